This is an optimization exercise on Yosys and OpenROAD, whose aim is small area, not a production implementation. Function was checked by simulation only, so behaviour that the tests miss may differ from the original. Order is by start time. A run may have started before the one above it ended, and the first run may already hold edits. The series may have gaps, and a smaller design here may also do less where the tests do not look.

==> flow/design.v <==
module spi (
input clk,
input rst,
input sclk_fall,
input en,
input [7:0] byte_idata,
output mosi,
output reg [2:0] state
);
always @(posedge clk) begin
  if (rst == 1'b1) begin
    state <= 7;
  end
  else begin
    if (en == 1'b1) begin
      if (sclk_fall == 1'b1) begin
        state <= state -1;
      end
    end
    else begin
      state <= 7;
    end
  end
end
assign mosi = (en == 1'b1) ? byte_idata[state] :  1'b1; 
endmodule
module SDDivider(
input clk,
input rst,
input en,
input [7:0] value,
output reg sclk,
output sclk_fall
);
reg [7:0] cpt;
always @(posedge clk) begin
  if (rst == 1'b1) begin
    sclk <= 1'b1;
    cpt <=0;
  end
  else begin 
    if (en == 1'b1) begin
      if (cpt == value ) begin
        sclk <= ~sclk;
        cpt <= 0;
      end
      else begin
        cpt <= cpt + 1;
      end
    end
  end
end
assign sclk_fall = ((cpt == 8'h00) && sclk==1'b0) ? 1'b1: 1'b0;
endmodule
module spi_cmd(
input clk,
input rst,
input [6:0] cmd,
input [31:0] idata,
input en,
input sclk_fall,
input sclk,
output mosi,
input miso, 
output valid_status,
output reg rdy,
output [6:0] resp_status,
output [7:0] data_out,
output data_out_valid
);
reg [2:0] cpt;
wire [45:0] cmd_message;
wire [7:0] data;
wire [2:0] spi_state;
wire known_cmd;
wire spi_en;
wire valid_status_internal;
reg valid_status_internal_q;
wire cpt_inf6;
reg sclk_q;
reg en_q;
reg [7:0] rsp_message;
reg [11:0] recv_cpt;
reg [1:0] recv_state;
reg data_out_valid_q;
assign cmd_message = (cmd == 6'd0) ?  46'h000000000095 :
                     (cmd == 6'd1) ?  46'h010000000095 :  
                     (cmd == 6'd17) ? {6'h11,idata,8'h00} :  
                                      46'hffffffffffff;
assign data = (cpt == 4'd0)  ? {2'b01,cmd_message[45:40]} : 
               (cpt == 4'd1)  ? cmd_message[39:32] :
               (cpt == 4'd2)  ? cmd_message[31:24] :
               (cpt == 4'd3)  ? cmd_message[23:16] :
               (cpt == 4'd4)  ? cmd_message[15:8] :
               (cpt == 4'd5)  ? cmd_message[7:0] : 
               8'hff;
always @(posedge clk) begin
  if (rst == 1'b1) begin
    cpt <= 0;
  end
  else begin
    if (en_q == 1'b1 ) begin
      if ( sclk_fall == 1'b1) begin
        if (spi_state == 3'b000 && cpt_inf6 == 1'b1)begin
          cpt <= cpt +1;
        end
      end
    end
    else begin
      cpt <= 0;
    end
  end
end
always @(posedge clk) begin 
  if (rst == 1'b1) begin
    rsp_message <= 8'hFF;
  end
  else begin
    if (sclk_q == 1'b0 && sclk == 1'b1) begin
      rsp_message <= {rsp_message[6:0],miso};
    end
  end
end
assign known_cmd = (cmd == 6'd0 || cmd == 6'd1 || cmd == 6'd17 );
assign valid_status_internal = (cpt == 6 && rsp_message[7] ==1'b0 && known_cmd && rdy== 1'b0) ? 1'b1 : 1'b0;
assign resp_status = rsp_message[6:0];
assign valid_status = valid_status_internal_q == 1'b0 && valid_status_internal == 1'b1 && recv_state==2'b00; 
always @(posedge clk) begin
  if (rst == 1'b1) begin
    rdy <= 1'b1;
    en_q <= 1'b0;
    valid_status_internal_q <= 1'b0;
  end
  else begin
    valid_status_internal_q <= valid_status_internal;
    if (en == 1'b1) begin
      rdy <= 1'b0; 
    end
    if (rdy == 1'b0) begin
      if (sclk == 1'b0) begin
        en_q <= 1'b1;
      end
    end
    if ((cmd == 6'd0 || cmd == 6'd1)  && cpt == 6 && valid_status == 1'b1 ) begin
      rdy <= 1'b1;
      en_q <= 1'b0;
    end
    else if ((cmd == 6'd17)  && recv_state == 2'b11 && recv_cpt[4] == 1'b1) begin
      rdy <= 1'b1;
      en_q <= 1'b0;
    end
  end
end
always @(posedge clk) begin
  if (rst == 1'b1) begin
    sclk_q <= 1'b1;
  end
  else begin
    sclk_q <= sclk;
  end 
end
assign spi_en = en_q && (cpt_inf6 == 1'b1);
assign cpt_inf6 = (cpt < 6)? 1'b1 : 1'b0;
spi spi0 (
.clk(clk),
.rst(rst),
.sclk_fall(sclk_fall),
.en(spi_en),
.byte_idata(data),
.mosi(mosi),
.state(spi_state)
);
always @(posedge clk) begin 
  if (rst == 1'b1) begin
    recv_state <= 2'b00;
    recv_cpt <= 0;
    data_out_valid_q <= 0;
  end
  else begin
    if ((data_out_valid == 1'b1 || data_out_valid_q==1'b1) && recv_cpt[2:0] == 3'b111 && recv_state == 2'b10 ) begin
      data_out_valid_q <= 1'b1;
    end
    else begin
      data_out_valid_q <= 1'b0;
    end
    if (sclk_q == 1'b0 && sclk == 1'b1) begin
       case(recv_state)
       2'b00: begin
         if (cmd == 6'd17 && rsp_message[7] == 1'b0 && valid_status_internal == 1'b1) begin
         recv_cpt <= 0;
         recv_state <=2'b01;
         end
       end
       2'b01: begin
       if (rsp_message[7:0] == 8'hfe) begin
         recv_state <= 2'b10;
       end
       end
       2'b10: begin
       if (recv_cpt == 12'b111111111111) begin
         recv_cpt <=0;
         recv_state <= 2'b11;
       end
       else begin
         recv_cpt <= recv_cpt + 1;
       end
       end
       2'b11:begin
       if (recv_cpt[4:0] == 5'b10000) begin
         recv_cpt <=0;
         recv_state <= 2'b00;
       end
       else begin
         recv_cpt <= recv_cpt + 1;
       end
       end
       endcase
    end
  end
end
assign data_out = rsp_message[7:0];
assign data_out_valid = data_out_valid_q == 1'b0 && recv_cpt[2:0] == 3'b111 && recv_state == 2'b10;
endmodule
module SDBoot(
    input clk,
    input rst,
    output [6:0] cmd,
    output reg SDctrl_start,
    output en_clk,
    output [7:0] div_clk,
    output reg cs,
    input sclk_fall,
    input SDctrl_valid_status,
    input [6:0] SDctrl_status,
    input SDctrl_available 
);
reg [1:0] state;
reg [6:0] cnt;
always @(posedge clk) begin
  if (rst == 1'b1) begin
    state <= 2'b00;
    cnt <= 7'b0000000;
    cs <= 1'b1;
    SDctrl_start <= 1'b0;
  end
  else begin
    SDctrl_start <= 1'b0;
    if (state != 2'b00 && SDctrl_valid_status == 1'b1) begin
      cnt <= SDctrl_status;
    end
    case(state)
      2'b00: begin
        if (cnt[3:0] == 4'b1111) begin
          state <= 2'b01;
          SDctrl_start <= 1'b1;
          cs <= 1'b0;
        end
        else begin
          if (sclk_fall == 1'b1) begin
            cnt[3:0] <= cnt[3:0] +1;
          end
        end
      end
      2'b01: begin
        if (SDctrl_available == 1'b1 && cnt == 7'h01 ) begin
          SDctrl_start <= 1'b1;
          state <= 2'b10;
        end
        else begin
          state <= 2'b01;
        end
      end
      2'b10: begin
        if (SDctrl_available == 1'b1 && cnt == 7'h00 ) begin
          state <= 2'b11;
        end
        else if (SDctrl_available == 1'b1 && cnt == 7'h01) begin
          state <= 2'b11;
        end
        else begin
          state <= 2'b10;
        end
      end
      2'b11: begin
        if (SDctrl_available == 1'b1 && cnt == 7'h01 ) begin
          SDctrl_start <= 1'b1;
          state<=2'b10;
        end
      end
    endcase
  end
end
assign div_clk = (cnt == 7'h00 && state == 2'b11  ) ? 8'h00 : 8'hff;
assign en_clk = 1'b1;
assign cmd = (cnt == 7'h00 && state == 2'b11) ? 7'h11 :
             (state == 2'b10 || state == 2'b11) ? 7'h01 : 7'h00;
endmodule
module SDctrl(
input clk,
input rst,
output sclk,
output mosi,
input miso, 
output cs,
output [6:0] cmd,
input [31:0] address,
input en,
output valid_status,
output [6:0] resp_status,
output rdy,
output [7:0] data_out,
output data_out_valid
);
wire sd_en_q; 
wire en_clk;
wire [7:0] div_clk;
wire en_boot;
wire sclk_fall;
SDDivider spi_clk0(
.clk(clk),
.rst(rst),
.en(en_clk),
.value(div_clk),
.sclk(sclk),
.sclk_fall(sclk_fall)
);
spi_cmd spi_cmd0(
.clk(clk),
.rst(rst),
.cmd(cmd),
.idata(address),
.en(sd_en_q),
.sclk_fall(sclk_fall),
.sclk(sclk),
.mosi(mosi),
.miso(miso), 
.resp_status(resp_status),
.valid_status(valid_status),
.rdy(rdy),
.data_out(data_out),
.data_out_valid(data_out_valid)
);
SDBoot SDBoot0(
.clk(clk),
.rst(rst),
.cmd(cmd),
.SDctrl_start(en_boot),
.en_clk(en_clk),
.div_clk(div_clk),
.cs(cs),
.sclk_fall(sclk_fall),
.SDctrl_valid_status(valid_status),
.SDctrl_status(resp_status),
.SDctrl_available(rdy) 
);
assign sd_en_q = en || en_boot;
endmodule
module SDdriver(
    input clk,
    input rst,
    input start,
    input stop,
    input [7:0] sample_code,
    input fifo_empty,
    input fifo_prog,
    output reg fifo_wr,
    output reg [15:0] fifo_data,
    input [7:0] SDctrl_data,
    input SDctrl_valid,
    input SDctrl_available,
    output [31:0] SDctrl_address,
    output reg SDctrl_start,
    output reg [2:0] state,
    output reg [31:0] nb_data
);
reg [10:0] data_cpt;
reg [7:0] addr;
reg [22:0] block_cnt;
reg block_part;
reg [7:0] sample_code_latch;
wire finish;
wire [8:0] cpt_bottom;
wire state_end;
reg state_end_latch;
reg SDctrl_available_latch;
always @(posedge clk) begin
  if(rst == 1'b1) begin
    fifo_wr <= 1'b0;
    SDctrl_start <= 1'b0;
    state <= 3'b000;
    block_cnt <= 23'h000000;
    nb_data <= 32'h00000000;
    data_cpt <= 11'h000;
    addr <= 8'h00;
    block_part <= 1'b0;
    sample_code_latch <= 8'h00;
  end
  else begin
    fifo_wr <= 1'b0;
    SDctrl_start <= 1'b0;
    case(state)
    3'b000: begin
      if (start == 1'b1 && SDctrl_available == 1'b1 && SDctrl_available_latch == 1'b1) begin
        state <= 3'b001;
        SDctrl_start <= 1'b1;
        data_cpt <= 11'h000;
        block_cnt <= 23'h000000;
	sample_code_latch <= sample_code+1;
      end
      else begin
        state <= 3'b000;
      end
    end
    3'b001: begin
      if (fifo_empty == 1'b1 & state_end_latch == 1'b1 & SDctrl_available == 1'b1 && SDctrl_available_latch == 1'b1) begin
	state <= 3'b100;
	data_cpt <= 11'h000;
	SDctrl_start <= 1'b1;
      end
      else begin
	state <= 3'b001;
	if (SDctrl_valid == 1'b1 ) begin
	  data_cpt <= data_cpt +1;
	  case(data_cpt)
            0+((sample_code_latch)<<3): addr[7:0] <= SDctrl_data;
            1+((sample_code_latch)<<3): {block_cnt[6:0],block_part} <= SDctrl_data;
            2+((sample_code_latch)<<3): block_cnt[14:7] <= SDctrl_data;
            3+((sample_code_latch)<<3): block_cnt[22:15] <= SDctrl_data;
            4+((sample_code_latch)<<3): nb_data[7:0] <= SDctrl_data;
            5+((sample_code_latch)<<3): nb_data[15:8] <= SDctrl_data;
            6+((sample_code_latch)<<3): nb_data[23:16] <= SDctrl_data;
            7+((sample_code_latch)<<3): nb_data[31:24] <= SDctrl_data;
	  endcase
	end
      end
    end
    3'b100: begin
      if (finish ==  1'b1)begin
        state <= 3'b000;
      end
      else if (SDctrl_available == 1'b1 &&SDctrl_available_latch == 1'b1 && state_end_latch == 1'b1) begin
	state <= 3'b011;
      end
      else begin
	state <= 3'b100;
	if (SDctrl_valid == 1'b1 ) begin
	  data_cpt <= data_cpt + 1;
	  if (data_cpt==11'h1ff) begin
	    block_cnt <= block_cnt +1;
	  end
	  if (cpt_bottom <= data_cpt ) begin
	    nb_data <= nb_data -1;
            if (data_cpt[0]==1'b0) begin
               fifo_data[7:0] <= SDctrl_data;
            end
            else begin
               fifo_data[15:8] <= SDctrl_data;
               fifo_wr<= 1'b1;
            end
	  end
	end
      end
    end
    3'b010: begin
      if (finish ==  1'b1 && state_end_latch == 1'b1)begin
        state <= 3'b000;
      end
      else if ( finish == 1'b0 && state_end_latch == 1'b1) begin
	state <= 3'b011;
	block_part <= ~block_part;
	if (block_part == 1'b1) begin
	  block_cnt <= block_cnt + 1;
        end
      end
      else begin
	state <= 3'b010;
	if (SDctrl_valid == 1'b1 ) begin
	  data_cpt <= data_cpt + 1;
	  if (cpt_bottom <= data_cpt ) begin
	    nb_data <= nb_data -1;
            if (data_cpt[0]==1'b0) begin
               fifo_data[7:0] <= SDctrl_data;
            end
            else begin
               fifo_data[15:8] <= SDctrl_data;
               fifo_wr<= 1'b1;
            end
	  end
	end
      end
    end
    3'b011:begin
      if (finish ==  1'b1)begin
        state <= 3'b000;
      end
      else if (fifo_prog == 1'b1 && SDctrl_available == 1'b1 && SDctrl_available_latch == 1'b1) begin
	state <= 3'b010;
        SDctrl_start <= 1'b1;
	data_cpt <= 11'h000;
      end
      else begin
	state <= 3'b011;
      end
    end
    endcase
  end
end
assign finish = (nb_data == 0 || stop==1'b1)? 1'b1 : 1'b0;
assign SDctrl_address = {block_cnt,9'b000000000} ; 
assign cpt_bottom = (state == 3'b100) ? {block_part,addr[7:0]} : {block_part,8'h00}; 
assign state_end = (state == 3'b001 && data_cpt == 7+((sample_code_latch)<<3) +1) ||
	           (state == 3'b100 && data_cpt == 11'h1ff) || 
		   (state == 3'b010 && block_part == 1'b0 && data_cpt == 11'h0ff) ||
		   (state == 3'b010 && block_part == 1'b1 && data_cpt == 11'h1ff) ||
		   finish;
always @(posedge clk) begin
  if(rst == 1'b1) begin
    state_end_latch <= 1'b0;
    SDctrl_available_latch <= 1'b0;
  end
  else begin
    SDctrl_available_latch <= SDctrl_available;
    if ((state == 3'b001 && state_end == 1'b1) ||
       (state == 3'b100 && state_end == 1'b1) ||
       (state == 3'b010 && state_end == 1'b1) 
       )
    begin
      state_end_latch <= 1'b1; 
    end
    else if (SDctrl_available_latch == 1'b1 ) begin
      state_end_latch <= 1'b0;
    end
  end
end
endmodule
module SDReader (
input clk,
input rst,
output sclk,
output mosi,
input miso,
output cs,
input [7:0] id,
input note_on,
input note_off,
output fifo_wr,
output [15:0] fifo_data,
input fifo_empty,
input fifo_prog,
output [2:0] state
);
wire [31:0] sd_address;
wire SDctrl_start;
wire rdy_w;
wire [7:0] data_driver;
wire data_driver_valid;
SDctrl SDctrl0(
.clk(clk),
.rst(rst),
.sclk(sclk),
.mosi(mosi),
.miso(miso),
.cs(cs),
.cmd(),
.address(sd_address),
.en( SDctrl_start ),
.valid_status(),
.resp_status(),
.rdy(rdy_w),
.data_out(data_driver),
.data_out_valid(data_driver_valid)
);
SDdriver SDdriver0(
.clk(clk),
.rst(rst),
.start(note_on),
.stop(note_off),
.sample_code(id),
.fifo_empty(fifo_empty),
.fifo_prog(fifo_prog),
.fifo_wr(fifo_wr),
.fifo_data(fifo_data),
.SDctrl_data(data_driver),
.SDctrl_valid(data_driver_valid),
.SDctrl_available(rdy_w),
.SDctrl_address(sd_address),
.SDctrl_start(SDctrl_start),
.state(state),
.nb_data()
);
endmodule
==> flow/run.sh <==
#!/bin/bash
# synth_recipe.tcl (not shown) runs the flow's synth.tcl, then flattens the netlist and writes it again
# the make line also repeats each setting of config.mk as NAME=value (left out here)
make -C /OpenROAD-flow-scripts/flow DESIGN_CONFIG=/design/flow/config.mk WORK_HOME=/design/flow/orfs CLKGATE_MAP_FILE= SYNTH_SCRIPT=/design/flow/synth_recipe.tcl finish
==> flow/config.mk <==
export PLATFORM = sky130hd
export DESIGN_NAME = SDReader
export DESIGN_NICKNAME = SDReader
export VERILOG_FILES = /design/flow/design.v
export SDC_FILE = /design/flow/constraint.sdc
export NUM_CORES = 4
export LEC_CHECK = 0
export CAP_MARGIN = 20
export CORE_MARGIN = 2
export CORE_UTILIZATION = 40
export SLEW_MARGIN = 20
==> flow/constraint.sdc <==
create_clock -name core_clock -period 10.0 [get_ports {clk}]
set_input_delay 2.0000 -clock core_clock [delete_from_list [all_inputs] [get_ports {clk}]]
set_output_delay 2.0000 -clock core_clock [all_outputs]
set_load 0.01 [all_outputs]
==> results of run 1 <==
-- routing by layer --
metal / track usage / vias to the layer above / wire (um)
met4: 0.0596 / 0 / 442
met2: 0.340 / 286 / 12000
met3: 0.0321 / 36 / 1550
met5: 0 / - / 0
li1: - / 4382 / -
met1: 0.318 / 4261 / 12800
-- state kept, by name, indices dropped and copies added (netlist names), 2 cells and up --
register	count
SDdriver0.addr	8
SDdriver0.fifo_data	16
SDdriver0.block_cnt	23
SDdriver0.state	3
SDctrl0.spi_cmd0.rsp_message	8
SDctrl0.spi_cmd0.recv_state	2
SDctrl0.spi_cmd0.recv_cpt	12
SDctrl0.SDBoot0.state	2
SDdriver0.sample_code_latch	8
SDctrl0.spi_clk0.cpt	8
SDctrl0.SDBoot0.cnt	7
SDdriver0.nb_data	32
SDctrl0.spi_cmd0.spi0.state	3
SDdriver0.data_cpt	11
SDctrl0.spi_cmd0.cpt	3
-- cells by family after synthesis --
family	count (synthesis)
AOI/OAI and AO/OA	318
xor gates and xnor gates	41
adders and majority gates	39
buffers and inverters	111
DFF	159
muxes	21
and+or+nand+nor	510
-- cells in the mapped netlist, types with 6 or more instances --
master and n:
edfxtp_1 16, xnor2_1 23, nand2_1 131, inv_1 41
nor2b_1 8, and3_1 19, xor2_1 16, o21a_1 6
o22ai_1 7, a21o_1 6, a31oi_1 18, nand4_1 22
a211oi_1 17, nand2b_1 18, or3_1 11, o211ai_1 7
o32ai_1 16, dfxtp_1 143, ha_1 39, clkbuf_1 53
o21ai_0 71, buf_2 11, o31ai_1 11, nor3_1 33
mux2i_1 20, a311oi_1 6, and2_1 14, nand3_1 53
a21oi_1 98, nor4_1 13, nor2_1 136
-- worst max-delay path by stage --
stage,endpoint,slack [ps],cells past startpoint
floorplan,mosi,5610,11
global placement,mosi,4820,6
detailed placement,mosi,4900,8
CTS,mosi,4430,8
global route,mosi,4150,10
finish,mosi,4380,7
-- final cells by class --
class,count,area share
Clock buffer,17,0.0397
Sequential cell,159,0.312
Inverter,43,0.0151
Timing Repair Buffer,49,0.0427
Multi-Input combinational cell,929,0.538
Tap cell,319,0.0373
Clock inverter,15,0.0155
-- tightest hold or removal path, stage by stage, from the launching register on --
cell	delay (ps)
dfxtp_1	310
nand2_1	50
nand2_1	40
-- per-stage QoR --
stage / worst slack, ps / cell area [sq um] / hold WS, ps
CTS: 4430 / 10700 / 455
finish: 4380 / 10700 / 449
floorplan: 5610 / 9540 / 424
detailed placement: 4900 / 10100 / 441
global placement: 4820 / 10100 / 440
global route: 4150 / 10700 / 485
==> summary.txt, run 1 <==
Clock network
  • Post-CTS Setup Bufs: 0
  • CTS root buf: clkbuf_16
  • Clock Pin Slew Worst Setup and Hold Paths: 80 ps
  • CTS tree: built
  • Count of hold-fix buffers inserted at cts: 0
  • CTS Buf Count: 17
  • Max Root-Sink Buffers: 2
  • Clock sinks: 159
  • CTS resizes: 0
  • H-tree lvl count: 4
  • Clock Latency Late Sink: 440 ps

Cells and area
  • Nets@finish: 1253
  • Layout area overhead: 12.3%
  • Commonest cells after routing, fill and taps aside: 143 x dfxtp_1, 136 x nor2_1, 131 x nand2_1, 97 x a21oi_1, 71 x o21ai_0
  • Fin cells: 1531
  • Area of the multi-input gates: 5760 sq um
  • Sequential cell area: 3340 sq um
  • Layout fillers: 2314
  • # diodes: 0
  • Fin util: 0.456
  • Layout cells sized above 1: 0.0611
  • Most common cell after layout, fill and taps aside: dfxtp_1

Timing
  • RSZ-0062 raised after global routing: false
  • Layout Skew: 11.0 ps
  • Fin crit share: 0.562
  • Setup tns final: 0 ps
  • Minimum clock period: 5620 ps
  • Final setup viols: 0
  • Final Hold Viols: 0
  • Max Slew Vio Count: 0
  • Worst slew pin tran: 973 ps
  • Fmax: 0.178 GHz
  • Slew HR: 0.345

Placement
  • Half-perimeter wire length after placement: 18900 um
  • Cells after DPL: 1499
  • Placer congestion estimate: 0.971
  • Count of buffers from port buffering: 37

Worst hold path
  • Worst hold start: SDctrl0.SDBoot0.cs$_SDFFE_PP1P_
  • HP Class: reg2reg
  • Min-Delay Endpoint: SDctrl0.SDBoot0.cs$_SDFFE_PP1P_
  • Hold path depth: 2

Floorplanning
  • Die area: 25100 sq um
  • Initial core utilization: 0.406
  • Core footprint: 23500 sq um
  • Die Wd: 158 um
  • Chip height: 158 um
  • FP Rows: 56
  • # IOs: 38

Setup path
  • WP data required: 8000 ps
  • CP max stage cell: or4b_1
  • CP max FO: 11
  • Worst path max stage delay: 590 ps
  • Crit path from: SDctrl0.SDBoot0.state[1]$_SDFFE_PP0P_
  • Critical Path End Type: primary output
  • CP cell instances: or4b_1, nor2_1, o211ai_1, o21ai_0, nor4b_1, or4_1, clkdlybuf4s50_1
  • FF-to-FF setup slack: 6140 ps
  • Top Family by Delay on Critical Path: simple AND/OR/NAND/NOR gates
  • CP Class: reg2out
  • R2R cell count: 10
  • WP data arrival: 3620 ps
  • Crit path launch type: register
  • Worst flop-to-flop path startpoint: SDdriver0.state[0]$_SDFFE_PP0N_
  • Reg-to-reg critical path endpoint: SDdriver0.nb_data[24]$_SDFFE_PP0P_
  • WP buf/inv: 1

Global routing
  • First-pass GRT wire length: 43700 um
  • GRT Overall Usage: 0.220
  • Initial antenna violation count: 0
  • Grt ovf: 0
  • Largest net degree at the start of global routing: 54
  • Vias in the first global route: 8095

Synthesis
  • Synth Area in Simple Gates: 0.272
  • Sequential-to-total area share from yosys stat: 0.351
  • Synth cell types: 83
  • Leading area contributor after synthesis: dfxtp_1
  • XOR/XNOR Fraction of Synth Area: 0.0404
  • Synthesized instance count: 1199
  • Yosys top cell area share: 0.300
  • Synth Area in Adders: 0.0512
  • Net Count, Synth: 1253
  • Largest family of logic cells by synthesized area: simple AND/OR/NAND/NOR gates
  • Post-synthesis mux area share: 0.0222
  • Post-synthesis register bit count: 159
  • Compound-cell area share of the yosys netlist: 0.217
  • Top_reg_cell synth: dfxtp_1
  • Mapped cell area: 9540 sq um
  • Post-synthesis area per instance: 7.95 sq um
  • Ys Warns: 6
  • Top post-synthesis cells by area: dfxtp_1 30%, nor2_1 5.4%, nand2_1 5.2%, a21oi_1 5.1%, ha_1 5.1%
  • FFs w/ async S/R, synth: 0
  • Number of synthesized flops with an enable pin: 16

Flow run
  • Max cap viols: 0

Detailed routing
  • Via density: 5.86
  • Via count: 8965
  • DRT Wirelength: 26800 um
  • First-iteration detailed-routing DRC count: 632
  • DRC viols: 0
  • Drt wl/cell: 17.5 um
  • Antenna Violating Nets Remaining: 0
  • DR pass1 iterations: 5

Run status
  • Status: finished clean
Power of run 1 is not shown: the default activity estimate is doubtful for this run.
==> run 2: changes to the inputs <==
==> flow/design.v (replaced) <==
module SDReader (
input clk,
input rst,
output sclk,
output mosi,
input miso,
output cs,
input [7:0] id,
input note_on,
input note_off,
output reg fifo_wr,
output [15:0] fifo_data,
input fifo_empty,
input fifo_prog,
output reg [2:0] state
);
localparam B_RESET = 2'd0, B_CMD0 = 2'd1, B_CMD1 = 2'd2, B_WAIT = 2'd3;
reg [1:0] bstate;
reg [3:0] bcnt;
reg bstart;
wire c0 = (bcnt == 4'd0);
wire c1 = (bcnt == 4'd1);
wire cmd17 = (bstate == B_WAIT) && c0;     
wire cmd1 = bstate[1] && !cmd17;
assign cs = (bstate == B_RESET);
reg sclk_r;
reg [7:0] dcpt;
wire dz = (dcpt == 8'd0);
wire tog = cmd17 ? dz : (dcpt == 8'hff);
wire sclk_fall = dz && !sclk_r;
assign sclk = sclk_r;
always @(posedge clk) begin
  if (rst) begin
    sclk_r <= 1'b1;
    dcpt <= 8'd0;
  end
  else begin
    if (tog) sclk_r <= ~sclk_r;
    dcpt <= (cmd17 && dz) ? 8'd0 : dcpt + 8'd1;
  end
end
reg [2:0] cpt;        
reg [2:0] sst;        
reg [7:0] rsp;
reg rdy, en_q, vsi_q, sclk_q, dov_q;
reg [1:0] rstate;
reg [11:0] rcpt;
localparam R_IDLE = 2'd0, R_HEADER = 2'd1, R_DATA = 2'd2, R_CRC = 2'd3;
wire dstart_w;
wire en = dstart_w | bstart;
wire rise = !sclk_q && sclk_r;
wire cpt_inf6 = (cpt < 3'd6);
wire spi_en = en_q && cpt_inf6;
wire vsi = (cpt == 3'd6) && !rsp[7] && !rdy;
wire valid_status = !vsi_q && vsi && (rstate == R_IDLE);
wire x7 = (rcpt[2:0] == 3'b111) && (rstate == R_DATA);
wire dvalid = x7 && !dov_q;
wire [22:0] blk;
reg [7:0] cbyte;
always @(*) begin
  case (cpt)
    3'd0: cbyte = {2'b01, 1'b0, cmd17, 3'b000, cmd17 | cmd1};
    3'd1: cbyte = cmd17 ? blk[22:15] : 8'h00;
    3'd2: cbyte = cmd17 ? blk[14:7] : 8'h00;
    3'd3: cbyte = cmd17 ? {blk[6:0], 1'b0} : 8'h00;
    3'd4: cbyte = 8'h00;
    default: cbyte = cmd17 ? 8'h00 : 8'h95;
  endcase
end
assign mosi = spi_en ? cbyte[sst] : 1'b1;
always @(posedge clk) begin
  if (en_q) begin
    if (sclk_fall && sst == 3'd0 && cpt_inf6) cpt <= cpt + 3'd1;
  end
  else cpt <= 3'd0;
  if (spi_en) begin
    if (sclk_fall) sst <= sst - 3'd1;
  end
  else sst <= 3'd7;
  if (rise) rsp <= {rsp[6:0], miso};
  vsi_q <= vsi;
  dov_q <= x7;
  if (rise) rcpt <= rstate[1] ? rcpt + 12'd1 : 12'd0;
end
always @(posedge clk) begin
  if (rst) begin
    rdy <= 1'b1;
    en_q <= 1'b0;
    sclk_q <= 1'b1;
    rstate <= R_IDLE;
  end
  else begin
    sclk_q <= sclk_r;
    if (en) rdy <= 1'b0;
    if (!rdy && !sclk_r) en_q <= 1'b1;
    if ((!cmd17 && valid_status) || (cmd17 && rstate == R_CRC && rcpt[4])) begin
      rdy <= 1'b1;
      en_q <= 1'b0;
    end
    if (rise) begin
      case (rstate)
        R_IDLE: if (cmd17 && vsi) rstate <= R_HEADER;
        R_HEADER: if (rsp == 8'hfe) rstate <= R_DATA;
        R_DATA: if (&rcpt) rstate <= R_CRC;
        R_CRC: if (rcpt[4:0] == 5'b10000) rstate <= R_IDLE;
      endcase
    end
  end
end
always @(posedge clk) begin
  if (rst) begin
    bstate <= B_RESET;
    bcnt <= 4'd0;
    bstart <= 1'b0;
  end
  else begin
    bstart <= 1'b0;
    if (bstate != B_RESET && valid_status)
      bcnt <= (|rsp[6:1]) ? 4'hf : {3'b000, rsp[0]};
    case (bstate)
      B_RESET:
        if (&bcnt) begin
          bstate <= B_CMD0;
          bstart <= 1'b1;
        end
        else if (sclk_fall) bcnt <= bcnt + 4'd1;
      B_CMD0:
        if (rdy && c1) begin
          bstart <= 1'b1;
          bstate <= B_CMD1;
        end
      B_CMD1:
        if (rdy && (c0 || c1)) bstate <= B_WAIT;
      B_WAIT:
        if (rdy && c1) begin
          bstart <= 1'b1;
          bstate <= B_CMD1;
        end
    endcase
  end
end
localparam S_IDLE = 3'b000, S_BOOT = 3'b001, S_FIRST = 3'b100, S_FETCH = 3'b010,
           S_WAIT = 3'b011;
reg dstart;
reg [22:0] block_cnt;
reg block_part;
reg [31:0] nb_data;
reg [10:0] dc;
reg [7:0] addr;
reg [7:0] lo;
reg sel;               
reg al;                
assign dstart_w = dstart;
assign blk = block_cnt;
assign fifo_data = {rsp, lo};
wire finish = (nb_data == 32'd0) || note_off;
wire st_boot = (state == S_BOOT);
wire st_first = (state == S_FIRST);
wire st_fetch = (state == S_FETCH);
wire end1ff = (dc[8:0] == 9'h1ff);
wire state_end = (st_boot && dc == 11'd8) ||
                 (st_first && end1ff) ||
                 (st_fetch && dc[7:0] == 8'hff && dc[8] == block_part) ||
                 finish;
wire bottom_ok = st_first ? ({block_part, addr} <= dc[8:0]) : (!block_part || dc[8]);
wire ready2 = rdy && al;
always @(posedge clk) begin
  if (rst) begin
    fifo_wr <= 1'b0;
    dstart <= 1'b0;
    state <= S_IDLE;
    nb_data <= 32'd0;
    addr <= 8'd0;
    block_part <= 1'b0;
    al <= 1'b0;
  end
  else begin
    fifo_wr <= 1'b0;
    dstart <= 1'b0;
    al <= rdy;
    case (state)
      S_IDLE:
        if (note_on && ready2) begin
          state <= S_BOOT;
          dstart <= 1'b1;
          dc <= {id == 8'hfe, ~id, 3'b000};
          block_cnt <= 23'd0;
        end
      S_BOOT:
        if (fifo_empty && sel && ready2) begin
          state <= S_FIRST;
          dc <= 11'd0;
          dstart <= 1'b1;
        end
        else if (dvalid) begin
          dc <= dc + 11'd1;
          if (dc[10:3] == 8'd0)
            case (dc[2:0])
              3'd0: addr <= rsp;
              3'd1: {block_cnt[6:0], block_part} <= rsp;
              3'd2: block_cnt[14:7] <= rsp;
              3'd3: block_cnt[22:15] <= rsp;
              3'd4: nb_data[7:0] <= rsp;
              3'd5: nb_data[15:8] <= rsp;
              3'd6: nb_data[23:16] <= rsp;
              3'd7: nb_data[31:24] <= rsp;
            endcase
        end
      S_FIRST:
        if (finish) state <= S_IDLE;
        else if (ready2 && sel) state <= S_WAIT;
        else if (dvalid) begin
          dc <= dc + 11'd1;
          if (end1ff) block_cnt <= block_cnt + 23'd1;
          if (bottom_ok) begin
            nb_data <= nb_data - 32'd1;
            if (!dc[0]) lo <= rsp;
            else fifo_wr <= 1'b1;
          end
        end
      S_FETCH:
        if (sel) begin
          if (finish) state <= S_IDLE;
          else begin
            state <= S_WAIT;
            block_part <= ~block_part;
            if (block_part) block_cnt <= block_cnt + 23'd1;
          end
        end
        else if (dvalid) begin
          dc <= dc + 11'd1;
          if (bottom_ok) begin
            nb_data <= nb_data - 32'd1;
            if (!dc[0]) lo <= rsp;
            else fifo_wr <= 1'b1;
          end
        end
      S_WAIT:
        if (finish) state <= S_IDLE;
        else if (fifo_prog && ready2) begin
          state <= S_FETCH;
          dstart <= 1'b1;
          dc <= 11'd0;
        end
      default: ;
    endcase
  end
end
always @(posedge clk) begin
  if ((st_boot || st_first || st_fetch) && state_end) sel <= 1'b1;
  else if (al) sel <= 1'b0;
end
endmodule
==> run 2 against run 1 <==
Compared with the run above:
- critical path depth grew 2
- global-route usage shrank 0.16 points
- die area shrank 12%
- critical endpoint unchanged
- non-clock buffer count grew 1
- flip-flop and latch count shrank 20
- clock-buffer cell count grew 1
- first-iteration DRC count grew 2.2%
- design area shrank 10%
- register-to-register slack gained 420 ps
- sequential share of layout area grew 4.1 points
- synthesized area shrank 12%
==> summary.txt, run 2 <==
Worst hold path
  • HP Class: reg2reg (unchanged)

Run status
  • Status: finished clean (unchanged)

Cells and area
  • Layout cells sized above 1: 0.0807 (was 0.0611)
  • Fin util: 0.471 (was 0.456)
  • Final Instance Area: 9630 sq um (was 10700 sq um)
  • Nets@finish: 1007 (was 1253)
  • Biggest register: nb_data (was SDdriver0.nb_data)
  • Commonest cells after routing, fill and taps aside: 84 x nand2_1, 77 x dfxtp_1, 75 x nor2_1, 66 x o21ai_0, 62 x edfxtp_1 (was 143 x dfxtp_1, 136 x nor2_1, 131 x nand2_1, 97 x a21oi_1, 71 x o21ai_0)
  • Largest register FFs: 32 (unchanged)
  • Layout area overhead: 14.8% (was 12.3%)
  • Most common cell after layout, fill and taps aside: nand2_1 (was dfxtp_1)
  • Biggest registers after layout: nb_data (32), block_cnt (23), rcpt (12) (was SDdriver0.nb_data (32), SDdriver0.block_cnt (23), SDdriver0.fifo_data (16))
  • # diodes: 0 (unchanged)

Timing
  • Worst slew pin tran: 942 ps (was 973 ps)
  • Final setup viols: 0 (unchanged)
  • Final Hold Viols: 0 (unchanged)
  • Setup tns final: 0 ps (unchanged)
  • Slew HR: 0.372 (was 0.345)
  • Fmax: 0.201 GHz (was 0.178 GHz)
  • PnR worst setup slack: 5030 ps (was 4380 ps)
  • Fin crit share: 0.497 (was 0.562)
  • RSZ-0062 raised after global routing: false (unchanged)
  • Layout Skew: 10.1 ps (was 11.0 ps)
  • Minimum clock period: 4970 ps (was 5620 ps)
  • Max Slew Vio Count: 0 (unchanged)

Setup path
  • Top Family by Delay on Critical Path: compound AO/OA/AOI/OAI gates (was simple AND/OR/NAND/NOR gates)
  • WP buf/inv: 2 (was 1)
  • WP data arrival: 2970 ps (was 3620 ps)
  • Critical Path End Type: primary output (unchanged)
  • CP cell instances: inv_1, ha_1, nor2b_1, a22oi_1, a31oi_1, o21ai_0, a31o_2, o21ai_0, clkdlybuf4s50_1 (was or4b_1, nor2_1, o211ai_1, o21ai_0, nor4b_1, or4_1, clkdlybuf4s50_1)
  • WP data required: 8000 ps (about the same)
  • CP Class: reg2out (unchanged)
  • Worst path max stage delay: 580 ps (was 590 ps)
  • Crit path launch type: register (unchanged)
  • Most frequent CP cell: o21ai_0
  • CP max FO: 8 (was 11)
  • CP max stage cell: clkdlybuf4s50_1 (was or4b_1)

Global routing
  • Largest net degree at the start of global routing: 61 (was 54)
  • First-pass GRT wire length: 38000 um (was 43700 um)
  • Initial antenna violation count: 0 (unchanged)
  • Vias in the first global route: 6979 (was 8095)
  • Grt ovf: 0 (unchanged)
  • GRT Overall Usage: 0.218 (was 0.220)

Clock network
  • Clock sinks: 139 (was 159)
  • Clock Latency Late Sink: 430 ps (was 440 ps)
  • Count of hold-fix buffers inserted at cts: 0 (unchanged)
  • CTS resizes: 0 (unchanged)
  • CTS root buf: clkbuf_16 (unchanged)
  • H-tree lvl count: 4 (unchanged)
  • Clock Pin Slew Worst Setup and Hold Paths: 60 ps (was 80 ps)
  • Post-CTS Setup Bufs: 0 (unchanged)
  • Max Root-Sink Buffers: 2 (unchanged)
  • CTS Buf Count: 17 (unchanged)
  • CTS tree: built (unchanged)

Synthesis
  • Post-synth top cells: 84 x nand2_1, 77 x dfxtp_1, 77 x nor2_1 (was 143 x dfxtp_1, 136 x nor2_1, 131 x nand2_1)
  • Post-synthesis register bit count: 139 (was 159)
  • Count leader, synth: nand2_1 (was dfxtp_1)
  • Synthesized instance count: 935 (was 1199)
  • Top_reg_cell synth: dfxtp_1 (unchanged)
  • Post-synthesis area per instance: 8.97 sq um (was 7.95 sq um)
  • FFs w/ async S/R, synth: 0 (unchanged)
  • Sequential-to-total area share from yosys stat: 0.406 (was 0.351)
  • Ys Warns: 1 (was 6)
  • Net Count, Synth: 988 (was 1253)
  • Leading area contributor after synthesis: edfxtp_1 (was dfxtp_1)
  • Top post-synthesis cells by area: edfxtp_1 22%, dfxtp_1 18%, ha_1 5.7%, o21ai_0 3.9%, nand2_1 3.8% (was dfxtp_1 30%, nor2_1 5.4%, nand2_1 5.2%, a21oi_1 5.1%, ha_1 5.1%)
  • Number of synthesized flops with an enable pin: 62 (was 16)
  • Yosys top cell area share: 0.222 (was 0.300)
  • Synth cell types: 88 (was 83)
  • Mapped cell area: 8390 sq um (was 9540 sq um)

Floorplanning
  • # IOs: 38 (unchanged)
  • Die area: 22100 sq um (was 25100 sq um)
  • Core footprint: 20400 sq um (was 23500 sq um)
  • Initial core utilization: 0.411 (was 0.406)
  • FP Rows: 52 (was 56)
  • Chip height: 149 um (was 158 um)
  • Die Wd: 149 um (was 158 um)

Detailed routing
  • Antenna Violating Nets Remaining: 0 (unchanged)
  • First-iteration detailed-routing DRC count: 646 (was 632)
  • DRT Wirelength: 23400 um (was 26800 um)
  • Via density: 5.96 (was 5.86)
  • Drt wl/cell: 18.9 um (was 17.5 um)
  • DR pass1 iterations: 5 (unchanged)
  • Via count: 7378 (was 8965)
  • DRC viols: 0 (unchanged)

Placement
  • Area of placed instances: 8990 sq um (was 10100 sq um)
  • Placer congestion estimate: 0.909 (was 0.971)
  • Setup Slack @ Placement: 5260 ps (was 4900 ps)
  • Count of buffers from port buffering: 37 (unchanged)
  • Half-perimeter wire length after placement: 16000 um (was 18900 um)

Flow run
  • Max cap viols: 0 (unchanged)
[run 2: cell types whose count changed in the layout (fill, tap and decap cells not counted), sizes merged, moves of 10 or more]
cell	before	now
a21oi	98	51
and3	20	8
dfxtp	143	77
edfxtp	16	62
nand2	131	85
nand2b	18	5
nand3	53	36
nor2	136	78
o32ai	18	8
[run 2: area by class of cell]
type / count / area [sq um]
tap: 270 / 338
clock buffer: 18 / 429
timing repair buffer: 50 / 463
sequential: 139 / 3400
clock inverter: 14 / 195
fill: 1985 / 10800
multi-input combinational: 706 / 4650
inverter: 40 / 150
[run 2: worst paths after layout]
| path | start | endpoint | slack, ps | cells past startpoint |
|---|---|---|---|---|
| setup / recovery | cpt[0]$_SDFFE_PN0P_ | mosi | 5030 | 9 |
| hold / removal | dcpt[0]$_SDFF_PP0_ | dcpt[0]$_SDFF_PP0_ | 460 | 1 |
| setup reg to reg | nb_data[22]$_SDFFE_PP0P_ | nb_data[23]$_SDFFE_PP0P_ | 6560 | 6 |
| hold reg to reg | dcpt[0]$_SDFF_PP0_ | dcpt[0]$_SDFF_PP0_ | 460 | 1 |
[run 2: metal layers]
metal	vias to the layer above	track usage	part of all wire
met4	0	0.0843	0.027
met3	44	0.0330	0.046
li1	3581	-	-
met2	230	0.333	0.44
met5	-	0	0
met1	3523	0.312	0.48
[run 2: kinds of logic (layout without fill, tap and decap cells)]
| family | count (synthesis) | in the layout | synth area share |
|---|---|---|---|
| flip-flops | 139 | 139 | 0.406 |
| AO/OA/AOI/OAI | 259 | 259 | 0.213 |
| multiplexers | 14 | 14 | 0.0169 |
| adder cells (fa/ha/maj) | 38 | 38 | 0.0567 |
| XOR/XNOR | 46 | 46 | 0.0480 |
| AND/OR/NAND/NOR | 349 | 349 | 0.215 |
| buffers and inverters | 90 | 122 | 0.0442 |
[run 2: worst reg2reg max path: cells and delay by family, from the launching register on]
family | cells | cell delay [ps]
AND/OR/NAND/NOR | 3 | 1390
flip-flops | 1 | 370
AO/OA/AOI/OAI | 3 | 1590
[run 2: stage by stage]
stage	cells	hold WS, ps
after global placement	1205	448
final	1237	462
after floorplan	935	430
after detailed placement	1205	457
after global routing	1237	488
after CTS	1237	469
Power of run 2 is not shown: the default activity estimate is doubtful for this run.
==> run 3: changes to the inputs <==
--- a/flow/config.mk
+++ b/flow/config.mk
@@ -7,5 +7,6 @@
 export LEC_CHECK = 0
 export CAP_MARGIN = 20
 export CORE_MARGIN = 2
-export CORE_UTILIZATION = 40
+export CORE_UTILIZATION = 60
+export CTS_BUF_LIST = sky130_fd_sc_hd__clkbuf_8
 export SLEW_MARGIN = 20
==> run 3 against run 2 <==
Compared with the run above:
- global-route usage grew 9.4 points
- clock skew grew 3.6 ps
- highest routed layer unchanged
- sequential share of layout area grew 1.1 points
- critical path type unchanged
- synthesized area is the same
- still clean
==> summary.txt, run 3 <==
Global routing
  • Grt peak-use layer: met2 (unchanged)
  • Grt ovf: 0 (unchanged)
  • Initial antenna violation count: 0 (unchanged)
  • Vias in the first global route: 7058 (was 6979)
  • Met2 Track Usage GR: 0.480 (was 0.333)
  • First-pass GRT wire length: 36500 um (was 38000 um)
  • Largest net degree at the start of global routing: 61 (unchanged)
  • Met3 Use GR: 0.0599 (was 0.0330)
  • GRT Overall Usage: 0.312 (was 0.218)
  • GR met1 Demand/Resource: 0.422 (was 0.312)

Clock network
  • CTS root buf: clkbuf_8 (was clkbuf_16)
  • H-tree lvl count: 4 (unchanged)
  • Clock sinks: 139 (unchanged)
  • Clock Latency Late Sink: 460 ps (was 430 ps)
  • CTS tree: built (unchanged)
  • Count of hold-fix buffers inserted at cts: 0 (unchanged)
  • Post-CTS Setup Bufs: 0 (unchanged)
  • CTS Buf Count: 17 (unchanged)
  • CTS resizes: 0 (unchanged)
  • Max Root-Sink Buffers: 2 (unchanged)
  • Clock Pin Slew Worst Setup and Hold Paths: 80 ps (was 60 ps)

Synthesis
  • Top post-synthesis cells by area: edfxtp_1 22%, dfxtp_1 18%, ha_1 5.7%, o21ai_0 3.9%, nand2_1 3.8% (unchanged)
  • Ys Warns: 1 (unchanged)
  • FFs w/ async S/R, synth: 0 (unchanged)
  • Yosys top cell area share: 0.222 (unchanged)
  • Synth cell types: 88 (unchanged)
  • Synthesized instance count: 935 (unchanged)
  • Count leader, synth: nand2_1 (unchanged)
  • Sequential-to-total area share from yosys stat: 0.406 (unchanged)
  • Mapped cell area: 8390 sq um (unchanged)
  • Net Count, Synth: 988 (unchanged)
  • Post-synthesis area per instance: 8.97 sq um (unchanged)
  • Number of synthesized flops with an enable pin: 62 (unchanged)
  • Leading area contributor after synthesis: edfxtp_1 (unchanged)
  • Top_reg_cell synth: dfxtp_1 (unchanged)
  • Post-synthesis register bit count: 139 (unchanged)
  • Post-synth top cells: 84 x nand2_1, 77 x dfxtp_1, 77 x nor2_1 (unchanged)

Cells and area
  • Area of the multi-input gates: 4640 sq um (was 4650 sq um)
  • Fin cells: 1149 (was 1237)
  • Commonest cells after routing, fill and taps aside: 84 x nand2_1, 77 x dfxtp_1, 75 x nor2_1, 66 x o21ai_0, 62 x edfxtp_1 (unchanged)
  • # diodes: 0 (unchanged)
  • Biggest registers after layout: nb_data (32), block_cnt (23), rcpt (12) (unchanged)
  • Largest register FFs: 32 (unchanged)
  • Layout cells sized above 1: 0.0795 (was 0.0807)
  • Most common cell after layout, fill and taps aside: nand2_1 (unchanged)
  • Nets@finish: 1009 (was 1007)
  • Layout fillers: 1126 (was 1985)
  • Layout area overhead: 11.2% (was 14.8%)
  • Fin util: 0.677 (was 0.471)
  • Biggest register: nb_data (unchanged)
  • Sequential cell area: 3400 sq um (unchanged)

Floorplanning
  • Die Wd: 122 um (was 149 um)
  • FP Rows: 43 (was 52)
  • Initial core utilization: 0.609 (was 0.411)
  • Core footprint: 13800 sq um (was 20400 sq um)
  • # IOs: 38 (unchanged)
  • Chip height: 122 um (was 149 um)
  • Die area: 14900 sq um (was 22100 sq um)

Setup path
  • Critical Path End Type: primary output (unchanged)
  • CP Class: reg2out (unchanged)
  • Worst flop-to-flop path startpoint: state[1]$_SDFFE_PP0P_ (was nb_data[22]$_SDFFE_PP0P_)
  • WP buf/inv: 2 (unchanged)
  • WP data required: 8000 ps (about the same)
  • Crit path launch type: register (unchanged)
  • WP data arrival: 3020 ps (was 2970 ps)
  • FF-to-FF setup slack: 6700 ps (was 6560 ps)
  • Most frequent CP cell: o21ai_0 (unchanged)
  • CP max stage cell: clkdlybuf4s50_1 (unchanged)
  • Worst path max stage delay: 580 ps (about the same)
  • Crit path from: cpt[0]$_SDFFE_PN0P_ (unchanged)
  • CP cell instances: inv_1, ha_1, nor2b_1, a22oi_1, a31oi_1, o21ai_0, a31o_2, o21ai_0, clkdlybuf4s50_1 (unchanged)
  • CP max FO: 8 (unchanged)
  • Top Family by Delay on Critical Path: compound AO/OA/AOI/OAI gates (unchanged)

Detailed routing
  • DR pass1 iterations: 6 (was 5)
  • Via density: 6.68 (was 5.96)
  • Via count: 7678 (was 7378)
  • DRC viols: 0 (unchanged)
  • First-iteration detailed-routing DRC count: 1000 (was 646)
  • DRT Wirelength: 23400 um (about the same)
  • Drt wl/cell: 20.4 um (was 18.9 um)
  • Antenna Violating Nets Remaining: 0 (unchanged)

Timing
  • Max Slew Vio Count: 0 (unchanged)
  • RSZ-0062 raised after global routing: false (unchanged)
  • Final Hold Viols: 0 (unchanged)
  • PnR worst setup slack: 4980 ps (was 5030 ps)
  • Minimum clock period: 5020 ps (was 4970 ps)
  • Final setup viols: 0 (unchanged)
  • Worst slew pin tran: 1190 ps (was 942 ps)
  • Layout Skew: 13.7 ps (was 10.1 ps)
  • Fmax: 0.199 GHz (was 0.201 GHz)
  • Slew HR: 0.205 (was 0.372)
  • Setup tns final: 0 ps (unchanged)
  • Fin crit share: 0.502 (was 0.497)

Run status
  • Status: finished clean (unchanged)

Placement
  • Cells after DPL: 1117 (was 1205)
  • Setup Slack @ Placement: 5260 ps (about the same)
  • Placer congestion estimate: 0.925 (was 0.909)
  • Count of buffers from port buffering: 37 (unchanged)
  • Half-perimeter wire length after placement: 16100 um (was 16000 um)

Worst hold path
  • HP Class: reg2reg (unchanged)
  • Worst hold start: dcpt[0]$_SDFF_PP0_ (unchanged)

Flow run
  • Max cap viols: 0 (unchanged)
-- run 3: cell counts after synthesis --
No cell type changed its count.
-- run 3: worst paths after layout --
| check | endpoint | depth (start not counted) |
|---|---|---|
| min reg2reg | dcpt[0]$_SDFF_PP0_ | 1 |
| max | mosi | 9 |
| min | dcpt[0]$_SDFF_PP0_ | 1 |
| max reg2reg | nb_data[24]$_SDFFE_PP0P_ | 6 |
-- run 3: final cells by class --
class	instances	area share
multi-input combinational	706	0.497
sequential	139	0.365
timing repair buffer	52	0.0513
clock buffer	17	0.0251
tap	180	0.0242
clock inverter	15	0.0213
inverter	40	0.0161
-- run 3: logic make-up (layout without fill, tap and decap cells) --
logic type	Yosys count	in the layout	synth area share
compound gates	259	259	0.213
xor+xnor	46	46	0.0480
fa+ha+maj	38	38	0.0567
buf+inv	90	124	0.0442
flops	139	139	0.406
mux	14	14	0.0169
simple gates	349	349	0.215
-- run 3: routing by layer --
layer | vias up | share of wire
met5 | - | 0
met4 | 0 | 0.034
met3 | 70 | 0.085
met2 | 415 | 0.46
met1 | 3626 | 0.42
li1 | 3567 | -
-- run 3: through the flow --
step	hold slack, ps	area, sq um
final	473	9330
after floorplan	430	8390
after global routing	484	9330
after CTS	476	9320
after detailed placement	462	8880
after global placement	445	8880
Power of run 3 is not shown: the default activity estimate is doubtful for this run.
==> run 4: changes to the inputs <==
--- a/flow/design.v
+++ b/flow/design.v
@@ -69,18 +69,12 @@
 end
 assign mosi = spi_en ? cbyte[sst] : 1'b1;
 always @(posedge clk) begin
-  if (en_q) begin
-    if (sclk_fall && sst == 3'd0 && cpt_inf6) cpt <= cpt + 3'd1;
-  end
-  else cpt <= 3'd0;
-  if (spi_en) begin
-    if (sclk_fall) sst <= sst - 3'd1;
-  end
-  else sst <= 3'd7;
+  cpt <= en_q ? cpt + {2'b00, sclk_fall && sst == 3'd0 && cpt_inf6} : 3'd0;
+  sst <= spi_en ? sst - {2'b00, sclk_fall} : 3'd7;
   if (rise) rsp <= {rsp[6:0], miso};
   vsi_q <= vsi;
   dov_q <= x7;
-  if (rise) rcpt <= rstate[1] ? rcpt + 12'd1 : 12'd0;
+  rcpt <= rstate[1] ? rcpt + {11'd0, rise} : 12'd0;
 end
 always @(posedge clk) begin
   if (rst) begin
@@ -115,7 +109,9 @@
   end
   else begin
     bstart <= 1'b0;
-    if (bstate != B_RESET && valid_status)
+    if (bstate == B_RESET)
+      bcnt <= bcnt + {3'b000, sclk_fall && !(&bcnt)};
+    else if (valid_status)
       bcnt <= (|rsp[6:1]) ? 4'hf : {3'b000, rsp[0]};
     case (bstate)
       B_RESET:
@@ -123,7 +119,6 @@
           bstate <= B_CMD0;
           bstart <= 1'b1;
         end
-        else if (sclk_fall) bcnt <= bcnt + 4'd1;
       B_CMD0:
         if (rdy && c1) begin
           bstart <= 1'b1;
@@ -153,10 +148,19 @@
 assign dstart_w = dstart;
 assign blk = block_cnt;
 assign fifo_data = {rsp, lo};
-wire finish = (nb_data == 32'd0) || note_off;
+wire [32:0] nb_bor;
+assign nb_bor[0] = 1'b1;
+genvar gi;
+generate for (gi = 0; gi < 32; gi = gi + 1) begin : g_bor
+  assign nb_bor[gi+1] = nb_bor[gi] & !nb_data[gi];
+end endgenerate
+wire [31:0] nb_dec = nb_data ^ nb_bor[31:0];
+wire finish = nb_bor[32] || note_off;
+wire st_idle = (state == S_IDLE);
 wire st_boot = (state == S_BOOT);
 wire st_first = (state == S_FIRST);
 wire st_fetch = (state == S_FETCH);
+wire st_wait = (state == S_WAIT);
 wire end1ff = (dc[8:0] == 9'h1ff);
 wire state_end = (st_boot && dc == 11'd8) ||
                  (st_first && end1ff) ||
@@ -164,89 +168,80 @@
                  finish;
 wire bottom_ok = st_first ? ({block_part, addr} <= dc[8:0]) : (!block_part || dc[8]);
 wire ready2 = rdy && al;
+wire go = st_idle && note_on && ready2;                  
+wire b2f = st_boot && fifo_empty && sel && ready2;       
+wire w2f = st_wait && !finish && fifo_prog && ready2;    
+wire fe_end = st_fetch && sel;                           
+wire cnt_b = st_boot && !b2f && dvalid;
+wire cnt_f = st_first && !finish && !(ready2 && sel) && dvalid;
+wire cnt_e = st_fetch && !sel && dvalid;
+wire wr_en = (cnt_f || cnt_e) && bottom_ok;
+wire cap = cnt_b && (dc[10:3] == 8'd0);
+wire blk_ci = (cnt_f && end1ff) || (fe_end && !finish && block_part);
 always @(posedge clk) begin
   if (rst) begin
     fifo_wr <= 1'b0;
     dstart <= 1'b0;
     state <= S_IDLE;
+  end
+  else begin
+    fifo_wr <= wr_en && dc[0];
+    dstart <= go || b2f || w2f;
+    case (state)
+      S_IDLE: if (go) state <= S_BOOT;
+      S_BOOT: if (b2f) state <= S_FIRST;
+      S_FIRST:
+        if (finish) state <= S_IDLE;
+        else if (ready2 && sel) state <= S_WAIT;
+      S_FETCH:
+        if (sel) state <= finish ? S_IDLE : S_WAIT;
+      S_WAIT:
+        if (finish) state <= S_IDLE;
+        else if (w2f) state <= S_FETCH;
+      default: ;
+    endcase
+  end
+end
+always @(posedge clk) begin
+  if (go) dc <= {id == 8'hfe, ~id, 3'b000};
+  else if (b2f || w2f) dc <= 11'd0;
+  else dc <= dc + {10'd0, cnt_b || cnt_f || cnt_e};
+end
+always @(posedge clk) begin
+  if (rst) begin
     nb_data <= 32'd0;
     addr <= 8'd0;
     block_part <= 1'b0;
-    al <= 1'b0;
-  end
-  else begin
-    fifo_wr <= 1'b0;
-    dstart <= 1'b0;
-    al <= rdy;
-    case (state)
-      S_IDLE:
-        if (note_on && ready2) begin
-          state <= S_BOOT;
-          dstart <= 1'b1;
-          dc <= {id == 8'hfe, ~id, 3'b000};
-          block_cnt <= 23'd0;
-        end
-      S_BOOT:
-        if (fifo_empty && sel && ready2) begin
-          state <= S_FIRST;
-          dc <= 11'd0;
-          dstart <= 1'b1;
-        end
-        else if (dvalid) begin
-          dc <= dc + 11'd1;
-          if (dc[10:3] == 8'd0)
-            case (dc[2:0])
-              3'd0: addr <= rsp;
-              3'd1: {block_cnt[6:0], block_part} <= rsp;
-              3'd2: block_cnt[14:7] <= rsp;
-              3'd3: block_cnt[22:15] <= rsp;
-              3'd4: nb_data[7:0] <= rsp;
-              3'd5: nb_data[15:8] <= rsp;
-              3'd6: nb_data[23:16] <= rsp;
-              3'd7: nb_data[31:24] <= rsp;
-            endcase
-        end
-      S_FIRST:
-        if (finish) state <= S_IDLE;
-        else if (ready2 && sel) state <= S_WAIT;
-        else if (dvalid) begin
-          dc <= dc + 11'd1;
-          if (end1ff) block_cnt <= block_cnt + 23'd1;
-          if (bottom_ok) begin
-            nb_data <= nb_data - 32'd1;
-            if (!dc[0]) lo <= rsp;
-            else fifo_wr <= 1'b1;
-          end
-        end
-      S_FETCH:
-        if (sel) begin
-          if (finish) state <= S_IDLE;
-          else begin
-            state <= S_WAIT;
-            block_part <= ~block_part;
-            if (block_part) block_cnt <= block_cnt + 23'd1;
-          end
-        end
-        else if (dvalid) begin
-          dc <= dc + 11'd1;
-          if (bottom_ok) begin
-            nb_data <= nb_data - 32'd1;
-            if (!dc[0]) lo <= rsp;
-            else fifo_wr <= 1'b1;
-          end
-        end
-      S_WAIT:
-        if (finish) state <= S_IDLE;
-        else if (fifo_prog && ready2) begin
-          state <= S_FETCH;
-          dstart <= 1'b1;
-          dc <= 11'd0;
-        end
-      default: ;
-    endcase
-  end
-end
-always @(posedge clk) begin
+  end
+  else begin
+    if (cap)
+      case (dc[2:0])
+        3'd0: addr <= rsp;
+        3'd1: block_part <= rsp[0];
+        3'd4: nb_data[7:0] <= rsp;
+        3'd5: nb_data[15:8] <= rsp;
+        3'd6: nb_data[23:16] <= rsp;
+        3'd7: nb_data[31:24] <= rsp;
+        default: ;
+      endcase
+    if (wr_en) nb_data <= nb_dec;
+    if (fe_end && !finish) block_part <= ~block_part;
+  end
+end
+wire [22:0] blk_inc = block_cnt + {22'd0, blk_ci};
+always @(posedge clk) begin
+  if (go) block_cnt <= 23'd0;
+  else if (cap && dc[2:0] == 3'd1) block_cnt[6:0] <= rsp[7:1];
+  else if (cap && dc[2:0] == 3'd2) block_cnt[14:7] <= rsp;
+  else if (cap && dc[2:0] == 3'd3) block_cnt[22:15] <= rsp;
+  else block_cnt <= blk_inc;
+end
+always @(posedge clk) begin
+  if (wr_en && !dc[0]) lo <= rsp;
+end
+always @(posedge clk) begin
+  if (rst) al <= 1'b0;
+  else al <= rdy;
   if ((st_boot || st_first || st_fetch) && state_end) sel <= 1'b1;
   else if (al) sel <= 1'b0;
 end
==> run 4 against run 3 <==
Compared with the run above:
- still clean on timing, DRC and antenna
- clock-buffer cell count grew 1
- global-route usage is 1.8 points lower
- worst hold slack worse by 10 ps
==> summary.txt, run 4 <==
Clock network
  • CTS Buf Count: 17 (unchanged)
  • CTS root buf: clkbuf_8 (unchanged)
  • Post-CTS Setup Bufs: 0 (unchanged)
  • H-tree lvl count: 4 (unchanged)
  • CTS resizes: 0 (unchanged)
  • CTS tree: built (unchanged)
  • Clock sinks: 139 (unchanged)
  • Clock Latency Late Sink: 460 ps (about the same)
  • Clock Pin Slew Worst Setup and Hold Paths: 80 ps (about the same)
  • Count of hold-fix buffers inserted at cts: 0 (unchanged)
  • Max Root-Sink Buffers: 2 (unchanged)

Setup path
  • Critical Path End Type: register (was primary output)
  • Crit path launch type: register (unchanged)
  • WP data required: 10380 ps (was 8000 ps)
  • Top Family by Delay on Critical Path: adder cells (was compound AO/OA/AOI/OAI gates)
  • Crit. path cell count: 44 (was 9)
  • Worst path max stage delay: 500 ps (was 580 ps)
  • R2R cell count: 44 (was 6)
  • CP Class: reg2reg (was reg2out)
  • WP buf/inv: 1 (was 2)
  • CP max FO: 4 (was 8)
  • Most frequent CP cell: ha_1 (was o21ai_0)
  • CP max stage cell: or4b_1 (was clkdlybuf4s50_1)
  • WP data arrival: 9060 ps (was 3020 ps)

Cells and area
  • Layout fillers: 1049 (was 1126)
  • Biggest register: nb_data (unchanged)
  • Layout cells sized above 1: 0.0873 (was 0.0795)
  • Largest register FFs: 32 (unchanged)
  • Layout area overhead: 10.3% (was 11.2%)
  • # diodes: 0 (unchanged)
  • Area of the multi-input gates: 4530 sq um (was 4640 sq um)
  • Nets@finish: 999 (was 1009)
  • Commonest cells after routing, fill and taps aside: 123 x dfxtp_1, 77 x nand2_1, 73 x a21oi_1, 66 x nor2_1, 59 x inv_1 (was 84 x nand2_1, 77 x dfxtp_1, 75 x nor2_1, 66 x o21ai_0, 62 x edfxtp_1)
  • Fin util: 0.684 (was 0.677)
  • Biggest registers after layout: nb_data (32), block_cnt (23), rcpt (12) (unchanged)
  • Most common cell after layout, fill and taps aside: dfxtp_1 (was nand2_1)
  • Sequential cell area: 2940 sq um (was 3400 sq um)

Synthesis
  • Synth cell types: 71 (was 88)
  • Post-synthesis register bit count: 139 (unchanged)
  • Post-synth top cells: 123 x dfxtp_1, 77 x nand2_1, 73 x a21oi_1 (was 84 x nand2_1, 77 x dfxtp_1, 77 x nor2_1)
  • Mapped cell area: 7930 sq um (was 8390 sq um)
  • Count leader, synth: dfxtp_1 (was nand2_1)
  • Top post-synthesis cells by area: dfxtp_1 31%, ha_1 9.2%, edfxtp_1 6.1%, a21oi_1 4.6%, a211oi_1 3.9% (was edfxtp_1 22%, dfxtp_1 18%, ha_1 5.7%, o21ai_0 3.9%, nand2_1 3.8%)
  • Sequential-to-total area share from yosys stat: 0.371 (was 0.406)
  • Number of synthesized flops with an enable pin: 16 (was 62)
  • FFs w/ async S/R, synth: 0 (unchanged)
  • Post-synthesis area per instance: 8.58 sq um (was 8.97 sq um)
  • Net Count, Synth: 997 (was 988)
  • Top_reg_cell synth: dfxtp_1 (unchanged)
  • Yosys top cell area share: 0.311 (was 0.222)
  • Ys Warns: 1 (unchanged)
  • Synthesized instance count: 924 (was 935)
  • Leading area contributor after synthesis: dfxtp_1 (was edfxtp_1)

Flow run
  • Max cap viols: 0 (unchanged)

Detailed routing
  • Via count: 6983 (was 7678)
  • Via density: 6.29 (was 6.68)
  • DRT Wirelength: 20100 um (was 23400 um)
  • DRC viols: 0 (unchanged)
  • First-iteration detailed-routing DRC count: 720 (was 1000)
  • Antenna Violating Nets Remaining: 0 (unchanged)
  • Drt wl/cell: 18.1 um (was 20.4 um)
  • DR pass1 iterations: 6 (unchanged)

Floorplanning
  • Core footprint: 12800 sq um (was 13800 sq um)
  • Chip height: 119 um (was 122 um)
  • FP Rows: 41 (was 43)
  • # IOs: 38 (unchanged)
  • Initial core utilization: 0.621 (was 0.609)
  • Die Wd: 119 um (was 122 um)
  • Die area: 14100 sq um (was 14900 sq um)

Timing
  • Fmax: 0.115 GHz (was 0.199 GHz)
  • Layout Skew: 11.7 ps (was 13.7 ps)
  • Minimum clock period: 8690 ps (was 5020 ps)
  • Fin crit share: 0.869 (was 0.502)
  • Final Hold Viols: 0 (unchanged)
  • Final setup viols: 0 (unchanged)
  • Worst slew pin tran: 883 ps (was 1190 ps)
  • Setup tns final: 0 ps (unchanged)
  • RSZ-0062 raised after global routing: false (unchanged)
  • Slew HR: 0.410 (was 0.205)
  • Max Slew Vio Count: 0 (unchanged)
  • Hold slack: 463 ps (was 473 ps)

Worst hold path
  • HP Class: reg2reg (unchanged)
  • Hold path depth: 2 (was 1)

Global routing
  • Grt ovf: 0 (unchanged)
  • First-pass GRT wire length: 33500 um (was 36500 um)
  • Vias in the first global route: 6685 (was 7058)
  • Largest net degree at the start of global routing: 62 (was 61)
  • Initial antenna violation count: 0 (unchanged)
  • GRT Overall Usage: 0.295 (was 0.312)

Placement
  • Count of buffers from port buffering: 37 (unchanged)
  • Placer congestion estimate: 0.986 (was 0.925)
  • Half-perimeter wire length after placement: 13700 um (was 16100 um)

Run status
  • Status: finished clean (unchanged)
run 4: cell types whose count changed after synthesis, moves of 22 or more:
cell      change
dfxtp_1      +46
a21oi_1      +22
mux2_2       +22
o21ai_0      -32
a211oi_1     +30
edfxtp_1     -46
run 4: kinds of logic after synthesis:
family	count (synthesis)	synth area share
muxes	30	0.0415
AOI/OAI and AO/OA	227	0.186
xor gates and xnor gates	35	0.0387
buffers and inverters	117	0.0587
adders and majority gates	58	0.0915
DFF	139	0.371
and+or+nand+nor	318	0.212
run 4: metrics by stage:
stage	setup WS (ps)	cells	instance area [sq um]
2_1_floorplan	2080	924	7930
3_3_place_gp	1650	1079	8300
3_5_place_dp	1440	1079	8300
4_1_cts	1360	1111	8740
5_1_grt	792	1111	8740
6_report	1310	1111	8740
run 4: per-layer routing:
| metal | up-vias | part of all wire | track usage |
|---|---|---|---|
| met5 | - | 0 | 0 |
| met4 | 0 | 0.017 | 0.0856 |
| met3 | 28 | 0.071 | 0.0632 |
| met2 | 265 | 0.46 | 0.459 |
| met1 | 3331 | 0.46 | 0.412 |
| li1 | 3359 | - | - |
run 4: final cells by class:
| class | instances | share of cell area |
|---|---|---|
| clock buffer | 18 | 0.0283 |
| clock inverter | 14 | 0.0220 |
| inverter | 59 | 0.0253 |
| multi-input combinational | 668 | 0.518 |
| sequential | 139 | 0.337 |
| tap | 172 | 0.0246 |
| timing repair buffer | 41 | 0.0452 |
run 4: worst register-to-register path, delay by kind of cell, from the launching register on:
kind	cells	cell delay, ps
AND/OR/NAND/NOR	8	1930
flip-flops	1	320
adder cells (fa/ha/maj)	32	5940
buffers and inverters	1	60
AO/OA/AOI/OAI	3	400
run 4: final timing paths:
check | from | endpoint | slack (ps)
max | nb_data[0]$_SDFFE_PP0P_ | block_cnt[21]$_SDFFE_PP0P_ | 1310
min | addr[2]$_SDFFE_PP0P_ | addr[2]$_SDFFE_PP0P_ | 460
max reg2reg | nb_data[0]$_SDFFE_PP0P_ | block_cnt[21]$_SDFFE_PP0P_ | 1310
min reg2reg | addr[2]$_SDFFE_PP0P_ | addr[2]$_SDFFE_PP0P_ | 460
Power of run 4 is not shown: the default activity estimate is doubtful for this run.
==> run 5: changes to the inputs <==
--- a/flow/config.mk
+++ b/flow/config.mk
@@ -8,5 +8,5 @@
 export CAP_MARGIN = 20
 export CORE_MARGIN = 2
 export CORE_UTILIZATION = 60
-export CTS_BUF_LIST = sky130_fd_sc_hd__clkbuf_8
+export CTS_BUF_LIST = sky130_fd_sc_hd__clkbuf_4 sky130_fd_sc_hd__clkbuf_8
 export SLEW_MARGIN = 20
==> run 5 against run 4 <==
Compared with the run above:
- cell count did not move
- register-to-register slack barely moved
- core utilization did not move
- critical path type unchanged
- worst hold slack did not move
- global-route usage did not move
==> summary.txt, run 5 <==
Run status
  • Status: finished clean (unchanged)

Setup path
  • Most frequent CP cell: ha_1 (unchanged)
  • WP data required: 10380 ps (about the same)
  • Crit path from: nb_data[0]$_SDFFE_PP0P_ (unchanged)
  • Reg-to-reg critical path endpoint: block_cnt[21]$_SDFFE_PP0P_ (unchanged)
  • Worst path max stage delay: 500 ps (about the same)
  • R2R cell count: 44 (unchanged)
  • Critical Path Sink: block_cnt[21]$_SDFFE_PP0P_ (unchanged)
  • Worst flop-to-flop path startpoint: nb_data[0]$_SDFFE_PP0P_ (unchanged)
  • Crit path launch type: register (unchanged)
  • Top Family by Delay on Critical Path: adder cells (unchanged)
  • Critical Path End Type: register (unchanged)
  • Crit. path cell count: 44 (unchanged)
  • WP buf/inv: 1 (unchanged)
  • CP Class: reg2reg (unchanged)
  • FF-to-FF setup slack: 1310 ps (about the same)
  • CP max stage cell: or4b_1 (unchanged)
  • CP max FO: 4 (unchanged)
  • WP data arrival: 9060 ps (about the same)

Clock network
  • Post-CTS Setup Bufs: 0 (unchanged)
  • Max Root-Sink Buffers: 2 (unchanged)
  • H-tree lvl count: 4 (unchanged)
  • CTS tree: built (unchanged)
  • Clock sinks: 139 (unchanged)
  • CTS resizes: 0 (unchanged)
  • Count of hold-fix buffers inserted at cts: 0 (unchanged)
  • CTS root buf: clkbuf_8 (unchanged)
  • Clock Latency Late Sink: 460 ps (about the same)
  • Clock Pin Slew Worst Setup and Hold Paths: 80 ps (about the same)
  • CTS Buf Count: 17 (unchanged)

Synthesis
  • FFs w/ async S/R, synth: 0 (unchanged)
  • Number of synthesized flops with an enable pin: 16 (unchanged)
  • Sequential-to-total area share from yosys stat: 0.371 (unchanged)
  • Leading area contributor after synthesis: dfxtp_1 (unchanged)
  • Top post-synthesis cells by area: dfxtp_1 31%, ha_1 9.2%, edfxtp_1 6.1%, a21oi_1 4.6%, a211oi_1 3.9% (unchanged)
  • Post-synthesis register bit count: 139 (unchanged)
  • Mapped cell area: 7930 sq um (unchanged)
  • Net Count, Synth: 997 (unchanged)
  • Post-synth top cells: 123 x dfxtp_1, 77 x nand2_1, 73 x a21oi_1 (unchanged)
  • Count leader, synth: dfxtp_1 (unchanged)
  • Synth cell types: 71 (unchanged)
  • Top_reg_cell synth: dfxtp_1 (unchanged)
  • Yosys top cell area share: 0.311 (unchanged)
  • Synthesized instance count: 924 (unchanged)
  • Post-synthesis area per instance: 8.58 sq um (unchanged)
  • Ys Warns: 1 (unchanged)

Global routing
  • First-pass GRT wire length: 33500 um (unchanged)
  • GRT Overall Usage: 0.295 (unchanged)
  • Vias in the first global route: 6685 (unchanged)
  • Initial antenna violation count: 0 (unchanged)
  • Grt ovf: 0 (unchanged)
  • Largest net degree at the start of global routing: 62 (unchanged)

Cells and area
  • Most common cell after layout, fill and taps aside: dfxtp_1 (unchanged)
  • Largest register FFs: 32 (unchanged)
  • Fin cells: 1111 (unchanged)
  • # diodes: 0 (unchanged)
  • Layout area overhead: 10.3% (unchanged)
  • Commonest cells after routing, fill and taps aside: 123 x dfxtp_1, 77 x nand2_1, 73 x a21oi_1, 66 x nor2_1, 59 x inv_1 (unchanged)
  • Biggest registers after layout: nb_data (32), block_cnt (23), rcpt (12) (unchanged)
  • Nets@finish: 999 (unchanged)
  • Layout cells sized above 1: 0.0873 (unchanged)
  • Biggest register: nb_data (unchanged)

Floorplanning
  • # IOs: 38 (unchanged)
  • Core footprint: 12800 sq um (unchanged)
  • Initial core utilization: 0.621 (unchanged)
  • FP Rows: 41 (unchanged)
  • Die area: 14100 sq um (unchanged)
  • Chip height: 119 um (unchanged)
  • Die Wd: 119 um (unchanged)

Timing
  • Fmax: 0.115 GHz (unchanged)
  • Final Hold Viols: 0 (unchanged)
  • Fin crit share: 0.869 (unchanged)
  • Layout Skew: 11.7 ps (unchanged)
  • Minimum clock period: 8690 ps (unchanged)
  • Slew HR: 0.410 (unchanged)
  • Max Slew Vio Count: 0 (unchanged)
  • RSZ-0062 raised after global routing: false (unchanged)
  • Setup tns final: 0 ps (unchanged)
  • Hold slack: 463 ps (unchanged)
  • Worst slew pin tran: 883 ps (unchanged)
  • Final setup viols: 0 (unchanged)

Placement
  • Count of buffers from port buffering: 37 (unchanged)
  • Placer congestion estimate: 0.986 (unchanged)
  • Cells after DPL: 1079 (unchanged)
  • Half-perimeter wire length after placement: 13700 um (unchanged)

Detailed routing
  • DR pass1 iterations: 6 (unchanged)
  • Via density: 6.29 (unchanged)
  • DRC viols: 0 (unchanged)
  • Drt wl/cell: 18.1 um (unchanged)
  • First-iteration detailed-routing DRC count: 720 (unchanged)
  • DRT Wirelength: 20100 um (unchanged)
  • Antenna Violating Nets Remaining: 0 (unchanged)
  • Via count: 6983 (unchanged)

Worst hold path
  • HP Class: reg2reg (unchanged)

Flow run
  • Max cap viols: 0 (unchanged)
run 5: cell type report:
| class | count | area [sq um] |
|---|---|---|
| Clock buffer | 18 | 248 |
| Clock inverter | 14 | 193 |
| Fill cell | 1049 | 4030 |
| Inverter | 59 | 221 |
| Multi-Input combinational cell | 668 | 4530 |
| Sequential cell | 139 | 2940 |
| Tap cell | 172 | 215 |
| Timing Repair Buffer | 41 | 395 |
run 5: worst min-delay path by stage:
stage	to	startpoint	slack [ps]	cells past startpoint
final	addr[2]$_SDFFE_PP0P_	addr[2]$_SDFFE_PP0P_	460	2
after global routing	addr[1]$_SDFFE_PP0P_	addr[1]$_SDFFE_PP0P_	480	2
after CTS	addr[1]$_SDFFE_PP0P_	addr[1]$_SDFFE_PP0P_	460	2
after detailed placement	addr[1]$_SDFFE_PP0P_	addr[1]$_SDFFE_PP0P_	450	2
after global placement	addr[0]$_SDFFE_PP0P_	addr[0]$_SDFFE_PP0P_	440	2
after floorplan	addr[0]$_SDFFE_PP0P_	addr[0]$_SDFFE_PP0P_	430	2
run 5: layer usage:
metal	global-route usage	share of wire	up-vias	routed length, um
met3	0.0632	0.071	28	1430
met4	0.0856	0.017	0	340
met2	0.459	0.46	265	9150
met1	0.412	0.46	3331	9170
li1	-	-	3359	-
met5	0	0	-	0
run 5: cells by family (layout without fill, tap and decap cells):
| family | after synthesis | count (layout) | share of synthesized area |
|---|---|---|---|
| adders and majority gates | 58 | 58 | 0.0915 |
| buffers and inverters | 117 | 132 | 0.0587 |
| xor gates and xnor gates | 35 | 35 | 0.0387 |
| AOI/OAI and AO/OA | 227 | 227 | 0.186 |
| and+or+nand+nor | 318 | 318 | 0.212 |
| muxes | 30 | 30 | 0.0415 |
| DFF | 139 | 139 | 0.371 |
run 5: metrics by stage:
stage | utilization | cell area (sq um) | setup WS, ps
after floorplan | - | 7930 | 2080
after detailed placement | 0.650 | 8300 | 1440
after global routing | 0.684 | 8740 | 792
final | 0.684 | 8740 | 1310
after CTS | 0.684 | 8740 | 1360
after global placement | 0.650 | 8300 | 1650
run 5: worst reg2reg max path, delay by kind of cell (launching register included):
kind	cells	cell delay, ps
buffers and inverters	1	60
AO/OA/AOI/OAI	3	400
flip-flops	1	320
adder cells (fa/ha/maj)	32	5940
AND/OR/NAND/NOR	8	1930
Power of run 5 is not shown: the default activity estimate is doubtful for this run.
==> run 6: changes to the inputs <==
--- a/flow/design.v
+++ b/flow/design.v
@@ -39,8 +39,6 @@
     dcpt <= (cmd17 && dz) ? 8'd0 : dcpt + 8'd1;
   end
 end
-reg [2:0] cpt;        
-reg [2:0] sst;        
 reg [7:0] rsp;
 reg rdy, en_q, vsi_q, sclk_q, dov_q;
 reg [1:0] rstate;
@@ -49,10 +47,12 @@
 wire dstart_w;
 wire en = dstart_w | bstart;
 wire rise = !sclk_q && sclk_r;
-wire cpt_inf6 = (cpt < 3'd6);
-wire spi_en = en_q && cpt_inf6;
-wire vsi = (cpt == 3'd6) && !rsp[7] && !rdy;
-wire valid_status = !vsi_q && vsi && (rstate == R_IDLE);
+wire r_idle = (rstate == R_IDLE);
+wire [2:0] cpt = rcpt[5:3];
+wire cpt6 = rcpt[5] && rcpt[4];             
+wire spi_en = en_q && r_idle && !cpt6;
+wire vsi = r_idle && cpt6 && !rsp[7] && !rdy;
+wire valid_status = !vsi_q && vsi;
 wire x7 = (rcpt[2:0] == 3'b111) && (rstate == R_DATA);
 wire dvalid = x7 && !dov_q;
 wire [22:0] blk;
@@ -67,14 +67,15 @@
     default: cbyte = cmd17 ? 8'h00 : 8'h95;
   endcase
 end
-assign mosi = spi_en ? cbyte[sst] : 1'b1;
-always @(posedge clk) begin
-  cpt <= en_q ? cpt + {2'b00, sclk_fall && sst == 3'd0 && cpt_inf6} : 3'd0;
-  sst <= spi_en ? sst - {2'b00, sclk_fall} : 3'd7;
+assign mosi = spi_en ? cbyte[~rcpt[2:0]] : 1'b1;
+always @(posedge clk) begin
   if (rise) rsp <= {rsp[6:0], miso};
   vsi_q <= vsi;
   dov_q <= x7;
-  rcpt <= rstate[1] ? rcpt + {11'd0, rise} : 12'd0;
+  if (rstate[1] || (r_idle && en_q))
+    rcpt <= rcpt + {11'd0, rstate[1] ? rise : (sclk_fall && !cpt6)};
+  else
+    rcpt <= 12'd0;
 end
 always @(posedge clk) begin
   if (rst) begin
@@ -140,7 +141,9 @@
 reg [22:0] block_cnt;
 reg block_part;
 reg [31:0] nb_data;
-reg [10:0] dc;
+reg done;              
+reg [5:0] ent;         
+reg ent_ok;            
 reg [7:0] addr;
 reg [7:0] lo;
 reg sel;               
@@ -161,13 +164,16 @@
 wire st_first = (state == S_FIRST);
 wire st_fetch = (state == S_FETCH);
 wire st_wait = (state == S_WAIT);
-wire end1ff = (dc[8:0] == 9'h1ff);
-wire state_end = (st_boot && dc == 11'd8) ||
-                 (st_first && end1ff) ||
-                 (st_fetch && dc[7:0] == 8'hff && dc[8] == block_part) ||
+wire [8:0] bc = rcpt[11:3];                     
+wire end1ff = (bc == 9'h1ff);
+wire ready2 = rdy && al;
+wire in_ent = ent_ok && (rcpt[11:6] == ent);
+wire state_end = (st_boot && ((dvalid && in_ent && rcpt[5:3] == 3'd7) ||
+                              (done && ent_ok && ent == 6'd63))) ||
+                 (st_first && dvalid && end1ff) ||
+                 (st_fetch && x7 && dov_q && rcpt[11:4] == {block_part, 7'h7f} && !rcpt[3]) ||
                  finish;
-wire bottom_ok = st_first ? ({block_part, addr} <= dc[8:0]) : (!block_part || dc[8]);
-wire ready2 = rdy && al;
+wire bottom_ok = st_first ? ({block_part, addr} <= bc) : (!block_part || bc[8]);
 wire go = st_idle && note_on && ready2;                  
 wire b2f = st_boot && fifo_empty && sel && ready2;       
 wire w2f = st_wait && !finish && fifo_prog && ready2;    
@@ -176,7 +182,7 @@
 wire cnt_f = st_first && !finish && !(ready2 && sel) && dvalid;
 wire cnt_e = st_fetch && !sel && dvalid;
 wire wr_en = (cnt_f || cnt_e) && bottom_ok;
-wire cap = cnt_b && (dc[10:3] == 8'd0);
+wire cap = cnt_b && in_ent;
 wire blk_ci = (cnt_f && end1ff) || (fe_end && !finish && block_part);
 always @(posedge clk) begin
   if (rst) begin
@@ -185,7 +191,7 @@
     state <= S_IDLE;
   end
   else begin
-    fifo_wr <= wr_en && dc[0];
+    fifo_wr <= wr_en && bc[0];
     dstart <= go || b2f || w2f;
     case (state)
       S_IDLE: if (go) state <= S_BOOT;
@@ -202,10 +208,14 @@
     endcase
   end
 end
-always @(posedge clk) begin
-  if (go) dc <= {id == 8'hfe, ~id, 3'b000};
-  else if (b2f || w2f) dc <= 11'd0;
-  else dc <= dc + {10'd0, cnt_b || cnt_f || cnt_e};
+wire [7:0] id1 = id + 8'd1;
+always @(posedge clk) begin
+  if (go || b2f || w2f) done <= 1'b0;
+  else if (rise && rstate == R_DATA && &rcpt) done <= 1'b1;
+  if (go) begin
+    ent <= id1[5:0];
+    ent_ok <= (id1[7:6] == 2'b00);
+  end
 end
 always @(posedge clk) begin
   if (rst) begin
@@ -215,7 +225,7 @@
   end
   else begin
     if (cap)
-      case (dc[2:0])
+      case (rcpt[5:3])
         3'd0: addr <= rsp;
         3'd1: block_part <= rsp[0];
         3'd4: nb_data[7:0] <= rsp;
@@ -231,13 +241,13 @@
 wire [22:0] blk_inc = block_cnt + {22'd0, blk_ci};
 always @(posedge clk) begin
   if (go) block_cnt <= 23'd0;
-  else if (cap && dc[2:0] == 3'd1) block_cnt[6:0] <= rsp[7:1];
-  else if (cap && dc[2:0] == 3'd2) block_cnt[14:7] <= rsp;
-  else if (cap && dc[2:0] == 3'd3) block_cnt[22:15] <= rsp;
+  else if (cap && rcpt[5:3] == 3'd1) block_cnt[6:0] <= rsp[7:1];
+  else if (cap && rcpt[5:3] == 3'd2) block_cnt[14:7] <= rsp;
+  else if (cap && rcpt[5:3] == 3'd3) block_cnt[22:15] <= rsp;
   else block_cnt <= blk_inc;
 end
 always @(posedge clk) begin
-  if (wr_en && !dc[0]) lo <= rsp;
+  if (wr_en && !bc[0]) lo <= rsp;
 end
 always @(posedge clk) begin
   if (rst) al <= 1'b0;
--- a/flow/config.mk
+++ b/flow/config.mk
@@ -8,5 +8,5 @@
 export CAP_MARGIN = 20
 export CORE_MARGIN = 2
 export CORE_UTILIZATION = 60
-export CTS_BUF_LIST = sky130_fd_sc_hd__clkbuf_4 sky130_fd_sc_hd__clkbuf_8
+export CTS_BUF_LIST = sky130_fd_sc_hd__clkbuf_8
 export SLEW_MARGIN = 20
==> run 6 against run 5 <==
Compared with the run above:
- critical path type unchanged
- via count fell by 6.4%
- clock-buffer cell count did not move
- routed wire length fell by 6.9%
- design area fell by 3.8%
- sequential share of layout area barely moved
- synthesized area fell by 3.3%
- still clean on timing, DRC and antenna
- synthesized cell count fell by 6.4%
- core utilization fell by 1.5 points
- fmax fell by 1.2%
- cell count fell by 5.0%
- highest routed layer unchanged
==> summary.txt, run 6 <==
Synthesis
  • Synthesized instance count: 865 (was 924)
  • Sequential-to-total area share from yosys stat: 0.370 (was 0.371)
  • Ys Warns: 1 (unchanged)
  • Mapped cell area: 7660 sq um (was 7930 sq um)
  • Leading area contributor after synthesis: dfxtp_1 (unchanged)
  • Count leader, synth: dfxtp_1 (unchanged)
  • FFs w/ async S/R, synth: 0 (unchanged)
  • Number of synthesized flops with an enable pin: 23 (was 16)
  • Post-synthesis register bit count: 130 (was 139)
  • Post-synth top cells: 107 x dfxtp_1, 88 x nor2_1, 70 x a211oi_1 (was 123 x dfxtp_1, 77 x nand2_1, 73 x a21oi_1)
  • Synth cell types: 73 (was 71)
  • Yosys top cell area share: 0.280 (was 0.311)
  • Top post-synthesis cells by area: dfxtp_1 28%, edfxtp_1 9.0%, ha_1 8.8%, a211oi_1 6.9%, nor2_1 4.3% (was dfxtp_1 31%, ha_1 9.2%, edfxtp_1 6.1%, a21oi_1 4.6%, a211oi_1 3.9%)
  • Top_reg_cell synth: dfxtp_1 (unchanged)
  • Net Count, Synth: 934 (was 997)
  • Post-synthesis area per instance: 8.86 sq um (was 8.58 sq um)

Worst hold path
  • HP Class: reg2reg (unchanged)

Timing
  • Minimum clock period: 8790 ps (was 8690 ps)
  • Hold slack: 456 ps (was 463 ps)
  • Final Hold Viols: 0 (unchanged)
  • Fin crit share: 0.879 (was 0.869)
  • Slew HR: 0.331 (was 0.410)
  • Fmax: 0.114 GHz (was 0.115 GHz)
  • Final setup viols: 0 (unchanged)
  • Setup tns final: 0 ps (unchanged)
  • PnR worst setup slack: 1210 ps (was 1310 ps)
  • RSZ-0062 raised after global routing: false (unchanged)
  • Layout Skew: 10.8 ps (was 11.7 ps)
  • Max Slew Vio Count: 0 (unchanged)
  • Worst slew pin tran: 1000 ps (was 883 ps)

Setup path
  • Crit path launch type: register (unchanged)
  • FF-to-FF setup slack: 1210 ps (was 1310 ps)
  • CP Class: reg2reg (unchanged)
  • WP data required: 10360 ps (was 10380 ps)
  • CP max FO: 9 (was 4)
  • CP max stage cell: nor2_1 (was or4b_1)
  • Worst path max stage delay: 460 ps (was 500 ps)
  • WP data arrival: 9160 ps (was 9060 ps)
  • Critical Path End Type: register (unchanged)
  • Most frequent CP cell: ha_1 (unchanged)

Floorplanning
  • Initial core utilization: 0.610 (was 0.621)
  • FP Rows: 41 (unchanged)
  • Core footprint: 12600 sq um (was 12800 sq um)
  • Die Wd: 117 um (was 119 um)
  • # IOs: 38 (unchanged)
  • Die area: 13700 sq um (was 14100 sq um)
  • Chip height: 117 um (was 119 um)

Cells and area
  • Layout cells sized above 1: 0.0815 (was 0.0873)
  • Layout area overhead: 9.78% (was 10.3%)
  • Biggest registers after layout: nb_data (32), block_cnt (23), rcpt (12) (unchanged)
  • Largest register FFs: 32 (unchanged)
  • Sequential cell area: 2830 sq um (was 2940 sq um)
  • Most common cell after layout, fill and taps aside: dfxtp_1 (unchanged)
  • Commonest cells after routing, fill and taps aside: 107 x dfxtp_1, 88 x nor2_1, 70 x a211oi_1, 64 x nand2_1, 55 x inv_1 (was 123 x dfxtp_1, 77 x nand2_1, 73 x a21oi_1, 66 x nor2_1, 59 x inv_1)
  • # diodes: 0 (unchanged)
  • Layout fillers: 1045 (was 1049)
  • Nets@finish: 939 (was 999)
  • Biggest register: nb_data (unchanged)
  • Area of the multi-input gates: 4320 sq um (was 4530 sq um)

Flow run
  • Max cap viols: 0 (unchanged)

Detailed routing
  • Drt wl/cell: 17.7 um (was 18.1 um)
  • First-iteration detailed-routing DRC count: 600 (was 720)
  • DR pass1 iterations: 5 (was 6)
  • Via count: 6535 (was 6983)
  • DRC viols: 0 (unchanged)
  • Antenna Violating Nets Remaining: 0 (unchanged)
  • DRT Wirelength: 18700 um (was 20100 um)
  • Via density: 6.19 (was 6.29)

Global routing
  • Grt ovf: 0 (unchanged)
  • Initial antenna violation count: 0 (unchanged)
  • Vias in the first global route: 5933 (was 6685)
  • GRT Overall Usage: 0.283 (was 0.295)
  • Largest net degree at the start of global routing: 67 (was 62)
  • First-pass GRT wire length: 29800 um (was 33500 um)

Clock network
  • CTS Buf Count: 17 (unchanged)
  • Post-CTS Setup Bufs: 0 (unchanged)
  • CTS root buf: clkbuf_8 (unchanged)
  • Count of hold-fix buffers inserted at cts: 0 (unchanged)
  • Clock Latency Late Sink: 450 ps (was 460 ps)
  • Max Root-Sink Buffers: 2 (unchanged)
  • CTS resizes: 0 (unchanged)
  • Clock sinks: 130 (was 139)
  • Clock Pin Slew Worst Setup and Hold Paths: 80 ps (about the same)
  • H-tree lvl count: 4 (unchanged)
  • CTS tree: built (unchanged)

Placement
  • Setup Slack @ Placement: 1290 ps (was 1440 ps)
  • Half-perimeter wire length after placement: 12900 um (was 13700 um)
  • Count of buffers from port buffering: 37 (unchanged)
  • Placer congestion estimate: 0.938 (was 0.986)

Run status
  • Status: finished clean (unchanged)
[run 6: cell count changes after synthesis, sizes merged, moves of 17 or more]
cell / change
a21oi: -31
a211oi: +30
nor2: +22
clkbuf: -18
mux2: -18
buf: +17
[run 6: worst max-delay path: cells and delay by family, from the launching register on]
| family | cells | cell delay, ps |
|---|---|---|
| buffers and inverters | 1 | 60 |
| adders and majority gates | 33 | 6140 |
| DFF | 1 | 310 |
| AOI/OAI and AO/OA | 2 | 270 |
| and+or+nand+nor | 8 | 1930 |
[run 6: per-layer routing]
| layer | vias to the layer above | global-route usage | routed length (um) |
|---|---|---|---|
| met5 | - | 0 | 0 |
| met4 | 0 | 0.122 | 570 |
| met3 | 48 | 0.0587 | 991 |
| met2 | 220 | 0.450 | 8860 |
| met1 | 3114 | 0.374 | 8280 |
| li1 | 3153 | - | - |
[run 6: cell type report]
cell class                 instances  area share
timing repair buffer              43      0.0491
multi-input combinational        624       0.513
clock inverter                    14      0.0222
clock buffer                      18      0.0294
inverter                          54      0.0241
tap                              172      0.0256
sequential                       130       0.337
[run 6: worst paths after layout]
path                           startpoint                    endpoint  depth (start not counted)
hold / removal       addr[0]$_SDFFE_PP0P_        addr[0]$_SDFFE_PP0P_                          2
hold reg to reg      addr[0]$_SDFFE_PP0P_        addr[0]$_SDFFE_PP0P_                          2
setup / recovery  nb_data[0]$_SDFFE_PP0P_  block_cnt[20]$_SDFFE_PP0P_                         44
setup reg to reg  nb_data[0]$_SDFFE_PP0P_  block_cnt[20]$_SDFFE_PP0P_                         44
[run 6: through the flow]
step,area (sq um),instances,util
final,8410,1055,0.669
after detailed placement,7980,1023,0.635
after floorplan,7660,865,-
after global placement,7980,1023,0.635
after CTS,8410,1055,0.669
after global routing,8410,1055,0.669
[run 6: cells by family after synthesis]
kind of cell / after synthesis / synth area share
and+or+nand+nor: 312 / 0.230
DFF: 130 / 0.370
muxes: 10 / 0.0139
buffers and inverters: 111 / 0.0673
AOI/OAI and AO/OA: 215 / 0.193
xor gates and xnor gates: 33 / 0.0387
adders and majority gates: 54 / 0.0882
Power of run 6 is not shown: the default activity estimate is doubtful for this run.
==> run 7: changes to the inputs <==
--- a/flow/design.v
+++ b/flow/design.v
@@ -40,7 +40,7 @@
   end
 end
 reg [7:0] rsp;
-reg rdy, en_q, vsi_q, sclk_q, dov_q;
+reg rdy, en_q, vsi_q, sclk_q;
 reg [1:0] rstate;
 reg [11:0] rcpt;
 localparam R_IDLE = 2'd0, R_HEADER = 2'd1, R_DATA = 2'd2, R_CRC = 2'd3;
@@ -54,7 +54,8 @@
 wire vsi = r_idle && cpt6 && !rsp[7] && !rdy;
 wire valid_status = !vsi_q && vsi;
 wire x7 = (rcpt[2:0] == 3'b111) && (rstate == R_DATA);
-wire dvalid = x7 && !dov_q;
+wire fall_now = sclk_q && !sclk_r;
+wire dvalid = x7 && fall_now;
 wire [22:0] blk;
 reg [7:0] cbyte;
 always @(*) begin
@@ -71,7 +72,6 @@
 always @(posedge clk) begin
   if (rise) rsp <= {rsp[6:0], miso};
   vsi_q <= vsi;
-  dov_q <= x7;
   if (rstate[1] || (r_idle && en_q))
     rcpt <= rcpt + {11'd0, rstate[1] ? rise : (sclk_fall && !cpt6)};
   else
@@ -158,7 +158,8 @@
   assign nb_bor[gi+1] = nb_bor[gi] & !nb_data[gi];
 end endgenerate
 wire [31:0] nb_dec = nb_data ^ nb_bor[31:0];
-wire finish = nb_bor[32] || note_off;
+reg nb_none;
+wire finish = nb_none || nb_bor[32] || note_off;
 wire st_idle = (state == S_IDLE);
 wire st_boot = (state == S_BOOT);
 wire st_first = (state == S_FIRST);
@@ -171,7 +172,7 @@
 wire state_end = (st_boot && ((dvalid && in_ent && rcpt[5:3] == 3'd7) ||
                               (done && ent_ok && ent == 6'd63))) ||
                  (st_first && dvalid && end1ff) ||
-                 (st_fetch && x7 && dov_q && rcpt[11:4] == {block_part, 7'h7f} && !rcpt[3]) ||
+                 (st_fetch && x7 && rise && rcpt[11:4] == {block_part, 7'h7f} && !rcpt[3]) ||
                  finish;
 wire bottom_ok = st_first ? ({block_part, addr} <= bc) : (!block_part || bc[8]);
 wire go = st_idle && note_on && ready2;                  
@@ -218,33 +219,27 @@
   end
 end
 always @(posedge clk) begin
-  if (rst) begin
-    nb_data <= 32'd0;
-    addr <= 8'd0;
-    block_part <= 1'b0;
-  end
-  else begin
-    if (cap)
-      case (rcpt[5:3])
-        3'd0: addr <= rsp;
-        3'd1: block_part <= rsp[0];
-        3'd4: nb_data[7:0] <= rsp;
-        3'd5: nb_data[15:8] <= rsp;
-        3'd6: nb_data[23:16] <= rsp;
-        3'd7: nb_data[31:24] <= rsp;
-        default: ;
-      endcase
-    if (wr_en) nb_data <= nb_dec;
-    if (fe_end && !finish) block_part <= ~block_part;
-  end
-end
-wire [22:0] blk_inc = block_cnt + {22'd0, blk_ci};
+  if (rst) nb_none <= 1'b1;
+  else if (cap && rcpt[5:3] == 3'd7) nb_none <= 1'b0;
+  if (cap)
+    case (rcpt[5:3])
+      3'd0: addr <= rsp;
+      3'd1: block_part <= rsp[0];
+      3'd4: nb_data[7:0] <= rsp;
+      3'd5: nb_data[15:8] <= rsp;
+      3'd6: nb_data[23:16] <= rsp;
+      3'd7: nb_data[31:24] <= rsp;
+      default: ;
+    endcase
+  if (wr_en) nb_data <= nb_dec;
+  if (fe_end && !finish) block_part <= ~block_part;
+end
 always @(posedge clk) begin
   if (go) block_cnt <= 23'd0;
   else if (cap && rcpt[5:3] == 3'd1) block_cnt[6:0] <= rsp[7:1];
   else if (cap && rcpt[5:3] == 3'd2) block_cnt[14:7] <= rsp;
   else if (cap && rcpt[5:3] == 3'd3) block_cnt[22:15] <= rsp;
-  else block_cnt <= blk_inc;
+  else if (blk_ci) block_cnt <= block_cnt + 23'd1;
 end
 always @(posedge clk) begin
   if (wr_en && !bc[0]) lo <= rsp;
==> flow/flow/run.sh (new file) <==
#!/bin/bash
set -o pipefail
export BUFFER_PORTS_ARGS="-buffer_cell sky130_fd_sc_hd__buf_1"
export CTS_ARGS="-sink_clustering_enable -repair_clock_nets -buf_list sky130_fd_sc_hd__clkbuf_4 -dont_use_dummy_load"
bash standard.sh > standard.log 2>&1
==> flow/standard.sh (new file) <==
#!/bin/bash
# synth_recipe.tcl (not shown) runs the flow's synth.tcl, then flattens the netlist and writes it again
# the make line also repeats each setting of config.mk as NAME=value (left out here)
make -C /OpenROAD-flow-scripts/flow DESIGN_CONFIG=/design/flow/config.mk WORK_HOME=/design/flow/orfs CLKGATE_MAP_FILE= SYNTH_SCRIPT=/design/flow/synth_recipe.tcl "${@:-finish}"
--- a/flow/config.mk
+++ b/flow/config.mk
@@ -8,5 +8,5 @@
 export CAP_MARGIN = 20
 export CORE_MARGIN = 2
 export CORE_UTILIZATION = 60
-export CTS_BUF_LIST = sky130_fd_sc_hd__clkbuf_8
+export CTS_BUF_LIST = sky130_fd_sc_hd__clkbuf_4
 export SLEW_MARGIN = 20
removed: flow/run.sh
==> run 7 against run 6 <==
Compared with the run above:
- still clean on timing, DRC and antenna
- design area decreased by 13%
- critical path depth decreased by 6
- cell count decreased by 15%
- non-clock buffer count unchanged
- via count decreased by 17%
- first-iteration DRC count decreased by 29%
- global-route usage decreased by 1.0 points
- register-to-register slack improved by 110 ps
- fmax increased by 1.2%
- clock skew increased by 19 ps
- synthesized cell count decreased by 16%
- routed wire length decreased by 12%
- critical endpoint is now nb_data[12]$_DFFE_PP_
==> summary.txt, run 7 <==
Synthesis
  • Count leader, synth: dfxtp_1 (unchanged)
  • Leading area contributor after synthesis: edfxtp_1 (was dfxtp_1)
  • Mapped cell area: 6960 sq um (was 7660 sq um)
  • FFs w/ async S/R, synth: 0 (unchanged)
  • Top_reg_cell synth: dfxtp_1 (unchanged)
  • Yosys top cell area share: 0.276 (was 0.280)
  • Top post-synthesis cells by area: edfxtp_1 28%, dfxtp_1 19%, ha_1 9.5%, a21oi_1 3.5%, nor2_1 3.2% (was dfxtp_1 28%, edfxtp_1 9.0%, ha_1 8.8%, a211oi_1 6.9%, nor2_1 4.3%)
  • Sequential-to-total area share from yosys stat: 0.466 (was 0.370)
  • Post-synth top cells: 66 x dfxtp_1, 64 x edfxtp_1, 59 x nor2_1 (was 107 x dfxtp_1, 88 x nor2_1, 70 x a211oi_1)
  • Number of synthesized flops with an enable pin: 64 (was 23)
  • Net Count, Synth: 796 (was 934)
  • Synthesized instance count: 728 (was 865)
  • Synth cell types: 67 (was 73)
  • Post-synthesis register bit count: 130 (unchanged)
  • Ys Warns: 1 (unchanged)
  • Post-synthesis area per instance: 9.56 sq um (was 8.86 sq um)

Timing
  • Slew HR: 0.302 (was 0.331)
  • Fmax: 0.115 GHz (was 0.114 GHz)
  • Fin crit share: 0.869 (was 0.879)
  • Hold slack: 479 ps (was 456 ps)
  • Layout Skew: 29.4 ps (was 10.8 ps)
  • Final setup viols: 0 (unchanged)
  • Minimum clock period: 8690 ps (was 8790 ps)
  • PnR worst setup slack: 1310 ps (was 1210 ps)
  • Final Hold Viols: 0 (unchanged)
  • RSZ-0062 raised after global routing: false (unchanged)
  • Max Slew Vio Count: 0 (unchanged)
  • Setup tns final: 0 ps (unchanged)
  • Worst slew pin tran: 1050 ps (was 1000 ps)

Setup path
  • FF-to-FF setup slack: 1310 ps (was 1210 ps)
  • WP data required: 10360 ps (about the same)
  • Crit path launch type: register (unchanged)
  • CP max stage cell: and3_1 (was nor2_1)
  • Worst path max stage delay: 880 ps (was 460 ps)
  • Reg-to-reg critical path endpoint: nb_data[12]$_DFFE_PP_ (was block_cnt[20]$_SDFFE_PP0P_)
  • CP Class: reg2reg (unchanged)
  • Critical Path End Type: register (unchanged)
  • Crit path from: nb_data[0]$_DFFE_PP_ (was nb_data[0]$_SDFFE_PP0P_)
  • R2R cell count: 38 (was 44)
  • Most frequent CP cell: ha_1 (unchanged)
  • WP data arrival: 9050 ps (was 9160 ps)
  • Worst flop-to-flop path startpoint: nb_data[0]$_DFFE_PP_ (was nb_data[0]$_SDFFE_PP0P_)
  • Critical Path Sink: nb_data[12]$_DFFE_PP_ (was block_cnt[20]$_SDFFE_PP0P_)
  • CP max FO: 31 (was 9)

Cells and area
  • Layout area overhead: 5.14% (was 9.78%)
  • Layout fillers: 961 (was 1045)
  • Most common cell after layout, fill and taps aside: dfxtp_1 (unchanged)
  • # diodes: 0 (unchanged)
  • Biggest register: nb_data (unchanged)
  • Commonest cells after routing, fill and taps aside: 66 x dfxtp_1, 64 x edfxtp_1, 59 x nor2_1, 57 x inv_1, 57 x nand2_1 (was 107 x dfxtp_1, 88 x nor2_1, 70 x a211oi_1, 64 x nand2_1, 55 x inv_1)
  • Biggest registers after layout: nb_data (32), block_cnt (23), rcpt (12) (unchanged)
  • Sequential cell area: 3240 sq um (was 2830 sq um)
  • Layout cells sized above 1: 0.0463 (was 0.0815)
  • Area of the multi-input gates: 3370 sq um (was 4320 sq um)
  • Fin util: 0.644 (was 0.669)
  • Largest register FFs: 32 (unchanged)
  • Nets@finish: 826 (was 939)

Placement
  • Half-perimeter wire length after placement: 11800 um (was 12900 um)
  • Setup Slack @ Placement: 1380 ps (was 1290 ps)
  • Placer congestion estimate: 0.846 (was 0.938)
  • Count of buffers from port buffering: 37 (unchanged)

Global routing
  • GRT Overall Usage: 0.272 (was 0.283)
  • Grt ovf: 0 (unchanged)
  • Largest net degree at the start of global routing: 32 (was 67)
  • Initial antenna violation count: 0 (unchanged)
  • First-pass GRT wire length: 26700 um (was 29800 um)
  • Vias in the first global route: 5279 (was 5933)

Floorplanning
  • Die Wd: 112 um (was 117 um)
  • FP Rows: 39 (was 41)
  • Initial core utilization: 0.612 (was 0.610)
  • Die area: 12500 sq um (was 13700 sq um)
  • # IOs: 38 (unchanged)
  • Core footprint: 11400 sq um (was 12600 sq um)
  • Chip height: 112 um (was 117 um)

Clock network
  • CTS resizes: 0 (unchanged)
  • Clock sinks: 130 (unchanged)
  • Post-CTS Setup Bufs: 0 (unchanged)
  • Clock Pin Slew Worst Setup and Hold Paths: 90 ps (was 80 ps)
  • CTS root buf: clkbuf_4 (was clkbuf_8)
  • Count of hold-fix buffers inserted at cts: 0 (unchanged)
  • CTS Buf Count: 17 (unchanged)
  • H-tree lvl count: 4 (unchanged)
  • Max Root-Sink Buffers: 2 (unchanged)
  • CTS tree: built (unchanged)
  • Clock Latency Late Sink: 540 ps (was 450 ps)

Detailed routing
  • DR pass1 iterations: 5 (unchanged)
  • DRC viols: 0 (unchanged)
  • M1 WL: 7290 um (was 8280 um)
  • Drt wl/cell: 18.2 um (was 17.7 um)
  • Via count: 5431 (was 6535)
  • Metal3 WL: 1120 um (was 991 um)
  • DRT Wirelength: 16400 um (was 18700 um)
  • Antenna Violating Nets Remaining: 0 (unchanged)
  • Met2 WL post-DR: 7560 um (was 8860 um)
  • Uppermost routed layer: met4 (unchanged)
  • First-iteration detailed-routing DRC count: 427 (was 600)
  • Via density: 6.04 (was 6.19)

Worst hold path
  • Worst hold start: done$_SDFFE_PP0P_ (was addr[0]$_SDFFE_PP0P_)
  • HP Class: reg2reg (unchanged)

Flow run
  • Max cap viols: 0 (unchanged)

Run status
  • Status: finished clean (unchanged)
==> run 7: changes by cell type in the layout (fill, tap and decap cells not counted), moves of 17 or more <==
| cell | change |
|---|---|
| edfxtp_1 | +41 |
| clkdlybuf4s50_1 | -36 |
| a211oi_1 | -67 |
| clkbuf_8 | -18 |
| xor2_1 | +17 |
| buf_1 | +37 |
| clkbuf_4 | +17 |
| dfxtp_1 | -41 |
| nor2_1 | -29 |
==> run 7: layer usage <==
metal | up-vias | GRT usage
li1 | 2660 | -
met1 | 2540 | 0.366
met2 | 193 | 0.428
met3 | 38 | 0.0582
met4 | 0 | 0.118
met5 | - | 0
==> run 7: area by class of cell <==
class / count / area share
clock buffer: 17 / 0.0174
inverter: 57 / 0.0292
multi-input combinational: 509 / 0.460
sequential: 130 / 0.443
tap: 143 / 0.0245
timing repair buffer: 43 / 0.0251
==> run 7: logic make-up after synthesis <==
logic type                 share of synthesized area
AOI/OAI and AO/OA                              0.128
adders and majority gates                     0.0953
and+or+nand+nor                                0.187
muxes                                         0.0106
DFF                                            0.466
buffers and inverters                         0.0498
xor gates and xnor gates                      0.0629
==> run 7: worst min-delay path by stage <==
stage                                     to  slack (ps)  cells after the start
final                      done$_SDFFE_PP0P_         480                      1
after global routing      dcpt[0]$_SDFF_PP0_         510                      1
after CTS                 dcpt[0]$_SDFF_PP0_         480                      1
after detailed placement  dcpt[0]$_SDFF_PP0_         460                      1
after global placement    dcpt[0]$_SDFF_PP0_         450                      1
after floorplan           dcpt[0]$_SDFF_PP0_         430                      1
==> run 7: worst max-delay path, delay by kind of cell, from the launching register on <==
family	cells	cell delay, ps
AO/OA/AOI/OAI	2	400
adder cells (fa/ha/maj)	31	5730
buffers and inverters	1	50
flip-flops	1	360
AND/OR/NAND/NOR	4	2000
==> run 7: per-stage QoR <==
stage | instances | cell area (sq um)
2_1_floorplan | 728 | 6960
3_3_place_gp | 882 | 7190
3_5_place_dp | 882 | 7190
4_1_cts | 899 | 7320
5_1_grt | 899 | 7320
6_report | 899 | 7320
Power of run 7 is not shown: the default activity estimate is doubtful for this run.
==> run 8: changes to the inputs <==
--- a/flow/config.mk
+++ b/flow/config.mk
@@ -5,8 +5,8 @@
 export SDC_FILE = /design/flow/constraint.sdc
 export NUM_CORES = 4
 export LEC_CHECK = 0
-export CAP_MARGIN = 20
+export CAP_MARGIN = 0
 export CORE_MARGIN = 2
 export CORE_UTILIZATION = 60
 export CTS_BUF_LIST = sky130_fd_sc_hd__clkbuf_4
-export SLEW_MARGIN = 20
+export SLEW_MARGIN = 0
==> run 8 against run 7 <==
Compared with the run above:
- flip-flop and latch count did not move
- fmax did not move
- clock-buffer cell count did not move
- die area did not move
- synthesized cell count did not move
- synthesized area did not move
- still clean
- register-to-register slack barely moved
- design area did not move
- largest cell class unchanged
==> summary.txt, run 8 <==
Clock network
  • Post-CTS Setup Bufs: 0 (unchanged)
  • Clock Pin Slew Worst Setup and Hold Paths: 90 ps (about the same)
  • CTS Buf Count: 17 (unchanged)
  • Clock Latency Late Sink: 540 ps (about the same)
  • CTS resizes: 0 (unchanged)
  • Max Root-Sink Buffers: 2 (unchanged)
  • CTS root buf: clkbuf_4 (unchanged)
  • CTS tree: built (unchanged)
  • H-tree lvl count: 4 (unchanged)
  • Clock sinks: 130 (unchanged)
  • Count of hold-fix buffers inserted at cts: 0 (unchanged)

Cells and area
  • Layout cells sized above 1: 0.0463 (unchanged)
  • Biggest registers after layout: nb_data (32), block_cnt (23), rcpt (12) (unchanged)
  • Nets@finish: 826 (unchanged)
  • Largest register FFs: 32 (unchanged)
  • # diodes: 0 (unchanged)
  • Layout area overhead: 5.14% (unchanged)
  • Biggest register: nb_data (unchanged)
  • Final Instance Area: 7320 sq um (unchanged)
  • Most common cell after layout, fill and taps aside: dfxtp_1 (unchanged)
  • Commonest cells after routing, fill and taps aside: 66 x dfxtp_1, 64 x edfxtp_1, 59 x nor2_1, 57 x inv_1, 57 x nand2_1 (unchanged)

Global routing
  • Initial antenna violation count: 0 (unchanged)
  • GRT Overall Usage: 0.272 (unchanged)
  • Grt ovf: 0 (unchanged)
  • Largest net degree at the start of global routing: 32 (unchanged)
  • Vias in the first global route: 5279 (unchanged)
  • First-pass GRT wire length: 26700 um (unchanged)

Detailed routing
  • Drt wl/cell: 18.2 um (unchanged)
  • Via density: 6.04 (unchanged)
  • DRT Wirelength: 16400 um (unchanged)
  • Metal3 WL: 1120 um (unchanged)
  • Via count: 5431 (unchanged)
  • DR pass1 iterations: 5 (unchanged)
  • M1 WL: 7290 um (unchanged)
  • Uppermost routed layer: met4 (unchanged)
  • First-iteration detailed-routing DRC count: 427 (unchanged)
  • Antenna Violating Nets Remaining: 0 (unchanged)
  • DRC viols: 0 (unchanged)
  • Met2 WL post-DR: 7560 um (unchanged)

Setup path
  • CP max stage cell: and3_1 (unchanged)
  • Critical Path End Type: register (unchanged)
  • CP max FO: 31 (unchanged)
  • CP Class: reg2reg (unchanged)
  • Most frequent CP cell: ha_1 (unchanged)
  • WP data arrival: 9050 ps (about the same)
  • Worst path max stage delay: 880 ps (about the same)
  • Crit path launch type: register (unchanged)
  • R2R cell count: 38 (unchanged)
  • WP data required: 10360 ps (about the same)

Worst hold path
  • Hold path depth: 1 (unchanged)
  • HP Class: reg2reg (unchanged)

Timing
  • Setup tns final: 0 ps (unchanged)
  • Worst slew pin tran: 1050 ps (unchanged)
  • Final setup viols: 0 (unchanged)
  • Layout Skew: 29.4 ps (unchanged)
  • Slew HR: 0.302 (unchanged)
  • Max Slew Vio Count: 0 (unchanged)
  • Final Hold Viols: 0 (unchanged)
  • RSZ-0062 raised after global routing: false (unchanged)
  • Fin crit share: 0.869 (unchanged)
  • Hold slack: 479 ps (unchanged)
  • Fmax: 0.115 GHz (unchanged)
  • Minimum clock period: 8690 ps (unchanged)
  • PnR worst setup slack: 1310 ps (unchanged)

Synthesis
  • Top post-synthesis cells by area: edfxtp_1 28%, dfxtp_1 19%, ha_1 9.5%, a21oi_1 3.5%, nor2_1 3.2% (unchanged)
  • Post-synthesis area per instance: 9.56 sq um (unchanged)
  • Sequential-to-total area share from yosys stat: 0.466 (unchanged)
  • Yosys top cell area share: 0.276 (unchanged)
  • Number of synthesized flops with an enable pin: 64 (unchanged)
  • Net Count, Synth: 796 (unchanged)
  • Mapped cell area: 6960 sq um (unchanged)
  • Synthesized instance count: 728 (unchanged)
  • Leading area contributor after synthesis: edfxtp_1 (unchanged)
  • Count leader, synth: dfxtp_1 (unchanged)
  • Post-synth top cells: 66 x dfxtp_1, 64 x edfxtp_1, 59 x nor2_1 (unchanged)
  • Synth cell types: 67 (unchanged)
  • Post-synthesis register bit count: 130 (unchanged)
  • Ys Warns: 1 (unchanged)
  • Top_reg_cell synth: dfxtp_1 (unchanged)
  • FFs w/ async S/R, synth: 0 (unchanged)

Floorplanning
  • Core footprint: 11400 sq um (unchanged)
  • # IOs: 38 (unchanged)
  • Chip height: 112 um (unchanged)
  • Die Wd: 112 um (unchanged)
  • Initial core utilization: 0.612 (unchanged)
  • Die area: 12500 sq um (unchanged)
  • FP Rows: 39 (unchanged)

Placement
  • Half-perimeter wire length after placement: 11800 um (unchanged)
  • Setup Slack @ Placement: 1380 ps (unchanged)
  • Count of buffers from port buffering: 37 (unchanged)
  • Area of placed instances: 7190 sq um (unchanged)
  • Placer congestion estimate: 0.846 (unchanged)

Run status
  • Status: finished clean (unchanged)

Flow run
  • Max cap viols: 0 (unchanged)
## run 8: cell counts in the layout (fill, tap and decap cells not counted)
Identical to the previous run, type by type.
## run 8: worst max-delay path: cells and delay by family (launching register included)
family	cells	cell delay, ps
flops	1	360
compound gates	2	400
buf+inv	1	50
simple gates	4	2000
fa+ha+maj	31	5730
## run 8: logic make-up after synthesis
kind of cell | share of synthesized area
AOI/OAI and AO/OA | 0.128
xor gates and xnor gates | 0.0629
adders and majority gates | 0.0953
buffers and inverters | 0.0498
DFF | 0.466
muxes | 0.0106
and+or+nand+nor | 0.187
## run 8: path summary, 6_finish.rpt
path,slack [ps],from,endpoint
setup / recovery,1310,nb_data[0]$_DFFE_PP_,nb_data[12]$_DFFE_PP_
setup reg to reg,1310,nb_data[0]$_DFFE_PP_,nb_data[12]$_DFFE_PP_
hold reg to reg,480,done$_SDFFE_PP0P_,done$_SDFFE_PP0P_
hold / removal,480,done$_SDFFE_PP0P_,done$_SDFFE_PP0P_
## run 8: per-stage QoR
stage | instances | utilization
floorplan | 728 | -
global placement | 882 | 0.632
detailed placement | 882 | 0.632
CTS | 899 | 0.644
global route | 899 | 0.644
finish | 899 | 0.644
## run 8: metal layers
layer | up-vias | global-route usage
met5 | - | 0
li1 | 2660 | -
met4 | 0 | 0.118
met3 | 38 | 0.0582
met1 | 2540 | 0.366
met2 | 193 | 0.428
## run 8: area by class of cell
cell class,count,area [sq um]
inverters,57,214
flip-flops and latches,130,3240
multi-input cells,509,3370
repair buffers,43,184
fillers,961,4050
clock buffers,17,128
well taps,143,179
Power of run 8 is not shown: the default activity estimate is doubtful for this run.
==> run 9: changes to the inputs <==
--- a/flow/config.mk
+++ b/flow/config.mk
@@ -9,4 +9,6 @@
 export CORE_MARGIN = 2
 export CORE_UTILIZATION = 60
 export CTS_BUF_LIST = sky130_fd_sc_hd__clkbuf_4
+export GPL_ROUTABILITY_DRIVEN = 0
+export GPL_TIMING_DRIVEN = 0
 export SLEW_MARGIN = 0
==> run 9 against run 8 <==
Compared with the run above:
- critical path depth unchanged
- setup slack got worse by 93 ps
- core utilization increased by 0.81 points
- first-iteration DRC count fell by 17%
- die area unchanged
- design area increased by 1.3%
- routed wire length rose by 2.8%
==> summary.txt, run 9 <==
Cells and area
  • Layout cells sized above 1: 0.0447 (was 0.0463)
  • Biggest register: nb_data (unchanged)
  • Commonest cells after routing, fill and taps aside: 66 x dfxtp_1, 64 x edfxtp_1, 59 x nor2_1, 57 x inv_1, 57 x nand2_1 (unchanged)
  • Most common cell after layout, fill and taps aside: dfxtp_1 (unchanged)
  • Fin util: 0.652 (was 0.644)
  • Nets@finish: 853 (was 826)
  • Layout area overhead: 6.47% (was 5.14%)
  • Layout fillers: 959 (was 961)
  • Biggest registers after layout: nb_data (32), block_cnt (23), rcpt (12) (unchanged)
  • # diodes: 0 (unchanged)
  • Largest register FFs: 32 (unchanged)

Synthesis
  • Net Count, Synth: 796 (unchanged)
  • Post-synthesis register bit count: 130 (unchanged)
  • Sequential-to-total area share from yosys stat: 0.466 (unchanged)
  • Ys Warns: 1 (unchanged)
  • FFs w/ async S/R, synth: 0 (unchanged)
  • Post-synthesis area per instance: 9.56 sq um (unchanged)
  • Post-synth top cells: 66 x dfxtp_1, 64 x edfxtp_1, 59 x nor2_1 (unchanged)
  • Count leader, synth: dfxtp_1 (unchanged)
  • Number of synthesized flops with an enable pin: 64 (unchanged)
  • Synth cell types: 67 (unchanged)
  • Synthesized instance count: 728 (unchanged)
  • Yosys top cell area share: 0.276 (unchanged)
  • Top post-synthesis cells by area: edfxtp_1 28%, dfxtp_1 19%, ha_1 9.5%, a21oi_1 3.5%, nor2_1 3.2% (unchanged)
  • Leading area contributor after synthesis: edfxtp_1 (unchanged)
  • Mapped cell area: 6960 sq um (unchanged)
  • Top_reg_cell synth: dfxtp_1 (unchanged)

Detailed routing
  • Via density: 6.05 (was 6.04)
  • Drt wl/cell: 18.2 um (about the same)
  • DR pass1 iterations: 5 (unchanged)
  • Antenna Violating Nets Remaining: 0 (unchanged)
  • DRT Wirelength: 16900 um (was 16400 um)
  • First-iteration detailed-routing DRC count: 356 (was 427)
  • Via count: 5599 (was 5431)
  • DRC viols: 0 (unchanged)

Floorplanning
  • FP Rows: 39 (unchanged)
  • # IOs: 38 (unchanged)
  • Initial core utilization: 0.612 (unchanged)
  • Die area: 12500 sq um (unchanged)
  • Chip height: 112 um (unchanged)
  • Die Wd: 112 um (unchanged)
  • Core footprint: 11400 sq um (unchanged)

Clock network
  • Post-CTS Setup Bufs: 0 (unchanged)
  • CTS Buf Count: 17 (unchanged)
  • CTS resizes: 0 (unchanged)
  • Clock sinks: 130 (unchanged)
  • Clock Pin Slew Worst Setup and Hold Paths: 110 ps (was 90 ps)
  • Clock Latency Late Sink: 550 ps (was 540 ps)
  • CTS root buf: clkbuf_4 (unchanged)
  • Max Root-Sink Buffers: 2 (unchanged)
  • CTS tree: built (unchanged)
  • Count of hold-fix buffers inserted at cts: 0 (unchanged)
  • H-tree lvl count: 4 (unchanged)

Global routing
  • Grt ovf: 0 (unchanged)
  • GRT Overall Usage: 0.283 (was 0.272)
  • First-pass GRT wire length: 27800 um (was 26700 um)
  • Vias in the first global route: 5485 (was 5279)
  • Initial antenna violation count: 0 (unchanged)
  • Largest net degree at the start of global routing: 17 (was 32)

Setup path
  • CP Class: reg2reg (unchanged)
  • Critical Path End Type: register (unchanged)
  • CP max stage cell: nor2_1 (was and3_1)
  • WP data arrival: 8950 ps (was 9050 ps)
  • Crit path from: nb_data[0]$_DFFE_PP_ (unchanged)
  • Most frequent CP cell: ha_1 (unchanged)
  • R2R cell count: 38 (unchanged)
  • Critical Path Sink: lo[1]$_DFFE_PP_ (was nb_data[12]$_DFFE_PP_)
  • CP max FO: 8 (was 31)
  • FF-to-FF setup slack: 1220 ps (was 1310 ps)
  • Worst flop-to-flop path startpoint: nb_data[0]$_DFFE_PP_ (unchanged)
  • Worst path max stage delay: 680 ps (was 880 ps)
  • Reg-to-reg critical path endpoint: lo[1]$_DFFE_PP_ (was nb_data[12]$_DFFE_PP_)
  • Crit path launch type: register (unchanged)
  • WP data required: 10170 ps (was 10360 ps)

Timing
  • Minimum clock period: 8780 ps (was 8690 ps)
  • Fin crit share: 0.878 (was 0.869)
  • RSZ-0062 raised after global routing: false (unchanged)
  • Max Slew Vio Count: 0 (unchanged)
  • Worst slew pin tran: 1350 ps (was 1050 ps)
  • Final Hold Viols: 0 (unchanged)
  • Hold slack: 478 ps (was 479 ps)
  • Slew HR: 0.0899 (was 0.302)
  • Fmax: 0.114 GHz (was 0.115 GHz)
  • Final setup viols: 0 (unchanged)
  • PnR worst setup slack: 1220 ps (was 1310 ps)
  • Setup tns final: 0 ps (unchanged)
  • Layout Skew: 30.9 ps (was 29.4 ps)

Worst hold path
  • Hold path depth: 1 (unchanged)
  • HP Class: reg2reg (unchanged)

Placement
  • Half-perimeter wire length after placement: 12300 um (was 11800 um)
  • Count of buffers from port buffering: 37 (unchanged)
  • Setup Slack @ Placement: 1240 ps (was 1380 ps)

Flow run
  • Max cap viols: 0 (unchanged)

Run status
  • Status: finished clean (unchanged)
==> run 9: changes by cell type in the layout (fill, tap and decap cells not counted), sizes merged <==
| cell | before | now |
|---|---|---|
| buf | 43 | 46 |
| clkbuf | 17 | 41 |
==> run 9: cell type report <==
| type | count | area [sq um] | share of cell area |
|---|---|---|---|
| inverters | 57 | 214 | 0.0289 |
| well taps | 143 | 179 | 0.0241 |
| multi-input cells | 509 | 3370 | 0.455 |
| flip-flops and latches | 130 | 3240 | 0.438 |
| plain buffers | 32 | 133 | 0.0179 |
| repair buffers | 38 | 144 | 0.0194 |
| clock buffers | 17 | 128 | 0.0172 |
==> run 9: how the worst min path moves through the flow <==
stage | start | endpoint | slack [ps]
floorplan | dcpt[0]$_SDFF_PP0_ | dcpt[0]$_SDFF_PP0_ | 430
global placement | dcpt[0]$_SDFF_PP0_ | dcpt[0]$_SDFF_PP0_ | 450
detailed placement | dcpt[0]$_SDFF_PP0_ | dcpt[0]$_SDFF_PP0_ | 460
CTS | dcpt[0]$_SDFF_PP0_ | dcpt[0]$_SDFF_PP0_ | 490
global route | nb_none$_SDFFE_PP1P_ | nb_none$_SDFFE_PP1P_ | 500
finish | dcpt[0]$_SDFF_PP0_ | dcpt[0]$_SDFF_PP0_ | 480
==> run 9: worst max-delay path: cells and delay by family, from the launching register on <==
family	cells	cell delay [ps]
AOI/OAI and AO/OA	1	280
adders and majority gates	31	5820
buffers and inverters	2	240
DFF	1	380
and+or+nand+nor	4	1670
==> run 9: logic make-up after synthesis <==
kind of cell               after synthesis  share of synthesized area
xor gates and xnor gates                50                     0.0629
DFF                                    130                      0.466
buffers and inverters                   89                     0.0498
muxes                                    7                     0.0106
and+or+nand+nor                        253                      0.187
adders and majority gates               53                     0.0953
AOI/OAI and AO/OA                      146                      0.128
==> run 9: metal layers <==
layer	GRT usage	vias to the layer above	wire length (um)
li1	-	2712	-
met1	0.377	2622	7260
met2	0.469	231	8020
met3	0.0474	34	1160
met4	0.106	0	415
met5	0	-	0
==> run 9: stage by stage <==
| stage | cells | area [sq um] |
|---|---|---|
| after floorplan | 728 | 6960 |
| after global placement | 908 | 7280 |
| after detailed placement | 909 | 7280 |
| after CTS | 926 | 7410 |
| after global routing | 926 | 7410 |
| final | 926 | 7410 |
Power of run 9 is not shown: the default activity estimate is doubtful for this run.
==> run 10: changes to the inputs <==
==> flow/config.mk (replaced) <==
export PLATFORM = sky130hd
export DESIGN_NAME = SDReader
export DESIGN_NICKNAME = SDReader
export VERILOG_FILES = /design/flow/design.v
export SDC_FILE = /design/flow/constraint.sdc
export NUM_CORES = 4
export LEC_CHECK = 0
export CAP_MARGIN = 20
export CORE_MARGIN = 2
export CORE_UTILIZATION = 75
export CTS_BUF_LIST = sky130_fd_sc_hd__clkbuf_4
export SLEW_MARGIN = 20
==> run 10 against run 9 <==
Compared with the run above:
- clock skew increased by 22 ps
- critical path depth stayed put
- critical path type unchanged
- synthesized cell count did not move
- via count is 1.3% lower
- flip-flop and latch count stayed put
- fmax up 0.63%
- core utilization rose by 15 points
- die area fell by 19%
- sequential share of layout area up 0.89 points
==> summary.txt, run 10 <==
Worst hold path
  • Worst hold start: dcpt[0]$_SDFF_PP0_ (unchanged)
  • HP Class: reg2reg (unchanged)
  • Hold path depth: 1 (unchanged)
  • Min-Delay Endpoint: dcpt[0]$_SDFF_PP0_ (unchanged)

Timing
  • Layout Skew: 52.9 ps (was 30.9 ps)
  • Worst slew pin tran: 1130 ps (was 1350 ps)
  • RSZ-0062 raised after global routing: false (unchanged)
  • Final Hold Viols: 0 (unchanged)
  • Slew HR: 0.241 (was 0.0899)
  • Max Slew Vio Count: 0 (unchanged)
  • Final setup viols: 0 (unchanged)
  • Fin crit share: 0.873 (was 0.878)
  • Minimum clock period: 8730 ps (was 8780 ps)
  • Fmax: 0.115 GHz (was 0.114 GHz)
  • Setup tns final: 0 ps (unchanged)

Cells and area
  • Area of the multi-input gates: 3370 sq um (unchanged)
  • Biggest register: nb_data (unchanged)
  • Largest register FFs: 32 (unchanged)
  • Biggest registers after layout: nb_data (32), block_cnt (23), rcpt (12) (unchanged)
  • Layout cells sized above 1: 0.0438 (was 0.0447)
  • Layout area overhead: 4.35% (was 6.47%)
  • Layout fillers: 623 (was 959)
  • Most common cell after layout, fill and taps aside: dfxtp_1 (unchanged)
  • Commonest cells after routing, fill and taps aside: 66 x dfxtp_1, 64 x edfxtp_1, 59 x nor2_1, 57 x inv_1, 57 x nand2_1 (unchanged)
  • Nets@finish: 824 (was 853)
  • Sequential cell area: 3240 sq um (unchanged)
  • # diodes: 0 (unchanged)
  • Final Instance Area: 7260 sq um (was 7410 sq um)

Synthesis
  • Synth Area in Adders: 0.0953 (unchanged)
  • Count leader, synth: dfxtp_1 (unchanged)
  • Post-synthesis mux area share: 0.0106 (unchanged)
  • FFs w/ async S/R, synth: 0 (unchanged)
  • Synth Area in Simple Gates: 0.187 (unchanged)
  • Compound-cell area share of the yosys netlist: 0.128 (unchanged)
  • Largest family of logic cells by synthesized area: simple AND/OR/NAND/NOR gates (unchanged)
  • Ys Warns: 1 (unchanged)
  • Sequential-to-total area share from yosys stat: 0.466 (unchanged)
  • Post-synthesis register bit count: 130 (unchanged)
  • Post-synthesis area per instance: 9.56 sq um (unchanged)
  • Mapped cell area: 6960 sq um (unchanged)
  • Number of synthesized flops with an enable pin: 64 (unchanged)
  • Synthesized instance count: 728 (unchanged)
  • Top post-synthesis cells by area: edfxtp_1 28%, dfxtp_1 19%, ha_1 9.5%, a21oi_1 3.5%, nor2_1 3.2% (unchanged)
  • Net Count, Synth: 796 (unchanged)
  • Yosys top cell area share: 0.276 (unchanged)
  • Top_reg_cell synth: dfxtp_1 (unchanged)
  • Leading area contributor after synthesis: edfxtp_1 (unchanged)
  • XOR/XNOR Fraction of Synth Area: 0.0629 (unchanged)
  • Synth cell types: 67 (unchanged)
  • Post-synth top cells: 66 x dfxtp_1, 64 x edfxtp_1, 59 x nor2_1 (unchanged)

Setup path
  • Worst path max stage delay: 850 ps (was 680 ps)
  • WP buf/inv: 1 (was 2)
  • CP max FO: 31 (was 8)
  • Worst flop-to-flop path startpoint: nb_data[0]$_DFFE_PP_ (unchanged)
  • FF-to-FF setup slack: 1270 ps (was 1220 ps)
  • Critical Path End Type: register (unchanged)
  • CP max stage cell: and3_1 (was nor2_1)
  • Most frequent CP cell: ha_1 (unchanged)
  • Reg-to-reg critical path endpoint: nb_data[19]$_DFFE_PP_ (was lo[1]$_DFFE_PP_)
  • Top Family by Delay on Critical Path: adder cells (unchanged)
  • Crit path from: nb_data[0]$_DFFE_PP_ (unchanged)
  • R2R cell count: 38 (unchanged)
  • WP data required: 10350 ps (was 10170 ps)
  • Crit path launch type: register (unchanged)
  • WP data arrival: 9080 ps (was 8950 ps)
  • CP Class: reg2reg (unchanged)

Floorplanning
  • Core footprint: 9110 sq um (was 11400 sq um)
  • FP Rows: 35 (was 39)
  • Die area: 10100 sq um (was 12500 sq um)
  • Chip height: 100 um (was 112 um)
  • # IOs: 38 (unchanged)
  • Die Wd: 100 um (was 112 um)
  • Initial core utilization: 0.764 (was 0.612)

Detailed routing
  • Via density: 6.39 (was 6.05)
  • DRT Wirelength: 15700 um (was 16900 um)
  • Antenna Violating Nets Remaining: 0 (unchanged)
  • First-iteration detailed-routing DRC count: 412 (was 356)
  • DR pass1 iterations: 5 (unchanged)
  • Drt wl/cell: 18.1 um (was 18.2 um)
  • DRC viols: 0 (unchanged)
  • Via count: 5525 (was 5599)

Clock network
  • CTS tree: built (unchanged)
  • Clock sinks: 130 (unchanged)
  • Max Root-Sink Buffers: 2 (unchanged)
  • Post-CTS Setup Bufs: 0 (unchanged)
  • CTS Buf Count: 17 (unchanged)
  • Count of hold-fix buffers inserted at cts: 0 (unchanged)
  • CTS root buf: clkbuf_4 (unchanged)
  • H-tree lvl count: 4 (unchanged)
  • Clock Pin Slew Worst Setup and Hold Paths: 120 ps (was 110 ps)
  • Clock Latency Late Sink: 520 ps (was 550 ps)
  • CTS resizes: 0 (unchanged)

Placement
  • Area of placed instances: 7130 sq um (was 7280 sq um)
  • Placer congestion estimate: 0.929
  • Count of buffers from port buffering: 37 (unchanged)
  • Half-perimeter wire length after placement: 11300 um (was 12300 um)

Global routing
  • First-pass GRT wire length: 24800 um (was 27800 um)
  • GRT Overall Usage: 0.319 (was 0.283)
  • Initial antenna violation count: 0 (unchanged)
  • Vias in the first global route: 5106 (was 5485)
  • Largest net degree at the start of global routing: 32 (was 17)
  • Grt ovf: 0 (unchanged)

Flow run
  • Max cap viols: 0 (unchanged)

Run status
  • Status: finished clean (unchanged)
-- run 10: changes by cell type in the layout (fill, tap and decap cells not counted), sizes merged --
cell and change:
buf -5, clkbuf -24
-- run 10: per-layer routing --
layer | vias to the layer above | global-route usage | share of wire
met1 | 2599 | 0.423 | 0.41
met4 | 0 | 0.119 | 0.023
met3 | 36 | 0.0557 | 0.080
li1 | 2648 | - | -
met2 | 242 | 0.526 | 0.48
met5 | - | 0 | 0
-- run 10: worst max-delay path by stage --
stage	endpoint	cells after the start
2_1_floorplan	lo[0]$_DFFE_PP_	38
3_3_place_gp	nb_data[11]$_DFFE_PP_	38
3_5_place_dp	nb_data[19]$_DFFE_PP_	38
4_1_cts	nb_data[3]$_DFFE_PP_	38
5_1_grt	nb_data[9]$_DFFE_PP_	38
6_report	nb_data[19]$_DFFE_PP_	38
-- run 10: area by class of cell --
class                           count  area share
Sequential cell                   130       0.447
Clock buffer                       17      0.0176
Tap cell                          111      0.0191
Inverter                           57      0.0295
Multi-Input combinational cell    509       0.464
Timing Repair Buffer               41      0.0233
-- run 10: cells by family (layout without fill, tap and decap cells) --
family                   after synthesis  count (layout)
multiplexers                           7               7
buffers and inverters                 89             115
AO/OA/AOI/OAI                        146             146
AND/OR/NAND/NOR                      253             253
adder cells (fa/ha/maj)               53              53
XOR/XNOR                              50              50
flip-flops                           130             130
-- run 10: worst reg2reg max path: cells and delay by family, from the launching register on --
| kind | cells | cell delay (ps) |
|---|---|---|
| simple gates | 4 | 1970 |
| buf+inv | 1 | 50 |
| compound gates | 2 | 430 |
| fa+ha+maj | 31 | 5790 |
| flops | 1 | 370 |
-- run 10: stage by stage --
stage / setup slack [ps] / instances / util / hold WS (ps)
6_report: 1270 / 865 / 0.797 / 473
3_5_place_dp: 1380 / 848 / 0.783 / 450
4_1_cts: 1340 / 865 / 0.797 / 480
5_1_grt: 819 / 865 / 0.797 / 502
3_3_place_gp: 1700 / 848 / 0.783 / 445
2_1_floorplan: 2340 / 728 / - / 430
Power of run 10 is not shown: the default activity estimate is doubtful for this run.

-- re-timing with driven ports --
The flow's constraints put no driver on any port. The routed layouts listed below were extracted and timed again, unchanged, in two steps.
Step 1 sets driving cells, clkbuf_16 on the clock port and buf_2 on the other inputs (assumed; they add their load-dependent delay and slew).
Step 2 times the ports against the registers' clock, not the clock port: input delays grow and output delays shrink by t, the midpoint of the rising clock arrivals with the driver on.
Slacks: ideal ports / drivers / drivers and shift; pairs: ideal ports / drivers.
| run | t (ns) | setup slack, ns | worst setup path after step 2 | latest minus earliest clock arrival (ns) | worst register clock-pin slew, ns |
|---|---|---|---|---|---|
| run 1 | 0.483 | 4.379 / 4.331 / 4.815 | register to output | 0.011 / 0.011 | 0.08 / 0.08 |
| run 2 | 0.473 | 5.029 / 4.979 / 5.231 | input to register | 0.010 / 0.010 | 0.06 / 0.06 |
| run 3 | 0.486 | 4.982 / 4.944 / 5.268 | input to register | 0.014 / 0.013 | 0.09 / 0.09 |
| run 4 | 0.489 | 1.315 / 1.315 / 1.315 | register to register | 0.011 / 0.011 | 0.08 / 0.08 |
| run 5 | 0.489 | 1.315 / 1.315 / 1.315 | register to register | 0.011 / 0.011 | 0.08 / 0.08 |
| run 6 | 0.478 | 1.206 / 1.206 / 1.206 | register to register | 0.011 / 0.011 | 0.08 / 0.08 |
| run 7 | 0.557 | 1.311 / 1.311 / 1.311 | register to register | 0.030 / 0.029 | 0.12 / 0.12 |
| run 8 | 0.557 | 1.311 / 1.311 / 1.311 | register to register | 0.030 / 0.029 | 0.12 / 0.12 |
| run 9 | 0.565 | 1.218 / 1.218 / 1.218 | register to register | 0.031 / 0.031 | 0.11 / 0.11 |
| run 10 | 0.530 | 1.273 / 1.273 / 1.273 | register to register | 0.053 / 0.053 | 0.12 / 0.12 |
After both steps every run listed still meets setup and hold.
